What follows belongs to an exercise in optimizing a design on an open flow for a short achievable clock period and few clock cycles; a production flow would make more cautious choices. Only simulation tests tie the RTL to the original design; equivalence was not proved. Runs are listed by start time; runs that overlapped did not see each other's results, and the first one shown may already differ from the original design. Not every run is shown, and edits may drop behaviour that the tests do not exercise. No driver is modelled on the clock port, so clocking that relies on it looks cheaper here than on a real chip. Power and IR drop assume default switching activity.

==> flow/design.v <==
module CLA(g0, p0, g1, p1, g2, p2, g3, p3, cin, C1, C2, C3, C4, G, P);
  input g0, p0, g1, p1, g2, p2, g3, p3;
  input cin;
  output C1, C2, C3, C4, G, P;
  assign C1 = g0 | cin & p0;
  assign C2 = g1 | C1 & p1;
  assign C3 = g2 | C2 & p2;
  assign C4 = g3 | C3 & p3;
  assign P = p0 & p1 & p2 & p3;
  assign G = g3 | g2 & p3 | g1 & p2 & p3 | g0 & p1 & p2 & p3;
endmodule
module OverflowDetection(a, bin, op, result, overflow);
  input a, bin;
  input [2:0] op;
  input result;
  output overflow;
  wire b = bin ^ op[2];
  assign overflow =  a &  b & ~result |
                    ~a & ~b &  result;
endmodule
module ALU1Bit(a, bin, cin, less, op, result, cout, g, p, set);
  input a, bin, cin, less;
  input [2:0] op;
  output reg result;
  output cout, g, p, set;
  wire b = bin ^ op[2];
  assign g = a & b;
  assign p = a | b;
  assign set = a ^ b ^ cin;
  assign cout = a & b | a & cin | b & cin;
  always @(*) begin
    casez (op)
    'b ?00: result <= g;
    'b ?01: result <= p;
    'b ?10: result <= set;
    'b ?11: result <= less;
    endcase
  end
endmodule
module ALU4Bit(a, b, cin, less, op, result, cout, G, P, set, overflow, zero);
  input [3:0] a, b;
  input cin, less;
  input [2:0] op;
  output [3:0] result;
  output cout, G, P, set, overflow, zero;
  wire g0, p0, g1, p1, g2, p2, g3, p3;
  wire C1, C2, C3;
  wire msb;
  supply0 gnd;
  assign zero = ~result[3] & ~result[2] & ~result[1] & ~result[0];
  assign set = msb ^ overflow;
  ALU1Bit alu1(a[0], b[0], cin, less, op, result[0],, g0, p0,);
  ALU1Bit alu2(a[1], b[1], C1,  gnd,  op, result[1],, g1, p1,);
  ALU1Bit alu3(a[2], b[2], C2,  gnd,  op, result[2],, g2, p2,);
  ALU1Bit alu4(a[3], b[3], C3,  gnd,  op, result[3],, g3, p3, msb);
  OverflowDetection ovf(a[3], b[3], op, msb, overflow);
  CLA cla(g0, p0, g1, p1, g2, p2, g3, p3, cin, C1, C2, C3, cout, G, P);
endmodule
module ALU16Bit(a, b, cin, less, op, result, cout, G, P, set, overflow, zero);
  input [15:0] a, b;
  input cin, less;
  input [2:0] op;
  output [15:0] result;
  output cout, G, P, set, overflow, zero;
  wire g0, p0, g1, p1, g2, p2, g3, p3;
  wire C1, C2, C3;
  wire [3:0] zeroes;
  supply0 gnd;
  assign zero = zeroes[3] & zeroes[2] & zeroes[1] & zeroes[0];
  ALU4Bit alu1(a[3:0],   b[3:0],   cin, less, op, result[3:0],,   g0, p0,,,     zeroes[0]);
  ALU4Bit alu2(a[7:4],   b[7:4],   C1,  gnd,  op, result[7:4],,   g1, p1,,,     zeroes[1]);
  ALU4Bit alu3(a[11:8],  b[11:8],  C2,  gnd,  op, result[11:8],,  g2, p2,,,     zeroes[2]);
  ALU4Bit alu4(a[15:12], b[15:12], C3,  gnd,  op, result[15:12],, g3, p3, set,, zeroes[3]);
  OverflowDetection ovf(a[15], b[15], op, result[15], overflow);
  CLA cla(g0, p0, g1, p1, g2, p2, g3, p3, cin, C1, C2, C3, cout, G, P);
endmodule
module ALU32Bit(a, b, op, result, set, zero, overflow);
  input [31:0] a, b;
  input [2:0] op;
  output [31:0] result;
  output set, zero, overflow;
  wire carry;
  wire [1:0] zeroes;
  supply0 gnd;
  assign zero = zeroes[1] & zeroes[0];
  ALU16Bit alu1(a[15:0],  b[15:0],  op[2], set, op, result[15:0], carry,,,,, zeroes[0]);
  ALU16Bit alu2(a[31:16], b[31:16], carry, gnd, op, result[31:16],,,, set,,  zeroes[1]);
  OverflowDetection ovf(a[31], b[31], op, result[31], overflow);
endmodule
module Mux32Bit2To1(a, b, op, result);
  input [31:0] a, b;
  input op;
  output [31:0] result;
  assign result = ~{32{op}} & a | {32{op}} & b;
endmodule
module Mux32Bit3To1(a, b, c, op, result);
  input [31:0] a, b, c;
  input [2:0] op;
  output reg [31:0] result;
  always @(*) begin
    case (op)
    'b 00: result = a;
    'b 01: result = b;
    default: result = c;
    endcase
  end
endmodule
module Mux5Bit2To1(a, b, op, result);
  input [4:0] a, b;
  input op;
  output [4:0] result;
  assign result = ~{5{op}} & a | {5{op}} & b;
endmodule
module SignExtension(a, result);
  input [15:0] a;
  output [31:0] result;
  assign result = {{16{a[15]}}, a};
endmodule
module Control(opcode, funct, ALUSrc, RegDst, MemWrite, MemRead, Beq, Bne, Jump,
               MemToReg, RegWrite, ALUControl);
  input [5:0] opcode, funct;
  output reg ALUSrc, RegDst, MemWrite, MemRead, Beq, Bne, Jump, MemToReg,
    RegWrite;
  output reg [2:0] ALUControl;
  always @(*) begin
    ALUSrc = 0;
    RegDst = 0;
    MemWrite = 0;
    MemRead = 0;
    Beq = 0;
    Bne = 0;
    Jump = 0;
    MemToReg = 0;
    RegWrite = 0;
    ALUControl = 'b 010;
    case (opcode)
    'b 000000: begin
      ALUSrc = 0;
      RegDst = 1;
      MemWrite = 0;
      MemRead = 0;
      Beq = 0;
      Bne = 0;
      Jump = 0;
      MemToReg = 0;
      RegWrite = 1;
      case (funct)
      'b 100000: ALUControl = 'b 010;
      'b 100010: ALUControl = 'b 110;
      'b 100100: ALUControl = 'b 000;
      'b 100101: ALUControl = 'b 001;
      'b 101010: ALUControl = 'b 111;
      endcase
    end
    'b 100011: begin
      ALUSrc = 1;
      RegDst = 0;
      MemWrite = 0;
      MemRead = 1;
      Beq = 0;
      Bne = 0;
      Jump = 0;
      MemToReg = 1;
      RegWrite = 1;
      ALUControl = 'b 010;
    end
    'b 101011: begin
      ALUSrc = 1;
      MemWrite = 1;
      MemRead = 0;
      Beq = 0;
      Bne = 0;
      Jump = 0;
      RegWrite = 0;
      ALUControl = 'b 010;
    end
    'b 000100: begin
      ALUSrc = 0;
      MemWrite = 0;
      MemRead = 0;
      Beq = 1;
      Bne = 0;
      Jump = 0;
      RegWrite = 0;
      ALUControl = 'b 110;
    end
    'b 000101: begin
      ALUSrc = 0;
      MemWrite = 0;
      MemRead = 0;
      Beq = 0;
      Bne = 1;
      Jump = 0;
      RegWrite = 0;
      ALUControl = 'b 110;
    end
    'b 000010: begin
      MemWrite = 0;
      MemRead = 0;
      Beq = 0;
      Bne = 0;
      Jump = 1;
      RegWrite = 0;
    end
    'b 001000: begin
      ALUSrc = 1;
      RegDst = 0;
      MemWrite = 0;
      MemRead = 0;
      Beq = 0;
      Bne = 0;
      Jump = 0;
      MemToReg = 0;
      RegWrite = 1;
      ALUControl = 'b 010;
    end
    endcase
  end
endmodule
module RegisterFile(
  input [4:0] ReadRegister1,
  input [4:0] ReadRegister2,
  input [4:0] WriteRegister,
  input [31:0] WriteData,
  input RegWrite,
  input Clk,
  output [31:0] ReadData1,
  output [31:0] ReadData2
);
  reg [31:0] tab[31:1];
  always @(posedge Clk) begin
    if (RegWrite && WriteRegister)
      tab[WriteRegister] <= WriteData;
  end
  assign ReadData1 = ReadRegister1 == 0 ? 32'b0 :
    (RegWrite && WriteRegister == ReadRegister1) ? WriteData : tab[ReadRegister1];
  assign ReadData2 = ReadRegister2 == 0 ? 32'b0 :
    (RegWrite && WriteRegister == ReadRegister2) ? WriteData : tab[ReadRegister2];
endmodule
module mips_pipeline(
  input clk,
  input rst,
  output [31:0] imem_addr,
  input [31:0] imem_data,
  output [31:0] dmem_addr,
  output [31:0] dmem_wdata,
  output dmem_we,
  input [31:0] dmem_rdata,
  output wb_en,
  output [4:0] wb_rd,
  output [31:0] wb_data
);
  reg [31:0] pc;
  reg [31:0] Inst;
  reg Jump, Stall;
  reg ALUSrc;
  reg [2:0] ALUControl;
  reg MemRead, MemWrite, RegWrite;
  reg [31:0] DataA, DataB, SignExtend;
  reg [4:0] Rs, Rt, Rd;
  reg EXRegWrite, EXMemRead;
  reg [4:0] EXRd;
  reg [31:0] EXALUData;
  reg MEMRegWrite;
  reg [4:0] MEMRd;
  reg [31:0] MEMData;
  wire [31:0] mem_data_n;
  Mux32Bit2To1 memmux(EXALUData, dmem_rdata, EXMemRead, mem_data_n);
  wire mem_regwrite_n = EXRegWrite;
  wire [4:0] mem_rd_n = EXRd;
  wire wb_write = MEMRegWrite && MEMRd != 0;
  reg [2:0] fwd_a, fwd_b;
  always @(*) begin
    if (mem_regwrite_n && mem_rd_n && mem_rd_n == Rs)
      fwd_a = 'b 01;
    else if (wb_write && MEMRd == Rs)
      fwd_a = 'b 10;
    else
      fwd_a = 'b 00;
    if (mem_regwrite_n && mem_rd_n && mem_rd_n == Rt)
      fwd_b = 'b 01;
    else if (wb_write && MEMRd == Rt)
      fwd_b = 'b 10;
    else
      fwd_b = 'b 00;
  end
  wire [31:0] input_a;
  Mux32Bit3To1 fam(DataA, mem_data_n, MEMData, fwd_a, input_a);
  wire [31:0] data_b;
  Mux32Bit3To1 fbm(DataB, mem_data_n, MEMData, fwd_b, data_b);
  wire [31:0] input_b;
  Mux32Bit2To1 ibm(data_b, SignExtend, ALUSrc, input_b);
  wire [31:0] alu_result;
  ALU32Bit alu(input_a, input_b, ALUControl, alu_result,,,);
  wire ex_regwrite_n = RegWrite;
  wire ex_memread_n = MemRead;
  wire [4:0] ex_rd_n = Rd;
  assign dmem_addr = alu_result;
  assign dmem_wdata = data_b;
  assign dmem_we = MemWrite && !rst;
  wire [5:0] opcode       = Inst[31:26];
  wire [4:0] rs           = Inst[25:21];
  wire [4:0] rt           = Inst[20:16];
  wire [4:0] rd           = Inst[15:11];
  wire [15:0] imm         = Inst[15:00];
  wire [25:0] jumpaddress = Inst[25:00];
  wire [5:0] funct        = Inst[05:00];
  wire alusrc, regdst, memwrite, memread, beq, bne, jump, memtoreg, regwrite;
  wire [2:0] alucontrol;
  Control ctrl(opcode, funct, alusrc, regdst, memwrite, memread, beq, bne, jump,
    memtoreg, regwrite, alucontrol);
  wire [31:0] reg_a, reg_b;
  RegisterFile rf(rs, rt, MEMRd, MEMData, MEMRegWrite, clk, reg_a, reg_b);
  wire [31:0] sign_ex;
  SignExtension se(imm, sign_ex);
  wire [31:0] cmp_a;
  Mux32Bit2To1 cam(reg_a, mem_data_n, mem_regwrite_n && mem_rd_n && mem_rd_n == rs, cmp_a);
  wire [31:0] cmp_b;
  Mux32Bit2To1 cbm(reg_b, mem_data_n, mem_regwrite_n && mem_rd_n && mem_rd_n == rt, cmp_b);
  wire cmp = cmp_a == cmp_b;
  wire [4:0] actual_rd;
  Mux5Bit2To1 rdmux(rt, rd, regdst, actual_rd);
  wire branch_n = cmp & beq | ~cmp & bne;
  wire jump_n = jump;
  reg stall_n;
  always @(*) begin
    if (Jump)
      stall_n = 0;
    else if (Stall)
      stall_n = 0;
    else if (ex_memread_n && ex_rd_n && (ex_rd_n == rs || ex_rd_n == rt))
      stall_n = 1;
    else if (ex_regwrite_n && ex_rd_n && (ex_rd_n == rs || ex_rd_n == rt))
      stall_n = beq | bne;
    else
      stall_n = 0;
  end
  wire [31:0] pc_next = pc + 1;
  reg [31:0] pc_n;
  always @(*) begin
    if (stall_n)
      pc_n = pc;
    else if (jump_n)
      pc_n = {pc_next[31:28], jumpaddress};
    else if (branch_n)
      pc_n = pc_next + sign_ex;
    else
      pc_n = pc_next;
  end
  assign imem_addr = rst ? 32'b0 : pc_n;
  assign wb_en = wb_write;
  assign wb_rd = MEMRd;
  assign wb_data = MEMData;
  always @(posedge clk) begin
    if (rst) begin
      pc <= 0;
      Inst <= 0;
      Jump <= 0;
      Stall <= 0;
      MemRead <= 0;
      MemWrite <= 0;
      RegWrite <= 0;
      ALUSrc <= 0;
      ALUControl <= 0;
      DataA <= 0;
      DataB <= 0;
      SignExtend <= 0;
      Rs <= 0;
      Rt <= 0;
      Rd <= 0;
      EXRegWrite <= 0;
      EXMemRead <= 0;
      EXRd <= 0;
      EXALUData <= 0;
      MEMRegWrite <= 0;
      MEMRd <= 0;
      MEMData <= 0;
    end else begin
      MEMRd <= mem_rd_n;
      MEMData <= mem_data_n;
      MEMRegWrite <= mem_regwrite_n;
      EXRegWrite <= ex_regwrite_n;
      EXMemRead <= ex_memread_n;
      EXRd <= ex_rd_n;
      EXALUData <= alu_result;
      Jump <= jump_n;
      Stall <= stall_n;
      ALUSrc <= alusrc;
      ALUControl <= alucontrol;
      MemRead <= memread;
      DataA <= reg_a;
      DataB <= reg_b;
      SignExtend <= sign_ex;
      Rs <= rs;
      Rt <= rt;
      Rd <= actual_rd;
      if (Stall) begin
        MemWrite <= 0;
        RegWrite <= 0;
      end else begin
        MemWrite <= memwrite;
        RegWrite <= regwrite;
      end
      pc <= pc_n;
      if (!stall_n)
        Inst <= (branch_n || jump_n) ? 32'b0 : imem_data;
    end
  end
endmodule
==> flow/run.sh <==
#!/bin/bash
# synth_recipe.tcl (not shown) runs the flow's synth.tcl, then flattens the netlist and writes it again
# the make line also repeats each setting of config.mk as NAME=value (left out here)
make -C /OpenROAD-flow-scripts/flow DESIGN_CONFIG=/design/flow/config.mk WORK_HOME=/design/flow/orfs CLKGATE_MAP_FILE= SYNTH_SCRIPT=/design/flow/synth_recipe.tcl finish
==> flow/config.mk <==
export PLATFORM = sky130hd
export DESIGN_NAME = mips_pipeline
export DESIGN_NICKNAME = mips_pipeline
export VERILOG_FILES = /design/flow/design.v
export SDC_FILE = /design/flow/constraint.sdc
export NUM_CORES = 4
export LEC_CHECK = 0
export ABC_CLOCK_PERIOD_IN_PS = 6000
export CAP_MARGIN = 20
export CORE_MARGIN = 2
export CORE_UTILIZATION = 40
export PLACE_DENSITY = 0.6
export SETUP_SLACK_MARGIN = 3
export SLEW_MARGIN = 20
==> flow/constraint.sdc <==
create_clock -name core_clock -period 10.0 [get_ports {clk}]
set_input_delay 2.0000 -clock core_clock [delete_from_list [all_inputs] [get_ports {clk}]]
set_output_delay 2.0000 -clock core_clock [all_outputs]
set_load 0.01 [all_outputs]
==> metrics.yaml, run 1 <==
fp.dieH_um: 403
crit_path_end_kind: "primary output"
synth_flop_cell: "edfxtp_1"
nNetsFinal: 5055
synth.distinct_cells: 91
cp-start-kind: "input port"
start_util: 0.403
clockBufferDepth: 3
synth_edf_count: 992
reg2regPathDepth: 32
worst_pin_slew_ns: 1.07
cts_tree: "done"
status: "finished clean"
die_w_um: 403
path_clk_slew_ns: 0.06
synthArstFlopShare: 0
grt_pass1_wl_mm: 324
synth.largest_area_cell: "edfxtp_1"
layout_common_cells: "edfxtp_1 (992), mux4_2 (450), buf_4 (349), nor2_1 (283), dfxtp_1 (233)"
synth_top_family_by_area: "multiplexers"
drt_drc_violations_left: 0
rsz0062_at_grt: "yes"
yosys.area.top_type_share: 0.468
slew_viol_final: 0
root_buffer: "clkbuf_16"
rows: 146
fin_skew_ns: 0.0330
drv_cap: 0
io_pins: 201
path_max_fanout: 3
timing.setup.tns_ns: 0
viasPerCell: 6.42
r2r_setup_slack_ns: 3.63
syn_nets: 4606
synth_compound_area_frac: 0.0969
netlist_area_mm2: 0.0637
h-tree-depth: 4
synthXorXnorAreaFrac: 0.0253
max_freq_mhz: 110
final_layout_size_suffix_gt1_frac: 0.323
min_period_ns: 9.11
hp-class: "flip-flop to flip-flop"
synthMuxAreaShare: 0.201
grt_usage: 0.280
power.leakage_nw: 26.7
coreArea_mm2: 0.158
seq_area_frac_synth: 0.548
power_density_mw_per_mm2: 171
relSlewSlack: 0.285
cts_num_sinks: 1247
cts_made_buffers: 137
finish.instance_area_mm2: 0.0774
synthSimpleGateAreaFrac: 0.0626
grt_max_degree: 68
yosys_warnings: 5
synthAdderAreaFrac: 0.0262
synthesis.instances: 4421
antenna_found_initial: 7
wl_mm: 235
clock_latency_ns: 0.79
numPortBuffers: 200
final_common_cell: "edfxtp_1"
placed_area_mm2: 0.0686
syn-mean-instance-area_um2: 14.4
p_total_mw: 13.2
dieArea_mm2: 0.162
hold_start: "MemRead"
grt_overflow: 0
hold_depth: 1
drt_iter0_drc: 6801
cp.arrival_ns: 7.11
first_global_vias: 43800
ant_nets: 0
avgRoutedWirePerCell_um: 33.3
ys_ff_latch: 1247
period_share: 0.911
ir_worst_vdd_mv: 0.198
hpwl_mm: 141
critical_path_class: "input port to primary output"
r2r-start: "MEMRd[4]"
num_vias: 45300
synth.area.top_cells: "edfxtp_1 (47%), mux4_2 (16%), dfxtp_1 (8.0%), mux2i_1 (3.2%), nor2_1 (1.9%)"
setup_viol: 0
whs_endpoint: "EXMemRead"
dr.pass1.iters: 8
final_hold_viol_count: 0
place_congestion: 0.920
r2r_end: "EXALUData[0]"
cp.required_ns: 8.00
worst_hold_slack_ns: 0.464
area_growth_pct: 21.5
[cell usage after synthesis, types with 24 or more instances]
library cell	instances
a211o_1	42
a211oi_1	32
a21oi_1	129
a221oi_1	34
a22o_1	56
a22oi_1	62
a31oi_1	29
and2_1	62
buf_2	63
buf_4	45
buf_6	39
clkbuf_1	187
dfxtp_1	255
edfxtp_1	992
fa_1	24
ha_1	95
inv_1	112
mux2_2	46
mux2i_1	203
mux4_2	450
nand2_1	176
nand3_1	54
nor2_1	329
nor2b_1	54
nor3_1	53
o211ai_1	37
o21ai_0	71
o221a_2	30
o22ai_1	125
xnor2_1	121
xor2_1	63
[metrics by stage]
step	instances	worst slack, ns	utilization
after floorplan	4421	1.59	-
after global placement	6564	0.242	0.433
after detailed placement	6564	0.225	0.433
after CTS	6946	0.913	0.478
after global routing	7052	0.684	0.489
final	7053	0.886	0.489
[state kept, by name (all words and copies together), names as in the netlist, 16 cells and up, named ones only]
register and flops:
rf.tab 992, pc 32, DataA 32, EXALUData 32, MEMData 32, Inst 32
SignExtend 16, DataB 32
[metal layers]
layer	GRT usage	vias up	routed length (um)
met5	0	-	13
met4	0.118	2	10900
met3	0.0577	540	26200
met2	0.431	2960	107000
met1	0.386	23400	90600
li1	-	18400	-
[critical path, stage by stage]
cell             delay (ns)
clkdlybuf4s50_1        0.47
mux2i_2                0.10
a21oi_2                0.28
mux2i_1                0.13
xnor2_1                0.17
inv_1                  0.12
ha_2                   0.20
inv_1                  0.05
a21o_1                 0.17
o41ai_2                0.34
buf_4                  0.19
o221a_4                0.20
a21oi_4                0.06
a211o_1                0.32
a21oi_2                0.17
o41ai_2                0.08
fa_2                   0.35
fa_2                   0.36
fa_2                   0.39
xor2_2                 0.17
nor2_1                 0.10
a21oi_1                0.05
mux4_2                 0.47
buf_2                  0.16
[cell type report]
type / instances / area, um2
fillers: 13400 / 80800
flip-flops and latches: 1247 / 34900
multi-input cells: 2696 / 28200
repair buffers: 674 / 6820
clock buffers: 174 / 3650
well taps: 2072 / 2590
clock inverters: 74 / 733
inverters: 114 / 433
diodes: 2 / 5.00
[timing repair]
item                                    in CTS  in global routing
hold buffers                                 0                  0
endpoints found under the setup margin      63                 64
setup buffers                              119                101
resized for setup                          521                195
cloned                                      15                  4
pin swaps                                   90                 84
[kinds of logic (layout without fill, tap and decap cells)]
group | after synthesis | in the layout
adder cells (fa/ha/maj) | 119 | 119
AND/OR/NAND/NOR | 849 | 849
AO/OA/AOI/OAI | 838 | 838
flip-flops | 1247 | 1247
other | 0 | 2
XOR/XNOR | 184 | 184
buffers and inverters | 478 | 1036
multiplexers | 706 | 706
[worst max-delay path by stage]
stage | slack [ns] | depth (start not counted) | start | end
6_report | 0.89 | 24 | dmem_rdata[9] | dmem_addr[0]
2_1_floorplan | 1.59 | 22 | dmem_rdata[4] | dmem_addr[0]
4_1_cts | 0.91 | 33 | MEMRd[4] | dmem_addr[0]
3_5_place_dp | 0.23 | 24 | dmem_rdata[4] | dmem_addr[0]
5_1_grt | 0.68 | 29 | MEMRd[4] | dmem_addr[0]
3_3_place_gp | 0.24 | 24 | dmem_rdata[4] | dmem_addr[0]
[power breakdown]
| group | leakage, nW | switching, mW | internal [mW] |
|---|---|---|---|
| logic | 13.3 | 1.38 | 1.04 |
| registers | 11.2 | 0.0813 | 5.70 |
| clock network | 2.13 | 2.18 | 2.86 |
Testbench counts, summed over its fixed seeds: cycles 13,430.
==> inputs of run 2 (changes only) <==
--- a/flow/design.v
+++ b/flow/design.v
@@ -250,160 +250,175 @@
   output [4:0] wb_rd,
   output [31:0] wb_data
 );
-  reg [31:0] pc;
-  reg [31:0] Inst;
-  reg Jump, Stall;
-  reg ALUSrc;
-  reg [2:0] ALUControl;
-  reg MemRead, MemWrite, RegWrite;
-  reg [31:0] DataA, DataB, SignExtend;
-  reg [4:0] Rs, Rt, Rd;
-  reg EXRegWrite, EXMemRead;
-  reg [4:0] EXRd;
-  reg [31:0] EXALUData;
-  reg MEMRegWrite;
-  reg [4:0] MEMRd;
-  reg [31:0] MEMData;
-  wire [31:0] mem_data_n;
-  Mux32Bit2To1 memmux(EXALUData, dmem_rdata, EXMemRead, mem_data_n);
-  wire mem_regwrite_n = EXRegWrite;
-  wire [4:0] mem_rd_n = EXRd;
-  wire wb_write = MEMRegWrite && MEMRd != 0;
-  reg [2:0] fwd_a, fwd_b;
-  always @(*) begin
-    if (mem_regwrite_n && mem_rd_n && mem_rd_n == Rs)
-      fwd_a = 'b 01;
-    else if (wb_write && MEMRd == Rs)
-      fwd_a = 'b 10;
-    else
-      fwd_a = 'b 00;
-    if (mem_regwrite_n && mem_rd_n && mem_rd_n == Rt)
-      fwd_b = 'b 01;
-    else if (wb_write && MEMRd == Rt)
-      fwd_b = 'b 10;
-    else
-      fwd_b = 'b 00;
-  end
-  wire [31:0] input_a;
-  Mux32Bit3To1 fam(DataA, mem_data_n, MEMData, fwd_a, input_a);
-  wire [31:0] data_b;
-  Mux32Bit3To1 fbm(DataB, mem_data_n, MEMData, fwd_b, data_b);
-  wire [31:0] input_b;
-  Mux32Bit2To1 ibm(data_b, SignExtend, ALUSrc, input_b);
-  wire [31:0] alu_result;
-  ALU32Bit alu(input_a, input_b, ALUControl, alu_result,,,);
-  wire ex_regwrite_n = RegWrite;
-  wire ex_memread_n = MemRead;
-  wire [4:0] ex_rd_n = Rd;
-  assign dmem_addr = alu_result;
-  assign dmem_wdata = data_b;
-  assign dmem_we = MemWrite && !rst;
-  wire [5:0] opcode       = Inst[31:26];
-  wire [4:0] rs           = Inst[25:21];
-  wire [4:0] rt           = Inst[20:16];
-  wire [4:0] rd           = Inst[15:11];
-  wire [15:0] imm         = Inst[15:00];
-  wire [25:0] jumpaddress = Inst[25:00];
-  wire [5:0] funct        = Inst[05:00];
-  wire alusrc, regdst, memwrite, memread, beq, bne, jump, memtoreg, regwrite;
-  wire [2:0] alucontrol;
-  Control ctrl(opcode, funct, alusrc, regdst, memwrite, memread, beq, bne, jump,
-    memtoreg, regwrite, alucontrol);
-  wire [31:0] reg_a, reg_b;
-  RegisterFile rf(rs, rt, MEMRd, MEMData, MEMRegWrite, clk, reg_a, reg_b);
-  wire [31:0] sign_ex;
-  SignExtension se(imm, sign_ex);
-  wire [31:0] cmp_a;
-  Mux32Bit2To1 cam(reg_a, mem_data_n, mem_regwrite_n && mem_rd_n && mem_rd_n == rs, cmp_a);
-  wire [31:0] cmp_b;
-  Mux32Bit2To1 cbm(reg_b, mem_data_n, mem_regwrite_n && mem_rd_n && mem_rd_n == rt, cmp_b);
-  wire cmp = cmp_a == cmp_b;
-  wire [4:0] actual_rd;
-  Mux5Bit2To1 rdmux(rt, rd, regdst, actual_rd);
-  wire branch_n = cmp & beq | ~cmp & bne;
-  wire jump_n = jump;
-  reg stall_n;
-  always @(*) begin
-    if (Jump)
-      stall_n = 0;
-    else if (Stall)
-      stall_n = 0;
-    else if (ex_memread_n && ex_rd_n && (ex_rd_n == rs || ex_rd_n == rt))
-      stall_n = 1;
-    else if (ex_regwrite_n && ex_rd_n && (ex_rd_n == rs || ex_rd_n == rt))
-      stall_n = beq | bne;
-    else
-      stall_n = 0;
-  end
-  wire [31:0] pc_next = pc + 1;
-  reg [31:0] pc_n;
-  always @(*) begin
-    if (stall_n)
-      pc_n = pc;
-    else if (jump_n)
-      pc_n = {pc_next[31:28], jumpaddress};
-    else if (branch_n)
-      pc_n = pc_next + sign_ex;
-    else
-      pc_n = pc_next;
+  localparam [5:0] OP_R = 6'b000000, OP_LW = 6'b100011, OP_SW = 6'b101011,
+                   OP_BEQ = 6'b000100, OP_BNE = 6'b000101, OP_J = 6'b000010,
+                   OP_ADDI = 6'b001000;
+  reg [31:0] pc_q;                  
+  reg [31:0] f2_pc;                 
+  reg f2_v;
+  reg [31:0] s_ins, s_pc;           
+  reg s_v;
+  reg [31:0] ir, ir_pc, ir_pc2;
+  reg ir_v;
+  reg e_v, e_wr, e_ld, e_st, e_br, e_beq, e_pred;
+  reg e_add, e_sub, e_and, e_or, e_slt;
+  reg [4:0] e_dst;
+  reg [31:0] e_a, e_b, e_sd, e_alt;
+  reg [3:0] e_fa, e_fb, e_fs;       
+  reg m1_wr, m1_ld, m1_we;
+  reg [4:0] m1_dst;
+  reg [31:0] m1_res, m1_sd;
+  reg m2_wr, m2_ld;
+  reg [4:0] m2_dst;
+  reg [31:0] m2_res;
+  reg w_wr;
+  reg [4:0] w_dst;
+  reg [31:0] w_data;
+  reg [31:0] rf [1:31];
+  function [31:0] fwd(input [3:0] sel, input [31:0] own, input [31:0] x1,
+                      input [31:0] x2, input [31:0] x3);
+    fwd = ({32{sel[0]}} & x1) | ({32{sel[1]}} & x2) | ({32{sel[2]}} & x3) |
+          ({32{sel[3]}} & own);
+  endfunction
+  wire [31:0] fa = fwd(e_fa, e_a, m1_res, m2_res, w_data);
+  wire [31:0] fb = fwd(e_fb, e_b, m1_res, m2_res, w_data);
+  wire [31:0] fs = fwd(e_fs, e_sd, m1_res, m2_res, w_data);
+  wire [31:0] bx = fb ^ {32{e_sub}};
+  wire [31:0] sum = fa + bx + {31'b0, e_sub};
+  wire lt = (fa[31] ^ fb[31]) ? fa[31] : sum[31];
+  wire [31:0] alu = ({32{e_add}} & sum) | ({32{e_and}} & (fa & fb)) |
+                    ({32{e_or}} & (fa | fb)) | {31'b0, e_slt & lt};
+  wire eq = fa == fb;
+  wire taken = e_beq ? eq : ~eq;
+  wire e_mis = e_v & e_br & (taken ^ e_pred);
+  wire [5:0] op = ir[31:26];
+  wire [4:0] rs = ir[25:21], rt = ir[20:16], rdf = ir[15:11];
+  wire [31:0] sext = {{16{ir[15]}}, ir[15:0]};
+  wire is_r = op == OP_R, is_lw = op == OP_LW, is_sw = op == OP_SW;
+  wire is_beq = op == OP_BEQ, is_bne = op == OP_BNE, is_j = op == OP_J;
+  wire is_addi = op == OP_ADDI;
+  wire is_br = is_beq | is_bne;
+  wire use_a = is_r | is_addi | is_lw | is_sw | is_br;
+  wire use_b = is_r | is_sw | is_br;
+  wire [4:0] dst = is_r ? rdf : rt;
+  wire d_wr = (is_r | is_addi | is_lw) && dst != 5'd0;
+  wire d_imm = is_addi | is_lw | is_sw;
+  wire [5:0] fn = ir[5:0];
+  wire r_sub = fn == 6'b100010, r_and = fn == 6'b100100, r_or = fn == 6'b100101,
+       r_slt = fn == 6'b101010;
+  wire hz_e = e_v & e_ld & ((use_a & rs == e_dst) | (use_b & rt == e_dst));
+  wire hz_m = m1_ld & ((use_a & rs == m1_dst) | (use_b & rt == m1_dst));
+  wire hz = hz_e | hz_m;
+  wire issue = ir_v & ~hz & ~e_mis;
+  wire same = rs == rt;
+  wire pred = same ? is_beq : (is_bne | ir[15]);
+  wire [31:0] btgt = ir_pc2 + sext;
+  wire [31:0] jtgt = {2'b00, ir_pc2[31:28], ir[25:0]};
+  wire d_redir = issue & (is_j | (is_br & pred));
+  wire [31:0] d_tgt = is_j ? jtgt : btgt;
+  function [3:0] fsel(input [4:0] r);
+    if (e_v & e_wr & e_dst == r) fsel = 4'b0001;
+    else if (m1_wr & m1_dst == r) fsel = 4'b0010;
+    else if (m2_wr & m2_dst == r) fsel = 4'b0100;
+    else fsel = 4'b1000;
+  endfunction
+  wire [31:0] rv_a = rs == 5'd0 ? 32'b0 : (w_wr & w_dst == rs) ? w_data : rf[rs];
+  wire [31:0] rv_b = rt == 5'd0 ? 32'b0 : (w_wr & w_dst == rt) ? w_data : rf[rt];
+  assign imem_addr = pc_q;
+  assign dmem_addr = m1_res;
+  assign dmem_wdata = m1_sd;
+  assign dmem_we = m1_we;
+  assign wb_en = w_wr;
+  assign wb_rd = w_dst;
+  assign wb_data = w_data;
+  wire adv = ~ir_v | issue;         
+  always @(posedge clk) begin
+    if (w_wr)
+      rf[w_dst] <= w_data;
   end
-  assign imem_addr = rst ? 32'b0 : pc_n;
-  assign wb_en = wb_write;
-  assign wb_rd = MEMRd;
-  assign wb_data = MEMData;
   always @(posedge clk) begin
     if (rst) begin
-      pc <= 0;
-      Inst <= 0;
-      Jump <= 0;
-      Stall <= 0;
-      MemRead <= 0;
-      MemWrite <= 0;
-      RegWrite <= 0;
-      ALUSrc <= 0;
-      ALUControl <= 0;
-      DataA <= 0;
-      DataB <= 0;
-      SignExtend <= 0;
-      Rs <= 0;
-      Rt <= 0;
-      Rd <= 0;
-      EXRegWrite <= 0;
-      EXMemRead <= 0;
-      EXRd <= 0;
-      EXALUData <= 0;
-      MEMRegWrite <= 0;
-      MEMRd <= 0;
-      MEMData <= 0;
+      pc_q <= 0;
+      f2_v <= 0;
+      s_v <= 0;
+      ir_v <= 0;
+      e_v <= 0;
+      m1_wr <= 0;
+      m1_ld <= 0;
+      m1_we <= 0;
+      m2_wr <= 0;
+      m2_ld <= 0;
+      w_wr <= 0;
     end else begin
-      MEMRd <= mem_rd_n;
-      MEMData <= mem_data_n;
-      MEMRegWrite <= mem_regwrite_n;
-      EXRegWrite <= ex_regwrite_n;
-      EXMemRead <= ex_memread_n;
-      EXRd <= ex_rd_n;
-      EXALUData <= alu_result;
-      Jump <= jump_n;
-      Stall <= stall_n;
-      ALUSrc <= alusrc;
-      ALUControl <= alucontrol;
-      MemRead <= memread;
-      DataA <= reg_a;
-      DataB <= reg_b;
-      SignExtend <= sign_ex;
-      Rs <= rs;
-      Rt <= rt;
-      Rd <= actual_rd;
-      if (Stall) begin
-        MemWrite <= 0;
-        RegWrite <= 0;
+      w_wr <= m2_wr;
+      w_dst <= m2_dst;
+      w_data <= m2_ld ? dmem_rdata : m2_res;
+      m2_wr <= m1_wr;
+      m2_ld <= m1_ld;
+      m2_dst <= m1_dst;
+      m2_res <= m1_res;
+      m1_wr <= e_v & e_wr;
+      m1_ld <= e_v & e_ld;
+      m1_we <= e_v & e_st;
+      m1_dst <= e_dst;
+      m1_res <= alu;
+      m1_sd <= fs;
+      e_v <= issue;
+      e_wr <= d_wr;
+      e_ld <= is_lw & d_wr;
+      e_st <= is_sw;
+      e_br <= is_br;
+      e_beq <= is_beq;
+      e_pred <= pred;
+      e_alt <= pred ? ir_pc + 32'd1 : btgt;
+      e_dst <= dst;
+      e_add <= ~is_r | ~(r_and | r_or | r_slt);
+      e_sub <= is_r & (r_sub | r_slt);
+      e_and <= is_r & r_and;
+      e_or <= is_r & r_or;
+      e_slt <= is_r & r_slt;
+      e_a <= rv_a;
+      e_b <= d_imm ? sext : rv_b;
+      e_sd <= rv_b;
+      e_fa <= use_a ? fsel(rs) : 4'b1000;
+      e_fb <= (use_b & ~d_imm) ? fsel(rt) : 4'b1000;
+      e_fs <= use_b ? fsel(rt) : 4'b1000;
+      f2_pc <= pc_q;
+      if (e_mis | d_redir) begin
+        pc_q <= e_mis ? e_alt : d_tgt;
+        f2_v <= 0;
+        s_v <= 0;
+        ir_v <= 0;
+      end else if (adv) begin
+        if (s_v) begin
+          ir <= s_ins;
+          ir_pc <= s_pc;
+          ir_pc2 <= s_pc + 32'd2;
+          ir_v <= 1;
+          s_ins <= imem_data;
+          s_pc <= f2_pc;
+          s_v <= f2_v;
+        end else begin
+          ir <= imem_data;
+          ir_pc <= f2_pc;
+          ir_pc2 <= f2_pc + 32'd2;
+          ir_v <= f2_v;
+        end
+        pc_q <= pc_q + 32'd1;
+        f2_v <= 1;
+      end else if (~s_v) begin
+        s_ins <= imem_data;
+        s_pc <= f2_pc;
+        s_v <= f2_v;
+        pc_q <= pc_q + 32'd1;
+        f2_v <= 1;
+      end else if (f2_v) begin
+        pc_q <= f2_pc;
+        f2_v <= 0;
       end else begin
-        MemWrite <= memwrite;
-        RegWrite <= regwrite;
+        pc_q <= pc_q + 32'd1;
+        f2_v <= 1;
       end
-      pc <= pc_n;
-      if (!stall_n)
-        Inst <= (branch_n || jump_n) ? 32'b0 : imem_data;
     end
   end
 endmodule
--- a/flow/config.mk
+++ b/flow/config.mk
@@ -5,10 +5,10 @@
 export SDC_FILE = /design/flow/constraint.sdc
 export NUM_CORES = 4
 export LEC_CHECK = 0
-export ABC_CLOCK_PERIOD_IN_PS = 6000
+export ABC_CLOCK_PERIOD_IN_PS = 2500
 export CAP_MARGIN = 20
 export CORE_MARGIN = 2
 export CORE_UTILIZATION = 40
 export PLACE_DENSITY = 0.6
-export SETUP_SLACK_MARGIN = 3
+export SETUP_SLACK_MARGIN = 5
 export SLEW_MARGIN = 20
==> run 2 against run 1 <==
  * Utilization shrank 2.9 points
  * Non-clock buffer count fell by 335
  * Critical path depth is 10 lower
  * Largest cell class unchanged
  * Design area up 12%
  * Still clean on timing, DRC and antenna
  * Sequential share of layout area is 7.4 points higher
  * Clock power is 23% higher
  * Hold slack got worse by 0.0040 ns
  * Clock skew grew 0.019 ns
  * Via count grew 5.7%
==> metrics.yaml, run 2 <==
cp.arrival_ns: 5.29
crit_path_top_delay_cell: "or2_4"
cp_cell_sequence: "buf_4 -> a22oi_1 -> nand2_1 -> ha_1 -> nor4_1 -> nand4_1 -> buf_4 -> o2111a_1 -> or2_2 -> a41oi_2 -> buf_6 -> nand2_2 -> or2_4 -> inv_16"
coreArea_mm2: 0.188
comb_power_share: 0.140
drt_drc_violations_left: 0
timing.setup.tns_ns: 0
grt_usage: 0.247
slowest_delay_ns: 0.46
ys_ff_latch: 1529
clockBufferDepth: 3
synthesis.instances: 4988
largest_register: "rf"
area_growth_pct: 14.3
p_total_mw: 16.0
cts_hold_buf: 0
avgRoutedWirePerCell_um: 30.9
finish.instance_area_mm2: 0.0865
yosys_warnings: 1
synth.largest_area_cell: "edfxtp_1"
max_freq_mhz: 208
drv_cap: 0
seq_area_frac_synth: 0.600
worst_pin_slew_ns: 1.17
dr.pass1.iters: 6
layout_common_cells: "edfxtp_1 (1482), mux4_2 (501), nand2_1 (308), a21oi_1 (279), nor2_1 (250)"
fillers: 16300
dieArea_mm2: 0.193
nNetsFinal: 5354
h-tree-depth: 4
root_buffer: "clkbuf_16"
crit_path_end_kind: "flip-flop"
post-place-ws_ns: 3.85
synth.distinct_cells: 82
io_pins: 201
critical_path_class: "flip-flop to flip-flop"
hp-class: "flip-flop to flip-flop"
post-synth-top-count-cell: "edfxtp_1"
place_congestion: 0.870
slew_viol_final: 0
placed_area_mm2: 0.0809
power.leakage_nw: 29.1
antenna_found_initial: 6
syn_nets: 5184
num_vias: 47900
relSlewSlack: 0.199
start_util: 0.403
power_density_mw_per_mm2: 185
final_hold_viol_count: 0
fin_skew_ns: 0.0519
synth.area.top_cells: "edfxtp_1 (59%), mux4_2 (15%), mux2i_1 (2.4%), ha_1 (2.1%), mux2_2 (2.0%)"
hpwl_mm: 141
first_global_vias: 48000
cp.buffers_inverters: 4
setup_viol: 0
cts_num_sinks: 1529
worst_hold_slack_ns: 0.460
grt_pass1_wl_mm: 344
wl_mm: 241
period_share: 0.480
cp_common_cell: "buf_4"
cp.required_ns: 10.49
fp.dieH_um: 439
setup_ws_ns: 5.20
cts_tree: "done"
viasPerCell: 6.14
final_common_cell: "edfxtp_1"
cp-start-kind: "flip-flop"
netlist_area_mm2: 0.0757
grt_max_degree: 113
syn-mean-instance-area_um2: 15.2
synth_flop_cell: "edfxtp_1"
switching_power_mw: 4.18
status: "finished clean"
clock_latency_ns: 0.82
rsz0062_at_grt: "no"
final_layout_size_suffix_gt1_frac: 0.208
seqPwrFrac: 0.471
internal_power_mw: 11.8
largest_register_ffs: 992
synth_commonest_cells: "edfxtp_1 (1482), mux4_2 (501), nand2_1 (310)"
min_period_ns: 4.80
path_max_fanout: 48
ir_worst_vdd_mv: 0.142
drt_iter0_drc: 5566
synth_edf_count: 1482
ant_nets: 0
numPortBuffers: 200
switching_share: 0.262
synthArstFlopShare: 0
die_w_um: 439
yosys.area.top_type_share: 0.588
clkPwrFrac: 0.388
cts_made_buffers: 166
path_delay_family: "simple AND/OR/NAND/NOR gates"
path_clk_slew_ns: 0.06
grt_overflow: 0
rows: 159
run 2: cell count changes in the layout (fill, tap and decap cells not counted), sizes merged, moves of 132 or more:
cell,delta
nand2,+135
dfxtp,-208
edfxtp,+490
a21oi,+150
a22oi,+132
buf,-388
run 2: metal layers:
layer  part of all wire  vias to the layer above  global-route usage
met3              0.078                      467              0.0395
met1               0.38                    24800               0.317
li1                   -                    20300                   -
met4              0.053                        0               0.123
met2               0.49                     2341               0.407
met5                  0                        -                   0
run 2: final timing paths:
path	startpoint	to	slack, ns	cells after the start
worst max-delay path	e_fb[2]	ir_pc2[18]	5.20	14
worst min-delay path	m1_ld	m2_ld	0.46	1
worst max register to register	e_fb[2]	ir_pc2[18]	5.20	14
worst min register to register	m1_ld	m2_ld	0.46	1
run 2: power by group through the flow:
stage	Sequential, mW	Clock [mW]	Combinational (mW)
final	7.52	6.20	2.24
after global routing	7.54	6.51	2.41
after CTS	7.52	6.28	2.24
after detailed placement	7.65	0	2.22
after global placement	7.65	0	2.21
after floorplan	7.66	0	1.38
run 2: what timing repair did:
item                                    4_1_cts  5_1_grt
cloned                                        1        0
pin swaps                                     1        1
gates resized for setup                      15       10
setup buffers                                 2        1
endpoints found under the setup margin      235      192
run 2: cell type report:
cell class / count / area (um2) / share of cell area
diodes: 2 / 5.00 / 0.0000579
clock buffers: 204 / 4320 / 0.0499
clock inverters: 102 / 1120 / 0.0129
inverters: 142 / 553 / 0.00639
multi-input cells: 2979 / 28700 / 0.331
flip-flops and latches: 1529 / 45500 / 0.526
well taps: 2495 / 3120 / 0.0361
repair buffers: 339 / 3220 / 0.0372
repair inverters: 1 / 16.3 / 0.000188
run 2: cell families (layout without fill, tap and decap cells):
group / after synthesis / after routing / synth area share
compound gates: 913 / 913 / 0.0786
xor+xnor: 225 / 225 / 0.0260
fa+ha+maj: 130 / 130 / 0.0217
buf+inv: 480 / 788 / 0.0256
flops: 1529 / 1529 / 0.600
mux: 831 / 831 / 0.195
other cells: 0 / 2 / 0
simple gates: 880 / 880 / 0.0526
run 2: stage by stage:
stage          std cells   util
6_report            7793  0.460
3_3_place_gp        7480  0.430
3_5_place_dp        7481  0.430
2_1_floorplan       4988      -
4_1_cts             7790  0.460
5_1_grt             7791  0.460
Testbench counts for the RTL of run 2, summed over its fixed seeds: cycles 14,842.
==> inputs of run 3 (changes only) <==
--- a/flow/design.v
+++ b/flow/design.v
@@ -254,12 +254,8 @@
                    OP_BEQ = 6'b000100, OP_BNE = 6'b000101, OP_J = 6'b000010,
                    OP_ADDI = 6'b001000;
   reg [31:0] pc_q;                  
-  reg [31:0] f2_pc;                 
-  reg f2_v;
-  reg [31:0] s_ins, s_pc;           
-  reg s_v;
-  reg [31:0] ir, ir_pc, ir_pc2;
-  reg ir_v;
+  reg [31:0] d_pc, d_pc1, d_pc2;    
+  reg d_v;
   reg e_v, e_wr, e_ld, e_st, e_br, e_beq, e_pred;
   reg e_add, e_sub, e_and, e_or, e_slt;
   reg [4:0] e_dst;
@@ -291,6 +287,7 @@
   wire eq = fa == fb;
   wire taken = e_beq ? eq : ~eq;
   wire e_mis = e_v & e_br & (taken ^ e_pred);
+  wire [31:0] ir = imem_data;
   wire [5:0] op = ir[31:26];
   wire [4:0] rs = ir[25:21], rt = ir[20:16], rdf = ir[15:11];
   wire [31:0] sext = {{16{ir[15]}}, ir[15:0]};
@@ -309,13 +306,13 @@
   wire hz_e = e_v & e_ld & ((use_a & rs == e_dst) | (use_b & rt == e_dst));
   wire hz_m = m1_ld & ((use_a & rs == m1_dst) | (use_b & rt == m1_dst));
   wire hz = hz_e | hz_m;
-  wire issue = ir_v & ~hz & ~e_mis;
+  wire go = d_v & ~hz;
+  wire stall = d_v & hz;
   wire same = rs == rt;
   wire pred = same ? is_beq : (is_bne | ir[15]);
-  wire [31:0] btgt = ir_pc2 + sext;
-  wire [31:0] jtgt = {2'b00, ir_pc2[31:28], ir[25:0]};
-  wire d_redir = issue & (is_j | (is_br & pred));
-  wire [31:0] d_tgt = is_j ? jtgt : btgt;
+  wire [31:0] btgt = d_pc2 + sext;
+  wire [31:0] jtgt = {2'b00, d_pc2[31:28], ir[25:0]};
+  wire redir = go & (is_j | (is_br & pred));
   function [3:0] fsel(input [4:0] r);
     if (e_v & e_wr & e_dst == r) fsel = 4'b0001;
     else if (m1_wr & m1_dst == r) fsel = 4'b0010;
@@ -324,6 +321,8 @@
   endfunction
   wire [31:0] rv_a = rs == 5'd0 ? 32'b0 : (w_wr & w_dst == rs) ? w_data : rf[rs];
   wire [31:0] rv_b = rt == 5'd0 ? 32'b0 : (w_wr & w_dst == rt) ? w_data : rf[rt];
+  wire [31:0] pc_d = redir ? (is_j ? jtgt : btgt) :
+                     stall ? d_pc : pc_q + 32'd1;
   assign imem_addr = pc_q;
   assign dmem_addr = m1_res;
   assign dmem_wdata = m1_sd;
@@ -331,7 +330,6 @@
   assign wb_en = w_wr;
   assign wb_rd = w_dst;
   assign wb_data = w_data;
-  wire adv = ~ir_v | issue;         
   always @(posedge clk) begin
     if (w_wr)
       rf[w_dst] <= w_data;
@@ -339,9 +337,7 @@
   always @(posedge clk) begin
     if (rst) begin
       pc_q <= 0;
-      f2_v <= 0;
-      s_v <= 0;
-      ir_v <= 0;
+      d_v <= 0;
       e_v <= 0;
       m1_wr <= 0;
       m1_ld <= 0;
@@ -363,14 +359,14 @@
       m1_dst <= e_dst;
       m1_res <= alu;
       m1_sd <= fs;
-      e_v <= issue;
+      e_v <= go & ~e_mis;
       e_wr <= d_wr;
       e_ld <= is_lw & d_wr;
       e_st <= is_sw;
       e_br <= is_br;
       e_beq <= is_beq;
       e_pred <= pred;
-      e_alt <= pred ? ir_pc + 32'd1 : btgt;
+      e_alt <= pred ? d_pc1 : btgt;
       e_dst <= dst;
       e_add <= ~is_r | ~(r_and | r_or | r_slt);
       e_sub <= is_r & (r_sub | r_slt);
@@ -383,42 +379,11 @@
       e_fa <= use_a ? fsel(rs) : 4'b1000;
       e_fb <= (use_b & ~d_imm) ? fsel(rt) : 4'b1000;
       e_fs <= use_b ? fsel(rt) : 4'b1000;
-      f2_pc <= pc_q;
-      if (e_mis | d_redir) begin
-        pc_q <= e_mis ? e_alt : d_tgt;
-        f2_v <= 0;
-        s_v <= 0;
-        ir_v <= 0;
-      end else if (adv) begin
-        if (s_v) begin
-          ir <= s_ins;
-          ir_pc <= s_pc;
-          ir_pc2 <= s_pc + 32'd2;
-          ir_v <= 1;
-          s_ins <= imem_data;
-          s_pc <= f2_pc;
-          s_v <= f2_v;
-        end else begin
-          ir <= imem_data;
-          ir_pc <= f2_pc;
-          ir_pc2 <= f2_pc + 32'd2;
-          ir_v <= f2_v;
-        end
-        pc_q <= pc_q + 32'd1;
-        f2_v <= 1;
-      end else if (~s_v) begin
-        s_ins <= imem_data;
-        s_pc <= f2_pc;
-        s_v <= f2_v;
-        pc_q <= pc_q + 32'd1;
-        f2_v <= 1;
-      end else if (f2_v) begin
-        pc_q <= f2_pc;
-        f2_v <= 0;
-      end else begin
-        pc_q <= pc_q + 32'd1;
-        f2_v <= 1;
-      end
+      pc_q <= e_mis ? e_alt : pc_d;
+      d_pc <= pc_q;
+      d_pc1 <= pc_q + 32'd1;
+      d_pc2 <= pc_q + 32'd2;
+      d_v <= ~e_mis & ~redir & ~stall;
     end
   end
 endmodule
==> flow/flow/run.sh (new file) <==
#!/bin/bash
set -euo pipefail
cd "$(dirname "$0")/.."
MARGIN=$(cat flow/margin.txt)
bash standard.sh SETUP_SLACK_MARGIN=$MARGIN finish > standard_flow.log 2>&1
==> flow/flow/margin.txt (new file) <==
6.5
==> flow/standard.sh (new file) <==
#!/bin/bash
# synth_recipe.tcl (not shown) runs the flow's synth.tcl, then flattens the netlist and writes it again
# the make line also repeats each setting of config.mk as NAME=value (left out here)
make -C /OpenROAD-flow-scripts/flow DESIGN_CONFIG=/design/flow/config.mk WORK_HOME=/design/flow/orfs CLKGATE_MAP_FILE= SYNTH_SCRIPT=/design/flow/synth_recipe.tcl "${@:-finish}"
removed: flow/run.sh
==> run 3 against run 2 <==
  * Setup slack improved by 0.97 ns
  * Still clean on timing, DRC and antenna
  * Via count grew 7.7%
  * Utilization grew 6.1 points
  * Critical endpoint is now m1_res[28]
  * Synthesized area down 6.7%
  * First-iteration DRC count is 51% higher
  * Fmax up 25%
  * Global-route usage is 6.2 points higher
==> metrics.yaml, run 3 <==
synthArstFlopShare: 0
yosys.area.top_type_share: 0.589
start_util: 0.402
synth.largest_area_cell: "edfxtp_1"
status: "finished clean"
final_hold_viol_count: 0
final_common_cell: "edfxtp_1"
ant_nets: 0
layout_common_cells: "edfxtp_1 (1386), mux4_2 (418), buf_4 (378), nand2_1 (287), mux2i_1 (201)"
synth.area.top_cells: "edfxtp_1 (59%), mux4_2 (13%), mux2i_1 (2.9%), mux2_2 (2.5%), ha_1 (2.3%)"
synth_flop_cell: "edfxtp_1"
r2r_setup_slack_ns: 6.17
wl_met1_mm: 106
post-synth-top-count-cell: "edfxtp_1"
multi_input_area_mm2: 0.0296
crit_path_end_kind: "flip-flop"
viasPerCell: 6.60
cts_made_buffers: 156
h-tree-depth: 4
top_layer: "met5"
root_buffer: "clkbuf_16"
fillers: 14100
dp.cells: 7009
synth_edf_count: 1386
largest_register: "rf"
crit_start: "e_fb[2]"
synth.distinct_cells: 75
path_clk_slew_ns: 0.07
grt_overflow: 0
final_cells: 7820
worst_pin_slew_ns: 1.14
max_freq_mhz: 261
yosys_warnings: 1
seq_area_frac_synth: 0.601
rows: 154
reg2regPathDepth: 16
avgRoutedWirePerCell_um: 37.5
fin_util: 0.521
drt_drc_violations_left: 0
clock_latency_ns: 0.83
nNetsFinal: 5537
fin_skew_ns: 0.0379
place_congestion: 0.874
cts_tree: "done"
cp.arrival_ns: 4.39
antenna_found_initial: 20
final_layout_size_suffix_gt1_frac: 0.384
grt_max_degree: 81
syn-mean-instance-area_um2: 15.1
setup_ws_ns: 6.17
r2r_end: "m1_res[28]"
area_growth_pct: 29.7
drt_iter0_drc: 8415
ir_worst_vdd_mv: 0.136
setup_viol: 0
largest_register_ffs: 992
synthesis.instances: 4675
coreArea_mm2: 0.176
cp-start-kind: "flip-flop"
syn_nets: 4870
p_total_mw: 15.5
r2r-start: "e_fb[2]"
cts_num_sinks: 1426
num_vias: 51600
power.leakage_nw: 32.5
slew_viol_final: 0
ys_ff_latch: 1426
critical_path_class: "flip-flop to flip-flop"
cp.required_ns: 10.57
wl_mm: 293
dr.pass1.iters: 8
die_w_um: 424
grt_usage: 0.309
grt_pass1_wl_mm: 388
dieArea_mm2: 0.180
netlist_area_mm2: 0.0706
drv_cap: 0
seqCellArea_mm2: 0.0425
hp-class: "flip-flop to flip-flop"
io_pins: 201
period_share: 0.383
crit_end: "m1_res[28]"
timing.setup.tns_ns: 0
rsz0062_at_grt: "yes"
clockBufferDepth: 3
relSlewSlack: 0.239
route.met2.wl_mm: 129
synth_commonest_cells: "edfxtp_1 (1386), mux4_2 (418), nand2_1 (322)"
numPortBuffers: 200
hpwl_mm: 150
power_density_mw_per_mm2: 169
min_period_ns: 3.83
path_max_fanout: 7
met3_length_mm: 40.3
post-place-ws_ns: 4.18
first_global_vias: 48700
fp.dieH_um: 424
## run 3: cell count changes in the layout (fill, tap and decap cells not counted), moves of 55 or more
cell / before / now
a211oi_1: 62 / 5
a21oi_1: 279 / 187
a21oi_2: 0 / 61
a221oi_2: 0 / 55
buf_12: 9 / 90
buf_16: 2 / 63
buf_4: 123 / 378
buf_6: 4 / 71
clkdlybuf4s50_1: 200 / 33
edfxtp_1: 1482 / 1386
mux4_2: 501 / 418
nor2_1: 250 / 133
## run 3: critical path: stages, from the launching register on
cell	delay (ns)
edfxtp_1	0.44
buf_12	0.18
buf_12	0.13
buf_12	0.12
a22oi_2	0.41
nand2_2	0.14
xor2_1	0.17
ha_1	0.35
nand2_2	0.10
nor2b_4	0.05
and3_4	0.17
a22oi_2	0.20
nand2_4	0.11
a21bo_4	0.23
o21a_1	0.19
or3_1	0.31
a31o_2	0.25
## run 3: worst min-delay path by stage
stage	startpoint	end	slack, ns	cells after the start
2_1_floorplan	e_alt[28]	pc_q[28]	0.42	2
3_5_place_dp	e_alt[28]	pc_q[28]	0.44	2
3_3_place_gp	e_alt[30]	pc_q[30]	0.43	2
6_report	e_alt[28]	pc_q[28]	0.44	2
4_1_cts	e_alt[28]	pc_q[28]	0.45	2
5_1_grt	e_alt[28]	pc_q[28]	0.47	2
## run 3: timing repair
action | CTS | global route
pin swaps | 153 | 157
gates resized for setup | 1185 | 270
gates cloned | 83 | 28
buffers inserted | 292 | 112
setup endpoints to repair | 588 | 201
hold buffers | 0 | 0
## run 3: layout make-up
type                    count  share of cell area
multi-input cells        2812               0.323
clock inverters           102              0.0117
clock buffers             188              0.0447
flip-flops and latches   1426               0.464
inverters                  99             0.00423
repair buffers            846               0.120
diodes                      6            0.000164
repair inverters            1           0.0000956
well taps                2340              0.0320
## run 3: cell families (layout without fill, tap and decap cells)
group	Yosys count	after routing	synth area share
AND/OR/NAND/NOR	768	772	0.0486
multiplexers	784	784	0.188
adder cells (fa/ha/maj)	129	129	0.0231
AO/OA/AOI/OAI	931	931	0.0891
other	0	6	0
buffers and inverters	441	1236	0.0262
XOR/XNOR	196	196	0.0243
flip-flops	1426	1426	0.601
## run 3: per-stage QoR
step,instance area [um2],hold WS [ns]
3_5_place_dp,76200,0.440
2_1_floorplan,72000,0.424
4_1_cts,88800,0.448
3_3_place_gp,76200,0.435
6_report,91600,0.445
5_1_grt,91600,0.474
## run 3: per-layer routing
layer | track usage | up-vias
met1 | 0.403 | 26500
met2 | 0.461 | 3935
met3 | 0.101 | 842
li1 | - | 20200
met4 | 0.159 | 26
met5 | 0 | -
## run 3: report_power, final
part	switching (mW)	total (mW)	leakage, nW	internal [mW]
registers	0.149	6.92	13.1	6.77
clock network	2.60	5.84	2.52	3.23
logic	1.52	2.73	16.9	1.21
Testbench counts for the RTL of run 3, summed over its fixed seeds: cycles 13,695.
==> inputs of run 4 (changes only) <==
--- a/flow/design.v
+++ b/flow/design.v
@@ -255,8 +255,11 @@
                    OP_ADDI = 6'b001000;
   reg [31:0] pc_q;                  
   reg [31:0] d_pc, d_pc1, d_pc2;    
+  reg [15:0] d_hi_inc, d_hi_dec;    
   reg d_v;
-  reg e_v, e_wr, e_ld, e_st, e_br, e_beq, e_pred;
+  reg d_sh;                         
+  reg e_v, e_wr, e_ld, e_st;
+  reg e_meq, e_mne;                 
   reg e_add, e_sub, e_and, e_or, e_slt;
   reg [4:0] e_dst;
   reg [31:0] e_a, e_b, e_sd, e_alt;
@@ -285,8 +288,7 @@
   wire [31:0] alu = ({32{e_add}} & sum) | ({32{e_and}} & (fa & fb)) |
                     ({32{e_or}} & (fa | fb)) | {31'b0, e_slt & lt};
   wire eq = fa == fb;
-  wire taken = e_beq ? eq : ~eq;
-  wire e_mis = e_v & e_br & (taken ^ e_pred);
+  wire e_mis = eq ? e_meq : e_mne;
   wire [31:0] ir = imem_data;
   wire [5:0] op = ir[31:26];
   wire [4:0] rs = ir[25:21], rt = ir[20:16], rdf = ir[15:11];
@@ -306,11 +308,16 @@
   wire hz_e = e_v & e_ld & ((use_a & rs == e_dst) | (use_b & rt == e_dst));
   wire hz_m = m1_ld & ((use_a & rs == m1_dst) | (use_b & rt == m1_dst));
   wire hz = hz_e | hz_m;
-  wire go = d_v & ~hz;
-  wire stall = d_v & hz;
+  wire live = e_mis ? d_sh : d_v;
+  wire go = live & ~hz;
+  wire stall = live & hz;
+  wire redir1 = ~hz & (is_j | (is_br & pred));
   wire same = rs == rt;
   wire pred = same ? is_beq : (is_bne | ir[15]);
-  wire [31:0] btgt = d_pc2 + sext;
+  wire [16:0] blo = {1'b0, d_pc2[15:0]} + {1'b0, ir[15:0]};
+  wire [15:0] bhi = (blo[16] == ir[15]) ? d_pc2[31:16] :
+                    blo[16] ? d_hi_inc : d_hi_dec;
+  wire [31:0] btgt = {bhi, blo[15:0]};
   wire [31:0] jtgt = {2'b00, d_pc2[31:28], ir[25:0]};
   wire redir = go & (is_j | (is_br & pred));
   function [3:0] fsel(input [4:0] r);
@@ -321,8 +328,11 @@
   endfunction
   wire [31:0] rv_a = rs == 5'd0 ? 32'b0 : (w_wr & w_dst == rs) ? w_data : rf[rs];
   wire [31:0] rv_b = rt == 5'd0 ? 32'b0 : (w_wr & w_dst == rt) ? w_data : rf[rt];
-  wire [31:0] pc_d = redir ? (is_j ? jtgt : btgt) :
-                     stall ? d_pc : pc_q + 32'd1;
+  wire [31:0] tgt = is_j ? jtgt : btgt;
+  wire [31:0] pc_d = redir ? tgt : stall ? d_pc : pc_q + 32'd1;
+  wire [31:0] pc_sh = redir1 ? tgt : hz ? d_pc : d_pc1;
+  wire [16:0] pc2_lo = {1'b0, pc_q[15:0]} + 17'd2;
+  wire pc2_c16 = pc2_lo[16];
   assign imem_addr = pc_q;
   assign dmem_addr = m1_res;
   assign dmem_wdata = m1_sd;
@@ -338,7 +348,10 @@
     if (rst) begin
       pc_q <= 0;
       d_v <= 0;
+      d_sh <= 0;
       e_v <= 0;
+      e_meq <= 0;
+      e_mne <= 0;
       m1_wr <= 0;
       m1_ld <= 0;
       m1_we <= 0;
@@ -347,43 +360,47 @@
       w_wr <= 0;
     end else begin
       w_wr <= m2_wr;
-      w_dst <= m2_dst;
-      w_data <= m2_ld ? dmem_rdata : m2_res;
       m2_wr <= m1_wr;
       m2_ld <= m1_ld;
-      m2_dst <= m1_dst;
-      m2_res <= m1_res;
       m1_wr <= e_v & e_wr;
       m1_ld <= e_v & e_ld;
       m1_we <= e_v & e_st;
-      m1_dst <= e_dst;
-      m1_res <= alu;
-      m1_sd <= fs;
-      e_v <= go & ~e_mis;
-      e_wr <= d_wr;
-      e_ld <= is_lw & d_wr;
-      e_st <= is_sw;
-      e_br <= is_br;
-      e_beq <= is_beq;
-      e_pred <= pred;
-      e_alt <= pred ? d_pc1 : btgt;
-      e_dst <= dst;
-      e_add <= ~is_r | ~(r_and | r_or | r_slt);
-      e_sub <= is_r & (r_sub | r_slt);
-      e_and <= is_r & r_and;
-      e_or <= is_r & r_or;
-      e_slt <= is_r & r_slt;
-      e_a <= rv_a;
-      e_b <= d_imm ? sext : rv_b;
-      e_sd <= rv_b;
-      e_fa <= use_a ? fsel(rs) : 4'b1000;
-      e_fb <= (use_b & ~d_imm) ? fsel(rt) : 4'b1000;
-      e_fs <= use_b ? fsel(rt) : 4'b1000;
-      pc_q <= e_mis ? e_alt : pc_d;
-      d_pc <= pc_q;
-      d_pc1 <= pc_q + 32'd1;
-      d_pc2 <= pc_q + 32'd2;
+      e_v <= go;
+      e_meq <= go & is_br & (is_beq ^ pred);
+      e_mne <= go & is_br & ~(is_beq ^ pred);
+      pc_q <= e_mis ? (d_sh ? pc_sh : e_alt) : pc_d;
       d_v <= ~e_mis & ~redir & ~stall;
+      d_sh <= ~e_mis & redir & is_br;
     end
   end
+  always @(posedge clk) begin
+    w_dst <= m2_dst;
+    w_data <= m2_ld ? dmem_rdata : m2_res;
+    m2_dst <= m1_dst;
+    m2_res <= m1_res;
+    m1_dst <= e_dst;
+    m1_res <= alu;
+    m1_sd <= fs;
+    e_wr <= d_wr;
+    e_ld <= is_lw & d_wr;
+    e_st <= is_sw;
+    e_alt <= pred ? d_pc1 : btgt;
+    e_dst <= dst;
+    e_add <= ~is_r | ~(r_and | r_or | r_slt);
+    e_sub <= is_r & (r_sub | r_slt);
+    e_and <= is_r & r_and;
+    e_or <= is_r & r_or;
+    e_slt <= is_r & r_slt;
+    e_a <= rv_a;
+    e_b <= d_imm ? sext : rv_b;
+    e_sd <= rv_b;
+    e_fa <= use_a ? fsel(rs) : 4'b1000;
+    e_fb <= (use_b & ~d_imm) ? fsel(rt) : 4'b1000;
+    e_fs <= use_b ? fsel(rt) : 4'b1000;
+    d_pc <= pc_q;
+    d_pc1 <= pc_q + 32'd1;
+    d_pc2 <= pc_q + 32'd2;
+    d_hi_inc <= pc_q[31:16] + {15'b0, pc2_c16} + 16'd1;
+    d_hi_dec <= pc_q[31:16] + {15'b0, pc2_c16} - 16'd1;
+  end
 endmodule
==> run 4 against run 3 <==
  * Synthesized area fell by 3.0%
  * Power rose by 17%
  * Hold slack got worse by 0.057 ns
  * Non-clock buffer count fell by 123
  * Die area fell by 3.0%
  * Critical path depth fell by 2
  * Clock power rose by 4.8%
  * Count of clock-buffer cells in the layout rose by 19
  * First-iteration DRC count fell by 19%
  * Largest cell class unchanged
  * Cell count fell by 1.1%
  * Register-to-register slack got worse by 0.41 ns
  * Sequential power rose by 12%
==> metrics.yaml, run 4 <==
status: "finished clean"
netlist_area_mm2: 0.0685
clock_latency_ns: 0.84
cts_made_buffers: 157
timing.setup.tns_ns: 0
syn_nets: 5027
antenna_found_initial: 15
drt_iter0_drc: 6822
area_growth_pct: 28.7
synth_commonest_cells: "edfxtp_1 (992), dfxtp_1 (465), mux4_2 (448)"
synth.largest_area_cell: "edfxtp_1"
cp.required_ns: 10.68
cp-start-kind: "flip-flop"
place_congestion: 0.874
synth_edf_count: 992
drt_drc_violations_left: 0
power_density_mw_per_mm2: 206
first_global_vias: 47900
synth.area.top_cells: "edfxtp_1 (44%), mux4_2 (15%), dfxtp_1 (14%), mux2i_1 (2.9%), mux2_2 (2.6%)"
dieArea_mm2: 0.175
yosys_warnings: 1
path_max_fanout: 32
critical_path_class: "flip-flop to flip-flop"
fin_skew_ns: 0.0322
min_period_ns: 4.23
rsz0062_at_grt: "yes"
root_buffer: "clkbuf_16"
synth.distinct_cells: 85
layout_common_cells: "edfxtp_1 (992), mux4_2 (448), dfxtp_1 (355), buf_4 (295), nand2_1 (243)"
slew_viol_final: 0
cp.arrival_ns: 4.91
rows: 151
final_common_cell: "edfxtp_1"
viasPerCell: 6.45
largest_register_ffs: 992
wl_mm: 260
num_vias: 49800
relSlewSlack: 0.240
die_w_um: 418
synthesis.instances: 4842
post-place-ws_ns: 3.90
cts_tree: "done"
hp-class: "flip-flop to flip-flop"
hpwl_mm: 139
grt_max_degree: 52
nNetsFinal: 5562
h-tree-depth: 4
p_total_mw: 18.2
post-synth-top-count-cell: "edfxtp_1"
max_freq_mhz: 236
avgRoutedWirePerCell_um: 33.6
seq_area_frac_synth: 0.571
drv_cap: 0
numPortBuffers: 200
ys_ff_latch: 1457
worst_pin_slew_ns: 1.13
start_util: 0.404
cts_num_sinks: 1457
dr.pass1.iters: 5
crit_path_end_kind: "flip-flop"
final_hold_viol_count: 0
final_layout_size_suffix_gt1_frac: 0.374
setup_ws_ns: 5.77
coreArea_mm2: 0.170
grt_overflow: 0
fin_util: 0.520
period_share: 0.423
grt_usage: 0.285
io_pins: 201
power.leakage_nw: 31.7
syn-mean-instance-area_um2: 14.1
yosys.area.top_type_share: 0.435
grt_pass1_wl_mm: 355
setup_viol: 0
ir_worst_vdd_mv: 0.193
synthArstFlopShare: 0
synth_flop_cell: "edfxtp_1"
largest_register: "rf"
fp.dieH_um: 418
clockBufferDepth: 3
path_clk_slew_ns: 0.06
ant_nets: 0
## run 4: cell types whose count changed after synthesis, moves of 16 or more
cell | previous run | this run
xnor2_1 | 80 | 115
nor2_1 | 180 | 237
dfxtp_1 | 40 | 465
nand3_1 | 45 | 72
nand2_1 | 322 | 274
edfxtp_1 | 1386 | 992
mux4_2 | 418 | 448
a21o_1 | 43 | 22
or3_1 | 11 | 27
## run 4: layout make-up
cell class,instances,area (um2)
multi-input cells,2926,30600
flip-flops and latches,1457,39400
well taps,2218,2780
inverters,112,429
diodes,4,10.0
fillers,13800,81500
clock inverters,84,1040
clock buffers,207,4330
repair buffers,723,9500
## run 4: report_power, final
part	total [mW]	switching (mW)	leakage [nW]	internal (mW)
clock network	6.12	2.54	2.62	3.58
logic	4.28	2.39	16.2	1.89
registers	7.78	0.392	12.8	7.39
total	18.2	5.33	31.7	12.9
## run 4: path summary, 6_finish.rpt
check | from | end | slack [ns] | depth (start not counted)
max | e_fa[2] | pc_q[22] | 5.77 | 14
min reg2reg | m1_res[9] | m2_res[9] | 0.39 | 0
max reg2reg | e_fa[2] | pc_q[22] | 5.77 | 14
min | m1_res[9] | m2_res[9] | 0.39 | 0
## run 4: worst max-delay path, cell delays in order (launching register included)
cell and delay [ns]:
dfxtp_1 0.33, buf_12 0.17, a22oi_2 0.26, nand2_2 0.14, ha_4 0.27, nor4_4 0.34, nand4_1 0.39, nor2_4 0.31
mux2_4 0.36, mux2i_4 0.19, or2_4 0.28, buf_12 0.15, mux2_2 0.28, a222oi_1 0.42, o31ai_1 0.14
## run 4: cells by family after synthesis
group                    Yosys count  synth area share
flip-flops                      1457             0.571
multiplexers                     809             0.203
XOR/XNOR                         219            0.0280
AND/OR/NAND/NOR                  867            0.0589
AO/OA/AOI/OAI                    905            0.0885
adder cells (fa/ha/maj)          119            0.0220
buffers and inverters            466            0.0284
## run 4: repair_timing
action | in CTS | in global routing
resized for setup | 1206 | 221
hold buffers | 0 | 0
gates cloned | 66 | 16
endpoints found under the setup margin | 358 | 194
pin swaps | 144 | 120
setup buffers | 236 | 84
## run 4: routing by layer
layer  vias up  wire, um  global-route usage
met3       559     33100              0.0818
met2      3351    116000               0.433
met1     25700     99500               0.385
met4         8     10900               0.113
met5         -        56                   0
li1      20200         -                   -
## run 4: per-stage QoR
step,cell area (um2),std cells,hold slack [ns]
after floorplan,70000,4842,0.367
after global placement,73700,7034,0.359
after detailed placement,73800,7034,0.369
after CTS,86100,7627,0.387
after global routing,88200,7729,0.399
final,88200,7731,0.388
Testbench counts for the RTL of run 4, summed over its fixed seeds: cycles 13,302.
==> inputs of run 5 (changes only) <==
--- a/flow/design.v
+++ b/flow/design.v
@@ -255,15 +255,17 @@
                    OP_ADDI = 6'b001000;
   reg [31:0] pc_q;                  
   reg [31:0] d_pc, d_pc1, d_pc2;    
-  reg [15:0] d_hi_inc, d_hi_dec;    
   reg d_v;
   reg d_sh;                         
   reg e_v, e_wr, e_ld, e_st;
   reg e_meq, e_mne;                 
   reg e_add, e_sub, e_and, e_or, e_slt;
   reg [4:0] e_dst;
-  reg [31:0] e_a, e_b, e_sd, e_alt;
+  reg [31:0] e_a, e_b, e_sd, e_imm, e_pc1, e_pc2;
+  reg e_pred;
   reg [3:0] e_fa, e_fb, e_fs;       
+  reg [3:0] e_fan, e_fbn;           
+  reg e_fsl;                        
   reg m1_wr, m1_ld, m1_we;
   reg [4:0] m1_dst;
   reg [31:0] m1_res, m1_sd;
@@ -279,14 +281,59 @@
     fwd = ({32{sel[0]}} & x1) | ({32{sel[1]}} & x2) | ({32{sel[2]}} & x3) |
           ({32{sel[3]}} & own);
   endfunction
+  function [32:0] ks32(input [31:0] a, input [31:0] b, input cin);
+    reg [31:0] p, G, P, Gn, Pn;
+    integer i, d;
+    begin
+      p = a ^ b;
+      G = a & b;
+      P = p;
+      G[0] = G[0] | (p[0] & cin);
+      for (d = 1; d < 32; d = d * 2) begin
+        Gn = G;
+        Pn = P;
+        for (i = d; i < 32; i = i + 1) begin
+          Gn[i] = G[i] | (P[i] & G[i-d]);
+          Pn[i] = P[i] & P[i-d];
+        end
+        G = Gn;
+        P = Pn;
+      end
+      ks32 = {G[31], p ^ {G[30:0], cin}};
+    end
+  endfunction
+  function [16:0] ks16(input [15:0] a, input [15:0] b);
+    reg [15:0] p, G, P, Gn, Pn;
+    integer i, d;
+    begin
+      p = a ^ b;
+      G = a & b;
+      P = p;
+      for (d = 1; d < 16; d = d * 2) begin
+        Gn = G;
+        Pn = P;
+        for (i = d; i < 16; i = i + 1) begin
+          Gn[i] = G[i] | (P[i] & G[i-d]);
+          Pn[i] = P[i] & P[i-d];
+        end
+        G = Gn;
+        P = Pn;
+      end
+      ks16 = {G[15], p ^ {G[14:0], 1'b0}};
+    end
+  endfunction
   wire [31:0] fa = fwd(e_fa, e_a, m1_res, m2_res, w_data);
   wire [31:0] fb = fwd(e_fb, e_b, m1_res, m2_res, w_data);
-  wire [31:0] fs = fwd(e_fs, e_sd, m1_res, m2_res, w_data);
-  wire [31:0] bx = fb ^ {32{e_sub}};
-  wire [31:0] sum = fa + bx + {31'b0, e_sub};
+  wire [31:0] fs = fwd(e_fs, e_sd, m1_res, m2_res, w_data) | ({32{e_fsl}} & dmem_rdata);
+  wire [31:0] nx = {32{e_sub}};
+  wire [31:0] bx = fwd(~e_fbn, e_b ^ nx, m1_res ^ nx, m2_res ^ nx, w_data ^ nx);
+  wire [31:0] fax = fwd(~e_fan, e_a, m1_res, m2_res, w_data);
+  wire [32:0] sum_c = ks32(fax, bx, e_sub);
+  wire [31:0] sum = sum_c[31:0];
   wire lt = (fa[31] ^ fb[31]) ? fa[31] : sum[31];
   wire [31:0] alu = ({32{e_add}} & sum) | ({32{e_and}} & (fa & fb)) |
                     ({32{e_or}} & (fa | fb)) | {31'b0, e_slt & lt};
+  wire [31:0] e_alt = e_pred ? e_pc1 : e_pc2 + e_imm;
   wire eq = fa == fb;
   wire e_mis = eq ? e_meq : e_mne;
   wire [31:0] ir = imem_data;
@@ -306,18 +353,18 @@
   wire r_sub = fn == 6'b100010, r_and = fn == 6'b100100, r_or = fn == 6'b100101,
        r_slt = fn == 6'b101010;
   wire hz_e = e_v & e_ld & ((use_a & rs == e_dst) | (use_b & rt == e_dst));
-  wire hz_m = m1_ld & ((use_a & rs == m1_dst) | (use_b & rt == m1_dst));
+  wire hz_m = m1_ld & ((use_a & rs == m1_dst) | (use_b & ~is_sw & rt == m1_dst));
+  wire sd_ld = m1_ld & m1_dst == rt & ~(e_v & e_wr & e_dst == rt);
   wire hz = hz_e | hz_m;
   wire live = e_mis ? d_sh : d_v;
   wire go = live & ~hz;
   wire stall = live & hz;
   wire redir1 = ~hz & (is_j | (is_br & pred));
   wire same = rs == rt;
-  wire pred = same ? is_beq : (is_bne | ir[15]);
-  wire [16:0] blo = {1'b0, d_pc2[15:0]} + {1'b0, ir[15:0]};
-  wire [15:0] bhi = (blo[16] == ir[15]) ? d_pc2[31:16] :
-                    blo[16] ? d_hi_inc : d_hi_dec;
-  wire [31:0] btgt = {bhi, blo[15:0]};
+  wire [8:0] blo = {1'b0, d_pc2[7:0]} + {1'b0, ir[7:0]};
+  wire near = (ir[15:7] == 9'h000 && !blo[8]) || (ir[15:7] == 9'h1ff && blo[8]);
+  wire pred = near & (same ? is_beq : (is_bne | ir[15]));
+  wire [31:0] btgt = {d_pc2[31:8], blo[7:0]};
   wire [31:0] jtgt = {2'b00, d_pc2[31:28], ir[25:0]};
   wire redir = go & (is_j | (is_br & pred));
   function [3:0] fsel(input [4:0] r);
@@ -326,13 +373,29 @@
     else if (m2_wr & m2_dst == r) fsel = 4'b0100;
     else fsel = 4'b1000;
   endfunction
-  wire [31:0] rv_a = rs == 5'd0 ? 32'b0 : (w_wr & w_dst == rs) ? w_data : rf[rs];
-  wire [31:0] rv_b = rt == 5'd0 ? 32'b0 : (w_wr & w_dst == rt) ? w_data : rf[rt];
+  wire [31:0] oh_a = 32'b1 << rs;
+  wire [31:0] oh_b = 32'b1 << rt;
+  reg [31:0] rf_a, rf_b;
+  integer k;
+  always @(*) begin
+    rf_a = 32'b0;
+    rf_b = 32'b0;
+    for (k = 1; k < 32; k = k + 1) begin
+      rf_a = rf_a | ({32{oh_a[k]}} & rf[k]);
+      rf_b = rf_b | ({32{oh_b[k]}} & rf[k]);
+    end
+  end
+  wire [31:0] rv_a = rf_a;
+  wire [31:0] rv_b = rf_b;
   wire [31:0] tgt = is_j ? jtgt : btgt;
-  wire [31:0] pc_d = redir ? tgt : stall ? d_pc : pc_q + 32'd1;
+  wire redir0 = d_v & ~hz & (is_j | (is_br & pred));
+  wire stall0 = d_v & hz;
+  wire [31:0] pc_d = redir0 ? tgt : stall0 ? d_pc : pc_q + 32'd1;
   wire [31:0] pc_sh = redir1 ? tgt : hz ? d_pc : d_pc1;
-  wire [16:0] pc2_lo = {1'b0, pc_q[15:0]} + 17'd2;
-  wire pc2_c16 = pc2_lo[16];
+  wire [31:0] pc_mis = rst ? 32'b0 : d_sh ? pc_sh : e_alt;
+  wire [31:0] pc_nomis = rst ? 32'b0 : pc_d;
+  wire [31:0] pc_eq = e_meq ? pc_mis : pc_nomis;
+  wire [31:0] pc_ne = e_mne ? pc_mis : pc_nomis;
   assign imem_addr = pc_q;
   assign dmem_addr = m1_res;
   assign dmem_wdata = m1_sd;
@@ -340,13 +403,13 @@
   assign wb_en = w_wr;
   assign wb_rd = w_dst;
   assign wb_data = w_data;
+  wire [31:0] m2_val = m2_ld ? dmem_rdata : m2_res;
   always @(posedge clk) begin
-    if (w_wr)
-      rf[w_dst] <= w_data;
+    if (m2_wr)
+      rf[m2_dst] <= m2_val;
   end
   always @(posedge clk) begin
     if (rst) begin
-      pc_q <= 0;
       d_v <= 0;
       d_sh <= 0;
       e_v <= 0;
@@ -368,14 +431,13 @@
       e_v <= go;
       e_meq <= go & is_br & (is_beq ^ pred);
       e_mne <= go & is_br & ~(is_beq ^ pred);
-      pc_q <= e_mis ? (d_sh ? pc_sh : e_alt) : pc_d;
-      d_v <= ~e_mis & ~redir & ~stall;
-      d_sh <= ~e_mis & redir & is_br;
+      d_v <= ~e_mis & ~redir0 & ~stall0;
+      d_sh <= ~e_mis & redir0 & is_br;
     end
   end
   always @(posedge clk) begin
     w_dst <= m2_dst;
-    w_data <= m2_ld ? dmem_rdata : m2_res;
+    w_data <= m2_val;
     m2_dst <= m1_dst;
     m2_res <= m1_res;
     m1_dst <= e_dst;
@@ -384,7 +446,10 @@
     e_wr <= d_wr;
     e_ld <= is_lw & d_wr;
     e_st <= is_sw;
-    e_alt <= pred ? d_pc1 : btgt;
+    e_pred <= pred;
+    e_pc1 <= d_pc1;
+    e_pc2 <= d_pc2;
+    e_imm <= sext;
     e_dst <= dst;
     e_add <= ~is_r | ~(r_and | r_or | r_slt);
     e_sub <= is_r & (r_sub | r_slt);
@@ -396,11 +461,13 @@
     e_sd <= rv_b;
     e_fa <= use_a ? fsel(rs) : 4'b1000;
     e_fb <= (use_b & ~d_imm) ? fsel(rt) : 4'b1000;
-    e_fs <= use_b ? fsel(rt) : 4'b1000;
+    e_fan <= ~(use_a ? fsel(rs) : 4'b1000);
+    e_fbn <= ~((use_b & ~d_imm) ? fsel(rt) : 4'b1000);
+    e_fs <= (use_b & ~sd_ld) ? fsel(rt) : 4'b0000;
+    e_fsl <= sd_ld;
+    pc_q <= eq ? pc_eq : pc_ne;
     d_pc <= pc_q;
     d_pc1 <= pc_q + 32'd1;
     d_pc2 <= pc_q + 32'd2;
-    d_hi_inc <= pc_q[31:16] + {15'b0, pc2_c16} + 16'd1;
-    d_hi_dec <= pc_q[31:16] + {15'b0, pc2_c16} - 16'd1;
   end
 endmodule
==> flow/flow/run.sh (replaced) <==
#!/bin/bash
set -euo pipefail
cd "$(dirname "$0")/.."
MARGIN=$(cat flow/margin.txt)
bash standard.sh SETUP_SLACK_MARGIN=$MARGIN cts > standard_cts.log 2>&1
RES=orfs/results/sky130hd/mips_pipeline/base
MARGIN=$MARGIN RES=$RES openroad -no_init -exit flow/repair.tcl > repair.log 2>&1
bash standard.sh SETUP_SLACK_MARGIN=$MARGIN finish > standard_finish.log 2>&1
==> flow/flow/repair.tcl (new file) <==
# Extra timing repair on the placed, clock-tree-synthesized design.
set plat $::env(FLOW_HOME)/platforms/sky130hd
set res $::env(RES)
read_liberty $plat/lib/sky130_fd_sc_hd__tt_025C_1v80.lib
read_db $res/4_cts.odb
read_sdc $res/4_cts.sdc
source $plat/setRC.tcl
set_propagated_clock [all_clocks]
set_dont_use [get_lib_cells {sky130_fd_sc_hd__probe_p_8 sky130_fd_sc_hd__probec_p_8 sky130_fd_sc_hd__lpflow_* sky130_fd_sc_hd__clkdlybuf4s*}]
estimate_parasitics -placement
report_worst_slack -max
# Port buffers: weak or delay cells on ports become buf_4 or stronger.
set n 0
foreach c [get_cells -quiet {input* output*}] {
  set r [get_property $c ref_name]
  if {[regexp {clkdlybuf|buf_1$|buf_2$} $r]} {
    replace_cell $c sky130_fd_sc_hd__buf_4
    incr n
  }
}
puts "port buffers replaced: $n"
estimate_parasitics -placement
report_worst_slack -max
repair_timing -setup -setup_margin $::env(MARGIN) -repair_tns 100 -verbose
repair_timing -hold -hold_margin 0 -verbose
detailed_placement
check_placement -verbose
estimate_parasitics -placement
report_worst_slack -max
report_worst_slack -min
write_db $res/4_cts.odb
==> run 5 against run 4 <==
  * Critical endpoint is now pc_q[7]
  * Count of clock-buffer cells in the layout is 28 lower
  * Largest cell class unchanged
  * Global-route usage is 8.5 points higher
  * Still clean
  * Via count rose by 21%
  * Combinational power decreased by 33%
  * Non-clock buffer count grew 24
  * Utilization down 0.72 points
==> metrics.yaml, run 5 <==
r2r_setup_slack_ns: 6.17
num_vias: 60100
final_layout_size_suffix_gt1_frac: 0.263
grt_overflow: 0
yosys_warnings: 1
synth.largest_area_cell: "edfxtp_1"
start_util: 0.402
rows: 148
hold_depth: 0
largest_register: "rf"
rsz0062_at_grt: "yes"
numPortBuffers: 200
hpwl_mm: 162
power.leakage_nw: 29.8
cp-start-kind: "input port"
post-place-ws_ns: 3.83
post-synth-top-count-cell: "edfxtp_1"
reg2regPathDepth: 20
finish.instance_area_mm2: 0.0831
gr-usage-met3: 0.169
whs_endpoint: "e_pc1[16]"
yosys.area.top_type_share: 0.457
netlist_area_mm2: 0.0652
coreArea_mm2: 0.162
grt_max_degree: 53
grt_usage: 0.370
syn_nets: 5550
synth_edf_count: 992
synth_flop_cell: "edfxtp_1"
cp_cell_sequence: "dlygate4sd2_1 -> ha_1 -> nand4_1 -> nand3_2 -> buf_4 -> nand3_2 -> a211oi_4 -> nand2b_4 -> buf_6 -> buf_6 -> a211oi_2 -> a211o_1 -> a32o_1"
final_hold_viol_count: 0
place_congestion: 0.934
area_growth_pct: 27.6
cts_num_sinks: 1484
relSlewSlack: 0.210
cts_tree: "done"
grtUsageMet1: 0.448
clockBufferDepth: 3
timing.setup.tns_ns: 0
first_global_vias: 54500
critical_path_class: "input port to flip-flop"
ant_nets: 0
viasPerCell: 7.33
use_met2: 0.519
layout_common_cells: "edfxtp_1 (992), a22oi_1 (736), buf_4 (424), dfxtp_1 (381), nand2_1 (289)"
hold_start: "d_pc1[16]"
placed_area_mm2: 0.0712
min_period_ns: 3.86
die_w_um: 408
hp-class: "flip-flop to flip-flop"
synthArstFlopShare: 0
antenna_found_initial: 25
final_common_cell: "edfxtp_1"
ys_ff_latch: 1484
top_usage_layer: "met2"
h-tree-depth: 4
slowest_delay_ns: 0.37
fin_skew_ns: 0.0608
path_max_fanout: 6
clock_latency_ns: 0.83
setup_ws_ns: 6.14
worst_pin_slew_ns: 1.19
power_density_mw_per_mm2: 203
ir_worst_vdd_mv: 0.194
drv_cap: 0
synthesis.instances: 5345
nNetsFinal: 6070
cp.arrival_ns: 4.56
avgRoutedWirePerCell_um: 40.4
max_freq_mhz: 259
syn-mean-instance-area_um2: 12.2
cp.required_ns: 10.70
path_clk_slew_ns: 0.06
crit_path_top_delay_cell: "a211oi_4"
r2r_end: "m1_res[20]"
period_share: 0.386
synth.distinct_cells: 86
dr.pass1.iters: 13
cts_made_buffers: 150
crit_path_end_kind: "flip-flop"
io_pins: 201
fp.dieH_um: 408
status: "finished clean"
drt_drc_violations_left: 0
seq_area_frac_synth: 0.608
synth.area.top_cells: "edfxtp_1 (46%), dfxtp_1 (15%), a22oi_1 (9.0%), ha_1 (2.6%), a221oi_1 (2.2%)"
wl_mm: 331
largest_register_ffs: 992
grt_pass1_wl_mm: 433
dieArea_mm2: 0.166
r2r-start: "e_fbn[2]"
drt_iter0_drc: 13500
slew_viol_final: 0
setup_viol: 0
synth_commonest_cells: "edfxtp_1 (992), a22oi_1 (783), dfxtp_1 (492)"
root_buffer: "clkbuf_16"
[run 5: cells by family after synthesis]
logic type / Yosys count / share of synthesized area
AO/OA/AOI/OAI: 1795 / 0.210
XOR/XNOR: 151 / 0.0203
adder cells (fa/ha/maj): 139 / 0.0271
buffers and inverters: 560 / 0.0337
flip-flops: 1484 / 0.608
multiplexers: 104 / 0.0164
AND/OR/NAND/NOR: 1112 / 0.0847
[run 5: final cells by class]
class                           instances  area [um2]
Clock inverter                         96        1070
Tap cell                             2175        2720
Sequential cell                      1484       40000
Fill cell                           13700       79100
Antenna cell                           37        92.6
Clock buffer                          179        4000
Timing Repair Buffer                  747        8050
Multi-Input combinational cell       3309       26500
Inverter                              173         673
[run 5: power breakdown]
part           total (mW)  leakage (nW)  switching, mW  internal (mW)
combinational        2.88          14.3           1.87           1.01
sequential           8.04          13.0          0.519           7.52
clock                5.92          2.47           2.62           3.30
[run 5: worst max path at each step]
stage	startpoint	end	slack [ns]	cells past startpoint
2_1_floorplan	imem_data[0]	pc_q[7]	5.54	13
3_3_place_gp	imem_data[19]	pc_q[15]	3.92	11
3_5_place_dp	imem_data[19]	pc_q[15]	3.83	11
4_1_cts	imem_data[0]	pc_q[0]	6.06	14
5_1_grt	imem_data[0]	pc_q[16]	6.05	14
6_report	imem_data[3]	pc_q[7]	6.14	13
[run 5: per-stage QoR]
| step | util | hold WS, ns | power [mW] | std cells |
|---|---|---|---|---|
| CTS | 0.495 | 0.339 | 16.4 | 7956 |
| floorplan | - | 0.326 | 9.17 | 5345 |
| finish | 0.512 | 0.336 | 16.8 | 8200 |
| global route | 0.512 | 0.350 | 17.2 | 8168 |
| detailed placement | 0.439 | 0.337 | 10.5 | 7497 |
| global placement | 0.439 | 0.332 | 10.4 | 7496 |
[run 5: metal layers]
layer | share of wire | routed length [um]
met1 | 0.33 | 110000
met2 | 0.40 | 131000
met3 | 0.17 | 57800
met4 | 0.096 | 31900
met5 | 0.00086 | 285
[run 5: worst max-delay path: cells and delay by family]
family | cells | cell delay [ns]
adder cells (fa/ha/maj) | 1 | 0.35
AO/OA/AOI/OAI | 4 | 0.90
buffers and inverters | 4 | 0.68
AND/OR/NAND/NOR | 4 | 0.62
[run 5: timing repair]
action / CTS / global route
gates resized for setup: 979 / 168
gates cloned: 24 / 19
setup buffers: 160 / 128
hold endpoints to repair: 0 / 0
setup endpoints to repair: 301 / 109
hold buffers: 0 / 0
pin swaps: 123 / 157
Testbench counts for the RTL of run 5, summed over its fixed seeds: cycles 13,270.

==> afterwards: timing with drivers on the ports <==
The results above use ideal ports. As a check the final layouts listed here were re-extracted and re-timed, cells and wires unchanged. Step 1 assumes that a clkbuf_16 drives the clock port and a buf_2 every other input. Step 2 adds t to the input delays and takes it off the output delays; t is the mean of the earliest and latest rising clock arrival at the registers after step 1. Input paths then give back, and output paths get back, about the clock's delay inside the block. a / b / c = no drivers / after step 1 / after step 2; a / b = the first two.
run | t (ns) | setup WS [ns] | worst setup path after step 2
run 1 | 0.849 | 0.886 / 0.859 / 0.859 | input to output
run 2 | 0.902 | 5.200 / 5.200 / 4.426 | input to register
run 3 | 0.899 | 6.175 / 5.909 / 5.010 | input to register
run 4 | 0.910 | 5.767 / 5.767 / 4.872 | input to register
run 5 | 0.887 | 6.139 / 6.173 / 5.286 | input to register
After both steps setup and hold are still met in every run listed. The setup slack of run 3, which loses most, moves by -0.266 ns with the drivers and by -1.165 ns with both steps.
